From an optimization exercise on the open Yosys and OpenROAD flow, aimed at small area and a short achievable clock period; shortcuts taken in it are not production practice.
Function was checked by simulation only, so behaviour that the tests miss may differ from the original.
The runs stand in the order in which they began. Some may have run side by side, so a run need not build on the results above it, and the first need not be the original design.
The series may have gaps, and a smaller design here may also do less where the tests do not look.

--- flow/design.v ---
module BCD (x, d);
  input [31:0] x;
  output [27:0] d;
  wire s = x[31];
  wire [30:0] y = x[30:0] ^ {31{s}};
  wire fs1 = y[1] ^ y[4] ^ y[5];
  wire fc2 = (y[1] & y[4]) | (y[1] & y[5]) | (y[4] & y[5]);
  wire fs3 = y[2] ^ y[4] ^ y[6];
  wire fc4 = (y[2] & y[4]) | (y[2] & y[6]) | (y[4] & y[6]);
  wire hs5 = y[8] ^ y[10];
  wire hc6 = y[8] & y[10];
  wire fs7 = fs1 ^ y[8] ^ y[9];
  wire fc8 = (fs1 & y[8]) | (fs1 & y[9]) | (y[8] & y[9]);
  wire fs9 = y[12] ^ y[13] ^ y[16];
  wire fc10 = (y[12] & y[13]) | (y[12] & y[16]) | (y[13] & y[16]);
  wire fs11 = fc2 ^ fs3 ^ hs5;
  wire fc12 = (fc2 & fs3) | (fc2 & hs5) | (fs3 & hs5);
  wire fs13 = y[12] ^ y[14] ^ y[16];
  wire fc14 = (y[12] & y[14]) | (y[12] & y[16]) | (y[14] & y[16]);
  wire fs15 = y[18] ^ y[20] ^ y[22];
  wire fc16 = (y[18] & y[20]) | (y[18] & y[22]) | (y[20] & y[22]);
  wire fs17 = fc4 ^ hc6 ^ y[3];
  wire fc18 = (fc4 & hc6) | (fc4 & y[3]) | (hc6 & y[3]);
  wire hs19 = y[7] ^ y[11];
  wire hc20 = y[7] & y[11];
  wire fs21 = fs7 ^ fs9 ^ y[17];
  wire fc22 = (fs7 & fs9) | (fs7 & y[17]) | (fs9 & y[17]);
  wire hs23 = y[20] ^ y[21];
  wire hc24 = y[20] & y[21];
  wire fs25 = fc8 ^ fc10 ^ fs11;
  wire fc26 = (fc8 & fc10) | (fc8 & fs11) | (fc10 & fs11);
  wire fs27 = fs13 ^ fs15 ^ y[24];
  wire fc28 = (fs13 & fs15) | (fs13 & y[24]) | (fs15 & y[24]);
  wire hs29 = y[26] ^ y[28];
  wire hc30 = y[26] & y[28];
  wire fs31 = fc12 ^ fc14 ^ fc16;
  wire fc32 = (fc12 & fc14) | (fc12 & fc16) | (fc14 & fc16);
  wire fs33 = fs17 ^ hs19 ^ y[15];
  wire fc34 = (fs17 & hs19) | (fs17 & y[15]) | (hs19 & y[15]);
  wire fs35 = y[19] ^ y[23] ^ y[27];
  wire fc36 = (y[19] & y[23]) | (y[19] & y[27]) | (y[23] & y[27]);
  wire fs37 = fs21 ^ hs23 ^ y[24];
  wire fc38 = (fs21 & hs23) | (fs21 & y[24]) | (hs23 & y[24]);
  wire fs39 = fc22 ^ hc24 ^ fs25;
  wire fc40 = (fc22 & hc24) | (fc22 & fs25) | (hc24 & fs25);
  wire hs41 = fs27 ^ hs29;
  wire hc42 = fs27 & hs29;
  wire fs43 = fc26 ^ fc28 ^ hc30;
  wire fc44 = (fc26 & fc28) | (fc26 & hc30) | (fc28 & hc30);
  wire fs45 = fs31 ^ fs33 ^ fs35;
  wire fc46 = (fs31 & fs33) | (fs31 & fs35) | (fs33 & fs35);
  wire fs47 = fc32 ^ fc34 ^ fc36;
  wire fc48 = (fc32 & fc34) | (fc32 & fc36) | (fc34 & fc36);
  wire hs49 = fc18 ^ hc20;
  wire hc50 = fc18 & hc20;
  wire hs51 = fs37 ^ y[25];
  wire hc52 = fs37 & y[25];
  wire fs53 = fc38 ^ fs39 ^ hs41;
  wire fc54 = (fc38 & fs39) | (fc38 & hs41) | (fs39 & hs41);
  wire fs55 = fc40 ^ hc42 ^ fs43;
  wire fc56 = (fc40 & hc42) | (fc40 & fs43) | (hc42 & fs43);
  wire fs57 = fc44 ^ fc46 ^ fs47;
  wire fc58 = (fc44 & fc46) | (fc44 & fs47) | (fc46 & fs47);
  wire hs59 = hs51 ^ y[28];
  wire hc60 = hs51 & y[28];
  wire fs61 = hc52 ^ fs53 ^ y[30];
  wire fc62 = (hc52 & fs53) | (hc52 & y[30]) | (fs53 & y[30]);
  wire fs63 = fc54 ^ fs55 ^ fs45;
  wire fc64 = (fc54 & fs55) | (fc54 & fs45) | (fs55 & fs45);
  wire fs65 = fc56 ^ fs57 ^ hs49;
  wire fc66 = (fc56 & fs57) | (fc56 & hs49) | (fs57 & hs49);
  wire fs67 = fc58 ^ fc48 ^ hc50;
  wire fc68 = (fc58 & fc48) | (fc58 & hc50) | (fc48 & hc50);
  wire [7:0] A0 = {1'b0,fc68,fc66,fc64,fc62,hc60,hs59,y[0]};
  wire [7:0] B0 = {1'b0,1'b0,fs67,fs65,fs63,fs61,y[29],s};
  wire [7:0] S0 = A0 + B0;
  wire hs69 = y[4] ^ y[5];
  wire hc70 = y[4] & y[5];
  wire fs71 = hs69 ^ y[8] ^ y[9];
  wire fc72 = (hs69 & y[8]) | (hs69 & y[9]) | (y[8] & y[9]);
  wire fs73 = y[12] ^ y[13] ^ y[16];
  wire fc74 = (y[12] & y[13]) | (y[12] & y[16]) | (y[13] & y[16]);
  wire fs75 = hc70 ^ y[5] ^ y[6];
  wire fc76 = (hc70 & y[5]) | (hc70 & y[6]) | (y[5] & y[6]);
  wire fs77 = y[7] ^ y[10] ^ y[15];
  wire fc78 = (y[7] & y[10]) | (y[7] & y[15]) | (y[10] & y[15]);
  wire fs79 = y[16] ^ y[17] ^ y[20];
  wire fc80 = (y[16] & y[17]) | (y[16] & y[20]) | (y[17] & y[20]);
  wire fs81 = y[6] ^ y[8] ^ y[11];
  wire fc82 = (y[6] & y[8]) | (y[6] & y[11]) | (y[8] & y[11]);
  wire fs83 = y[15] ^ y[17] ^ y[18];
  wire fc84 = (y[15] & y[17]) | (y[15] & y[18]) | (y[17] & y[18]);
  wire fs85 = fs71 ^ fs73 ^ y[17];
  wire fc86 = (fs71 & fs73) | (fs71 & y[17]) | (fs73 & y[17]);
  wire hs87 = y[20] ^ y[21];
  wire hc88 = y[20] & y[21];
  wire fs89 = fc72 ^ fc74 ^ fs75;
  wire fc90 = (fc72 & fc74) | (fc72 & fs75) | (fc74 & fs75);
  wire fs91 = fs77 ^ fs79 ^ y[25];
  wire fc92 = (fs77 & fs79) | (fs77 & y[25]) | (fs79 & y[25]);
  wire hs93 = y[26] ^ y[27];
  wire hc94 = y[26] & y[27];
  wire fs95 = fc76 ^ fc78 ^ fc80;
  wire fc96 = (fc76 & fc78) | (fc76 & fc80) | (fc78 & fc80);
  wire fs97 = fs81 ^ fs83 ^ y[20];
  wire fc98 = (fs81 & fs83) | (fs81 & y[20]) | (fs83 & y[20]);
  wire fs99 = y[21] ^ y[26] ^ y[28];
  wire fc100 = (y[21] & y[26]) | (y[21] & y[28]) | (y[26] & y[28]);
  wire fs101 = fc82 ^ fc84 ^ y[12];
  wire fc102 = (fc82 & fc84) | (fc82 & y[12]) | (fc84 & y[12]);
  wire hs103 = y[13] ^ y[14];
  wire hc104 = y[13] & y[14];
  wire fs105 = fs85 ^ hs87 ^ y[24];
  wire fc106 = (fs85 & hs87) | (fs85 & y[24]) | (hs87 & y[24]);
  wire fs107 = fc86 ^ hc88 ^ fs89;
  wire fc108 = (fc86 & hc88) | (fc86 & fs89) | (hc88 & fs89);
  wire hs109 = fs91 ^ hs93;
  wire hc110 = fs91 & hs93;
  wire fs111 = fc90 ^ fc92 ^ hc94;
  wire fc112 = (fc90 & fc92) | (fc90 & hc94) | (fc92 & hc94);
  wire fs113 = fs95 ^ fs97 ^ fs99;
  wire fc114 = (fs95 & fs97) | (fs95 & fs99) | (fs97 & fs99);
  wire fs115 = fc96 ^ fc98 ^ fc100;
  wire fc116 = (fc96 & fc98) | (fc96 & fc100) | (fc98 & fc100);
  wire fs117 = fs101 ^ hs103 ^ y[19];
  wire fc118 = (fs101 & hs103) | (fs101 & y[19]) | (hs103 & y[19]);
  wire hs119 = fs105 ^ y[25];
  wire hc120 = fs105 & y[25];
  wire fs121 = fc106 ^ fs107 ^ hs109;
  wire fc122 = (fc106 & fs107) | (fc106 & hs109) | (fs107 & hs109);
  wire fs123 = fc108 ^ hc110 ^ fs111;
  wire fc124 = (fc108 & hc110) | (fc108 & fs111) | (hc110 & fs111);
  wire fs125 = fc112 ^ fc114 ^ fs115;
  wire fc126 = (fc112 & fc114) | (fc112 & fs115) | (fc114 & fs115);
  wire fs127 = fc116 ^ fc118 ^ fc102;
  wire fc128 = (fc116 & fc118) | (fc116 & fc102) | (fc118 & fc102);
  wire hs129 = hs119 ^ y[28];
  wire hc130 = hs119 & y[28];
  wire fs131 = hc120 ^ fs121 ^ y[30];
  wire fc132 = (hc120 & fs121) | (hc120 & y[30]) | (fs121 & y[30]);
  wire fs133 = fc122 ^ fs123 ^ fs113;
  wire fc134 = (fc122 & fs123) | (fc122 & fs113) | (fs123 & fs113);
  wire fs135 = fc124 ^ fs125 ^ fs117;
  wire fc136 = (fc124 & fs125) | (fc124 & fs117) | (fs125 & fs117);
  wire fs137 = fc126 ^ fs127 ^ hc104;
  wire fc138 = (fc126 & fs127) | (fc126 & hc104) | (fs127 & hc104);
  wire [7:0] A1 = {1'b0,1'b0,fc138,fc136,fc134,fc132,hc130,hs129};
  wire [7:0] B1 = {1'b0,1'b0,fc128,fs137,fs135,fs133,fs131,y[29]};
  wire [7:0] S1 = A1 + B1;
  wire fs139 = y[7] ^ y[9] ^ y[13];
  wire fc140 = (y[7] & y[9]) | (y[7] & y[13]) | (y[9] & y[13]);
  wire hs141 = y[14] ^ y[15];
  wire hc142 = y[14] & y[15];
  wire hs143 = y[8] ^ y[14];
  wire hc144 = y[8] & y[14];
  wire fs145 = fs139 ^ hs141 ^ y[16];
  wire fc146 = (fs139 & hs141) | (fs139 & y[16]) | (hs141 & y[16]);
  wire hs147 = y[18] ^ y[20];
  wire hc148 = y[18] & y[20];
  wire fs149 = fc140 ^ hc142 ^ hs143;
  wire fc150 = (fc140 & hc142) | (fc140 & hs143) | (hc142 & hs143);
  wire fs151 = y[15] ^ y[19] ^ y[22];
  wire fc152 = (y[15] & y[19]) | (y[15] & y[22]) | (y[19] & y[22]);
  wire hs153 = y[23] ^ y[24];
  wire hc154 = y[23] & y[24];
  wire fs155 = hc144 ^ y[9] ^ y[15];
  wire fc156 = (hc144 & y[9]) | (hc144 & y[15]) | (y[9] & y[15]);
  wire fs157 = y[16] ^ y[20] ^ y[23];
  wire fc158 = (y[16] & y[20]) | (y[16] & y[23]) | (y[20] & y[23]);
  wire fs159 = y[25] ^ y[27] ^ y[28];
  wire fc160 = (y[25] & y[27]) | (y[25] & y[28]) | (y[27] & y[28]);
  wire fs161 = fs145 ^ hs147 ^ y[21];
  wire fc162 = (fs145 & hs147) | (fs145 & y[21]) | (hs147 & y[21]);
  wire fs163 = fc146 ^ hc148 ^ fs149;
  wire fc164 = (fc146 & hc148) | (fc146 & fs149) | (hc148 & fs149);
  wire hs165 = fs151 ^ hs153;
  wire hc166 = fs151 & hs153;
  wire fs167 = fc150 ^ fc152 ^ hc154;
  wire fc168 = (fc150 & fc152) | (fc150 & hc154) | (fc152 & hc154);
  wire fs169 = fs155 ^ fs157 ^ fs159;
  wire fc170 = (fs155 & fs157) | (fs155 & fs159) | (fs157 & fs159);
  wire fs171 = fc156 ^ fc158 ^ fc160;
  wire fc172 = (fc156 & fc158) | (fc156 & fc160) | (fc158 & fc160);
  wire fs173 = y[26] ^ y[29] ^ y[30];
  wire fc174 = (y[26] & y[29]) | (y[26] & y[30]) | (y[29] & y[30]);
  wire hs175 = fs161 ^ y[22];
  wire hc176 = fs161 & y[22];
  wire fs177 = fc162 ^ fs163 ^ hs165;
  wire fc178 = (fc162 & fs163) | (fc162 & hs165) | (fs163 & hs165);
  wire fs179 = fc164 ^ hc166 ^ fs167;
  wire fc180 = (fc164 & hc166) | (fc164 & fs167) | (hc166 & fs167);
  wire fs181 = fc168 ^ fc170 ^ fs171;
  wire fc182 = (fc168 & fc170) | (fc168 & fs171) | (fc170 & fs171);
  wire hs183 = hs175 ^ y[27];
  wire hc184 = hs175 & y[27];
  wire fs185 = hc176 ^ fs177 ^ y[27];
  wire fc186 = (hc176 & fs177) | (hc176 & y[27]) | (fs177 & y[27]);
  wire fs187 = fc178 ^ fs179 ^ fs169;
  wire fc188 = (fc178 & fs179) | (fc178 & fs169) | (fs179 & fs169);
  wire fs189 = fc180 ^ fs181 ^ fs173;
  wire fc190 = (fc180 & fs181) | (fc180 & fs173) | (fs181 & fs173);
  wire fs191 = fc182 ^ fc172 ^ fc174;
  wire fc192 = (fc182 & fc172) | (fc182 & fc174) | (fc172 & fc174);
  wire [7:0] A2 = {1'b0,1'b0,fc192,fc190,fc188,fc186,hc184,hs183};
  wire [7:0] B2 = {1'b0,1'b0,1'b0,fs191,fs189,fs187,fs185,y[29]};
  wire [7:0] S2 = A2 + B2;
  wire hs193 = y[12] ^ y[14];
  wire hc194 = y[12] & y[14];
  wire fs195 = y[10] ^ y[16] ^ y[17];
  wire fc196 = (y[10] & y[16]) | (y[10] & y[17]) | (y[16] & y[17]);
  wire fs197 = y[11] ^ y[14] ^ y[15];
  wire fc198 = (y[11] & y[14]) | (y[11] & y[15]) | (y[14] & y[15]);
  wire fs199 = hs193 ^ y[16] ^ y[19];
  wire fc200 = (hs193 & y[16]) | (hs193 & y[19]) | (y[16] & y[19]);
  wire fs201 = y[21] ^ y[22] ^ y[24];
  wire fc202 = (y[21] & y[22]) | (y[21] & y[24]) | (y[22] & y[24]);
  wire hs203 = hc194 ^ y[13];
  wire hc204 = hc194 & y[13];
  wire fs205 = fs195 ^ y[21] ^ y[24];
  wire fc206 = (fs195 & y[21]) | (fs195 & y[24]) | (y[21] & y[24]);
  wire fs207 = fc196 ^ fs197 ^ y[18];
  wire fc208 = (fc196 & fs197) | (fc196 & y[18]) | (fs197 & y[18]);
  wire hs209 = y[21] ^ y[24];
  wire hc210 = y[21] & y[24];
  wire fs211 = fc198 ^ fs199 ^ fs201;
  wire fc212 = (fc198 & fs199) | (fc198 & fs201) | (fs199 & fs201);
  wire fs213 = y[25] ^ y[27] ^ y[28];
  wire fc214 = (y[25] & y[27]) | (y[25] & y[28]) | (y[27] & y[28]);
  wire fs215 = fc200 ^ fc202 ^ hs203;
  wire fc216 = (fc200 & fc202) | (fc200 & hs203) | (fc202 & hs203);
  wire fs217 = y[20] ^ y[23] ^ y[26];
  wire fc218 = (y[20] & y[23]) | (y[20] & y[26]) | (y[23] & y[26]);
  wire hs219 = fs205 ^ y[27];
  wire hc220 = fs205 & y[27];
  wire fs221 = fc206 ^ fs207 ^ hs209;
  wire fc222 = (fc206 & fs207) | (fc206 & hs209) | (fs207 & hs209);
  wire fs223 = fc208 ^ hc210 ^ fs211;
  wire fc224 = (fc208 & hc210) | (fc208 & fs211) | (hc210 & fs211);
  wire fs225 = fc212 ^ fc214 ^ fs215;
  wire fc226 = (fc212 & fc214) | (fc212 & fs215) | (fc214 & fs215);
  wire hs227 = fc216 ^ fc218;
  wire hc228 = fc216 & fc218;
  wire hs229 = hs219 ^ y[28];
  wire hc230 = hs219 & y[28];
  wire fs231 = hc220 ^ fs221 ^ y[27];
  wire fc232 = (hc220 & fs221) | (hc220 & y[27]) | (fs221 & y[27]);
  wire fs233 = fc222 ^ fs223 ^ fs213;
  wire fc234 = (fc222 & fs223) | (fc222 & fs213) | (fs223 & fs213);
  wire fs235 = fc224 ^ fs225 ^ fs217;
  wire fc236 = (fc224 & fs225) | (fc224 & fs217) | (fs225 & fs217);
  wire fs237 = fc226 ^ hs227 ^ hc204;
  wire fc238 = (fc226 & hs227) | (fc226 & hc204) | (hs227 & hc204);
  wire [7:0] A3 = {1'b0,1'b0,fc238,fc236,fc234,fc232,hc230,hs229};
  wire [7:0] B3 = {1'b0,1'b0,hc228,fs237,fs235,fs233,fs231,y[30]};
  wire [7:0] S3 = A3 + B3;
  wire hs239 = y[14] ^ y[15];
  wire hc240 = y[14] & y[15];
  wire fs241 = hs239 ^ y[17] ^ y[21];
  wire fc242 = (hs239 & y[17]) | (hs239 & y[21]) | (y[17] & y[21]);
  wire hs243 = y[22] ^ y[24];
  wire hc244 = y[22] & y[24];
  wire fs245 = hc240 ^ y[15] ^ y[16];
  wire fc246 = (hc240 & y[15]) | (hc240 & y[16]) | (y[15] & y[16]);
  wire fs247 = y[17] ^ y[18] ^ y[19];
  wire fc248 = (y[17] & y[18]) | (y[17] & y[19]) | (y[18] & y[19]);
  wire hs249 = y[24] ^ y[28];
  wire hc250 = y[24] & y[28];
  wire fs251 = y[16] ^ y[18] ^ y[20];
  wire fc252 = (y[16] & y[18]) | (y[16] & y[20]) | (y[18] & y[20]);
  wire fs253 = y[24] ^ y[25] ^ y[29];
  wire fc254 = (y[24] & y[25]) | (y[24] & y[29]) | (y[25] & y[29]);
  wire fs255 = fs241 ^ hs243 ^ y[25];
  wire fc256 = (fs241 & hs243) | (fs241 & y[25]) | (hs243 & y[25]);
  wire fs257 = fc242 ^ hc244 ^ fs245;
  wire fc258 = (fc242 & hc244) | (fc242 & fs245) | (hc244 & fs245);
  wire hs259 = fs247 ^ hs249;
  wire hc260 = fs247 & hs249;
  wire fs261 = fc246 ^ fc248 ^ hc250;
  wire fc262 = (fc246 & fc248) | (fc246 & hc250) | (fc248 & hc250);
  wire fs263 = fs251 ^ fs253 ^ y[30];
  wire fc264 = (fs251 & fs253) | (fs251 & y[30]) | (fs253 & y[30]);
  wire fs265 = fc252 ^ fc254 ^ y[21];
  wire fc266 = (fc252 & fc254) | (fc252 & y[21]) | (fc254 & y[21]);
  wire hs267 = y[22] ^ y[23];
  wire hc268 = y[22] & y[23];
  wire hs269 = fs255 ^ y[27];
  wire hc270 = fs255 & y[27];
  wire fs271 = fc256 ^ fs257 ^ hs259;
  wire fc272 = (fc256 & fs257) | (fc256 & hs259) | (fs257 & hs259);
  wire fs273 = fc258 ^ hc260 ^ fs261;
  wire fc274 = (fc258 & hc260) | (fc258 & fs261) | (hc260 & fs261);
  wire fs275 = fc262 ^ fc264 ^ fs265;
  wire fc276 = (fc262 & fc264) | (fc262 & fs265) | (fc264 & fs265);
  wire hs277 = hs269 ^ y[28];
  wire hc278 = hs269 & y[28];
  wire fs279 = hc270 ^ fs271 ^ y[29];
  wire fc280 = (hc270 & fs271) | (hc270 & y[29]) | (fs271 & y[29]);
  wire fs281 = fc272 ^ fs273 ^ fs263;
  wire fc282 = (fc272 & fs273) | (fc272 & fs263) | (fs273 & fs263);
  wire fs283 = fc274 ^ fs275 ^ hs267;
  wire fc284 = (fc274 & fs275) | (fc274 & hs267) | (fs275 & hs267);
  wire fs285 = fc276 ^ fc266 ^ hc268;
  wire fc286 = (fc276 & fc266) | (fc276 & hc268) | (fc266 & hc268);
  wire [7:0] A4 = {1'b0,1'b0,fc286,fc284,fc282,fc280,hc278,hs277};
  wire [7:0] B4 = {1'b0,1'b0,1'b0,fs285,fs283,fs281,fs279,y[29]};
  wire [7:0] S4 = A4 + B4;
  wire fs287 = y[17] ^ y[19] ^ y[22];
  wire fc288 = (y[17] & y[19]) | (y[17] & y[22]) | (y[19] & y[22]);
  wire fs289 = fs287 ^ y[23] ^ y[24];
  wire fc290 = (fs287 & y[23]) | (fs287 & y[24]) | (y[23] & y[24]);
  wire fs291 = fc288 ^ y[18] ^ y[23];
  wire fc292 = (fc288 & y[18]) | (fc288 & y[23]) | (y[18] & y[23]);
  wire hs293 = y[24] ^ y[27];
  wire hc294 = y[24] & y[27];
  wire fs295 = y[19] ^ y[24] ^ y[25];
  wire fc296 = (y[19] & y[24]) | (y[19] & y[25]) | (y[24] & y[25]);
  wire hs297 = y[28] ^ y[30];
  wire hc298 = y[28] & y[30];
  wire hs299 = fs289 ^ y[25];
  wire hc300 = fs289 & y[25];
  wire fs301 = fc290 ^ fs291 ^ hs293;
  wire fc302 = (fc290 & fs291) | (fc290 & hs293) | (fs291 & hs293);
  wire fs303 = fc292 ^ hc294 ^ fs295;
  wire fc304 = (fc292 & hc294) | (fc292 & fs295) | (hc294 & fs295);
  wire hs305 = fc296 ^ hc298;
  wire hc306 = fc296 & hc298;
  wire hs307 = hs299 ^ y[26];
  wire hc308 = hs299 & y[26];
  wire fs309 = hc300 ^ fs301 ^ y[30];
  wire fc310 = (hc300 & fs301) | (hc300 & y[30]) | (fs301 & y[30]);
  wire fs311 = fc302 ^ fs303 ^ hs297;
  wire fc312 = (fc302 & fs303) | (fc302 & hs297) | (fs303 & hs297);
  wire fs313 = fc304 ^ hs305 ^ y[29];
  wire fc314 = (fc304 & hs305) | (fc304 & y[29]) | (hs305 & y[29]);
  wire [7:0] A5 = {1'b0,1'b0,1'b0,fc314,fc312,fc310,hc308,hs307};
  wire [7:0] B5 = {1'b0,1'b0,1'b0,hc306,fs313,fs311,fs309,y[30]};
  wire [7:0] S5 = A5 + B5;
  wire fs315 = y[21] ^ y[24] ^ y[25];
  wire fc316 = (y[21] & y[24]) | (y[21] & y[25]) | (y[24] & y[25]);
  wire fs317 = y[22] ^ y[24] ^ y[26];
  wire fc318 = (y[22] & y[24]) | (y[22] & y[26]) | (y[24] & y[26]);
  wire hs319 = y[20] ^ y[25];
  wire hc320 = y[20] & y[25];
  wire fs321 = fs315 ^ y[26] ^ y[29];
  wire fc322 = (fs315 & y[26]) | (fs315 & y[29]) | (y[26] & y[29]);
  wire fs323 = fc316 ^ fs317 ^ y[27];
  wire fc324 = (fc316 & fs317) | (fc316 & y[27]) | (fs317 & y[27]);
  wire hs325 = fc318 ^ y[23];
  wire hc326 = fc318 & y[23];
  wire hs327 = hs319 ^ y[26];
  wire hc328 = hs319 & y[26];
  wire fs329 = hc320 ^ fs321 ^ y[30];
  wire fc330 = (hc320 & fs321) | (hc320 & y[30]) | (fs321 & y[30]);
  wire fs331 = fc322 ^ fs323 ^ y[29];
  wire fc332 = (fc322 & fs323) | (fc322 & y[29]) | (fs323 & y[29]);
  wire fs333 = fc324 ^ hs325 ^ y[28];
  wire fc334 = (fc324 & hs325) | (fc324 & y[28]) | (hs325 & y[28]);
  wire [7:0] A6 = {1'b0,1'b0,1'b0,fc334,fc332,fc330,hc328,hs327};
  wire [7:0] B6 = {1'b0,1'b0,1'b0,hc326,fs333,fs331,fs329,y[30]};
  wire [7:0] S6 = A6 + B6;
  wire [3:0] a0 = S0 / 8'd10;
  wire [3:0] b0 = S0 % 8'd10;
  wire [3:0] a1 = S1 / 8'd10;
  wire [3:0] b1 = S1 % 8'd10;
  wire [3:0] a2 = S2 / 8'd10;
  wire [3:0] b2 = S2 % 8'd10;
  wire [3:0] a3 = S3 / 8'd10;
  wire [3:0] b3 = S3 % 8'd10;
  wire [3:0] a4 = S4 / 8'd10;
  wire [3:0] b4 = S4 % 8'd10;
  wire [3:0] a5 = S5 / 8'd10;
  wire [3:0] b5 = S5 % 8'd10;
  wire [3:0] a6 = S6 / 8'd10;
  wire [3:0] b6 = S6 % 8'd10;
  wire [4:0] T0 = b0 + 4'd0;
  wire [1:0] c0 = (T0 >= 5'd20) ? 2'd2 : (T0 >= 5'd10) ? 2'd1 : 2'd0;
  wire [3:0] e0 = T0 - c0*5'd10;
  wire [4:0] T1 = b1 + a0;
  wire [1:0] c1 = (T1 >= 5'd20) ? 2'd2 : (T1 >= 5'd10) ? 2'd1 : 2'd0;
  wire [3:0] e1 = T1 - c1*5'd10;
  wire [4:0] T2 = b2 + a1;
  wire [1:0] c2 = (T2 >= 5'd20) ? 2'd2 : (T2 >= 5'd10) ? 2'd1 : 2'd0;
  wire [3:0] e2 = T2 - c2*5'd10;
  wire [4:0] T3 = b3 + a2;
  wire [1:0] c3 = (T3 >= 5'd20) ? 2'd2 : (T3 >= 5'd10) ? 2'd1 : 2'd0;
  wire [3:0] e3 = T3 - c3*5'd10;
  wire [4:0] T4 = b4 + a3;
  wire [1:0] c4 = (T4 >= 5'd20) ? 2'd2 : (T4 >= 5'd10) ? 2'd1 : 2'd0;
  wire [3:0] e4 = T4 - c4*5'd10;
  wire [4:0] T5 = b5 + a4;
  wire [1:0] c5 = (T5 >= 5'd20) ? 2'd2 : (T5 >= 5'd10) ? 2'd1 : 2'd0;
  wire [3:0] e5 = T5 - c5*5'd10;
  wire [4:0] T6 = b6 + a5;
  wire [1:0] c6 = (T6 >= 5'd20) ? 2'd2 : (T6 >= 5'd10) ? 2'd1 : 2'd0;
  wire [3:0] e6 = T6 - c6*5'd10;
  wire [3:0] U0 = e0 + 2'd0;
  wire g0 = U0 >= 4'd10;
  wire p0 = U0 == 4'd9;
  wire [3:0] U1 = e1 + c0;
  wire g1 = U1 >= 4'd10;
  wire p1 = U1 == 4'd9;
  wire [3:0] U2 = e2 + c1;
  wire g2 = U2 >= 4'd10;
  wire p2 = U2 == 4'd9;
  wire [3:0] U3 = e3 + c2;
  wire g3 = U3 >= 4'd10;
  wire p3 = U3 == 4'd9;
  wire [3:0] U4 = e4 + c3;
  wire g4 = U4 >= 4'd10;
  wire p4 = U4 == 4'd9;
  wire [3:0] U5 = e5 + c4;
  wire g5 = U5 >= 4'd10;
  wire p5 = U5 == 4'd9;
  wire [3:0] U6 = e6 + c5;
  wire g6 = U6 >= 4'd10;
  wire p6 = U6 == 4'd9;
  wire ci0 = 1'b0;
  wire ci1 = g0 | (p0 & ci0);
  wire ci2 = g1 | (p1 & ci1);
  wire ci3 = g2 | (p2 & ci2);
  wire ci4 = g3 | (p3 & ci3);
  wire ci5 = g4 | (p4 & ci4);
  wire ci6 = g5 | (p5 & ci5);
  wire [4:0] V0 = U0 + ci0;
  assign d[3:0] = (V0 >= 5'd10) ? V0 - 5'd10 : V0;
  wire [4:0] V1 = U1 + ci1;
  assign d[7:4] = (V1 >= 5'd10) ? V1 - 5'd10 : V1;
  wire [4:0] V2 = U2 + ci2;
  assign d[11:8] = (V2 >= 5'd10) ? V2 - 5'd10 : V2;
  wire [4:0] V3 = U3 + ci3;
  assign d[15:12] = (V3 >= 5'd10) ? V3 - 5'd10 : V3;
  wire [4:0] V4 = U4 + ci4;
  assign d[19:16] = (V4 >= 5'd10) ? V4 - 5'd10 : V4;
  wire [4:0] V5 = U5 + ci5;
  assign d[23:20] = (V5 >= 5'd10) ? V5 - 5'd10 : V5;
  wire [4:0] V6 = U6 + ci6;
  assign d[27:24] = (V6 >= 5'd10) ? V6 - 5'd10 : V6;
endmodule
module Display(Out, In);
	input [3:0] In;
	output reg [6:0] Out;
	always @(*)
		case (In)
			0: Out = 7'b1000000;
			1: Out = 7'b1111001;
			2: Out = 7'b0100100;
			3: Out = 7'b0110000;
			4: Out = 7'b0011001;
			5: Out = 7'b0010010;
			6: Out = 7'b0000010;
			7: Out = 7'b1111000;
			8: Out = 7'b0000000;
			9: Out = 7'b0010000;
			default: Out = 7'b1111111;
		endcase
endmodule
module HardCore (switches, instr, reset, inread, outend,
	display0, display1, display2, display3, display4, display5,
	display6, display7, clk, pc);
	input [14:0] switches;
	input clk;
	input [31:0] instr;
	input reset;
	input inread, outend;
	output reg [31:0] pc;
	output [6:0] display0, display1, display2, display3, display4,
		display5, display6;
	output [6:0] display7;
	wire [5:0] op = instr[31:26];
	wire [4:0] rs = instr[25:21];
	wire [4:0] rt = instr[20:16];
	wire [4:0] rd = instr[15:11];
	wire [4:0] sh = instr[10:6];
	wire op_add = (op == 6'd1);
	wire op_sub = (op == 6'd2);
	wire op_lw  = (op == 6'd3);
	wire op_mov = (op == 6'd4);
	wire op_sw  = (op == 6'd5);
	wire op_li  = (op == 6'd6);
	wire op_or  = (op == 6'd7) | (op == 6'd8);
	wire op_not = (op == 6'd9);
	wire op_xor = (op == 6'd10);
	wire op_shr = (op == 6'd11);
	wire op_shl = (op == 6'd12);
	wire op_beq = (op == 6'd13);
	wire op_bne = (op == 6'd14);
	wire op_bgt = (op == 6'd15);
	wire op_blt = (op == 6'd16);
	wire op_j   = (op == 6'd17);
	wire op_jr  = (op == 6'd18);
	wire op_in  = (op == 6'd19);
	wire op_out = (op == 6'd20);
	wire op_hlt = (op == 6'd63);
	wire op_br  = op_beq | op_bne | op_bgt | op_blt;
	wire op_alu = op_add | op_sub | op_or | op_not | op_xor | op_shr | op_shl;
	reg [31:0] R [0:31];
	wire [31:0] A = R[rs];
	wire [31:0] B = R[rt];
	wire [31:0] C = R[rd];
	reg [31:0] M [0:20];
	wire inrange = (A < 32'd21);
	wire [31:0] memrd = inrange ? M[A[4:0]] : 32'd0;
	always @(posedge clk)
		if (op_sw && inrange)
			M[A[4:0]] <= B;
	wire subtract = op_sub | op_br;
	wire [31:0] Bx = B ^ {32{subtract}};
	wire [31:0] sum = A + Bx + {31'd0, subtract};
	wire ovf = (A[31] == Bx[31]) & (sum[31] != A[31]);
	reg [31:0] wd;
	always @(*) begin
		wd = sum;
		if (op_or)  wd = A | B;
		if (op_not) wd = ~A;
		if (op_xor) wd = A ^ B;
		if (op_shr) wd = A >> sh;
		if (op_shl) wd = A << sh;
		if (op_lw)  wd = memrd;
		if (op_mov) wd = A;
		if (op_li)  wd = {{11{instr[20]}}, instr[20:0]};
		if (op_in)  wd = {{17{switches[14]}}, switches};
	end
	wire we = op_alu | op_lw | op_mov | op_li | op_in;
	wire [4:0] wa = (op_li | op_in) ? rs : (op_lw | op_mov) ? rt : rd;
	always @(posedge clk)
		if (we)
			R[wa] <= wd;
	wire zero = (sum == 32'd0);
	wire taken = (op_beq & zero) | (op_bne & ~zero) |
		(op_bgt & ~sum[31] & ~zero) | (op_blt & sum[31]);
	wire halt = op_hlt | (op_in & ~inread) | (op_out & ~outend) |
		((op_add | op_sub | op_br) & ovf);
	always @(posedge clk)
		if (reset)
			pc <= 32'd0;
		else if (halt)
			pc <= pc;
		else if (op_j)
			pc <= {{6{instr[25]}}, instr[25:0]};
		else if (op_jr)
			pc <= A;
		else if (taken)
			pc <= C;
		else
			pc <= pc + 32'd1;
	wire [27:0] dig;
	BCD conv(.x(A), .d(dig));
	wire [6:0] s0, s1, s2, s3, s4, s5, s6;
	Display d0(.In(dig[3:0]),   .Out(s0));
	Display d1(.In(dig[7:4]),   .Out(s1));
	Display d2(.In(dig[11:8]),  .Out(s2));
	Display d3(.In(dig[15:12]), .Out(s3));
	Display d4(.In(dig[19:16]), .Out(s4));
	Display d5(.In(dig[23:20]), .Out(s5));
	Display d6(.In(dig[27:24]), .Out(s6));
	assign display0 = op_out ? s0 : 7'b1000000;
	assign display1 = op_out ? s1 : 7'b1000000;
	assign display2 = op_out ? s2 : 7'b1000000;
	assign display3 = op_out ? s3 : 7'b1000000;
	assign display4 = op_out ? s4 : 7'b1000000;
	assign display5 = op_out ? s5 : 7'b1000000;
	assign display6 = op_out ? s6 : 7'b1000000;
	assign display7 = (op_out & A[31]) ? 7'b0111111 : 7'b1111111;
endmodule
--- flow/run.sh ---
#!/bin/bash
# synth_recipe.tcl (not shown) runs the flow's synth.tcl, then flattens the netlist and writes it again
# the make line also repeats each setting of config.mk as NAME=value (left out here)
make -C /OpenROAD-flow-scripts/flow DESIGN_CONFIG=/design/flow/config.mk WORK_HOME=/design/flow/orfs CLKGATE_MAP_FILE= SYNTH_SCRIPT=/design/flow/synth_recipe.tcl finish
--- flow/config.mk ---
export PLATFORM = sky130hd
export DESIGN_NAME = HardCore
export DESIGN_NICKNAME = HardCore
export VERILOG_FILES = /design/flow/design.v
export SDC_FILE = /design/flow/constraint.sdc
export NUM_CORES = 4
export LEC_CHECK = 0
export CAP_MARGIN = 20
export CORE_MARGIN = 2
export CORE_UTILIZATION = 40
export SLEW_MARGIN = 20
--- flow/constraint.sdc ---
create_clock -name core_clock -period 70.0 [get_ports {clk}]
set_input_delay 14.0000 -clock core_clock [delete_from_list [all_inputs] [get_ports {clk}]]
set_output_delay 14.0000 -clock core_clock [all_outputs]
set_load 0.01 [all_outputs]
==> impl_metrics.yaml, run 1 <==
detailed_routing:
  wire_per_inst_um: 32.7
  viasPerCell: 6.49
  routed_wl_um: 359000
  drc_errors: 0
  drt_iter0_drc: 9815
  dr.pass1.iters: 7
  antenna_left: 0
  num_vias: 71154
logic_synthesis:
  yosysWarnings: 2
  synth_top_flop_cell: "edfxtp_1"
  synthSimpleGateAreaFrac: 0.0675
  muxShareOfSynthArea: 0.249
  synth.avg_cell_area_um2: 14.2
  synth_seq_area_share: 0.497
  synth_edf_count: 1696
  ys_async_sr_fraction: 0
  synth_top_family_by_area: "multiplexers"
  synth-adder-area-share: 0.0584
  ys_seq_elements: 1728
  synth_xor_area_frac: 0.0200
  syn_inst: 7326
  synth.cell_area_um2: 104000
  synth-compound-area-share: 0.0760
  synth_cell_types: 95
worst_setup_path:
  end_kind: "output port"
  max_stage_delay_ns: 0.77
  worst-path-buf-inv: 15
  crit_type: "primary input to output port"
  cp_slowest_cell: "buf_4"
  crit_family: "adder cells"
  r2r_slack_ns: 61.89
  reg2reg_from: "R[26][6]"
  worstPathArrival_ns: 32.74
  cp.required_ns: 56.00
  ff2ff_path_depth: 20
  critPathLaunchType: "primary input"
  path_max_fanout: 52
  cp_common_cell: "inv_1"
  timing.rr.end: "pc[1]"
clock_tree:
  cts_made_buffers: 182
  h-tree-depth: 4
  cts_sinks: 1728
  post-cts-setup-buffers: 0
  hold_buffers: 0
  cts_tree: "done"
  path_clk_slew_ns: 0.06
  cts_max_path_buffers: 3
  root_buffer: "clkbuf_16"
  clk_latency_ns: 0.87
  cts_resized: 0
grt:
  antenna_found_initial: 9
  grt_pass1_vias: 70202
  track_usage: 0.269
  grt_first_pass_wirelength_um: 512000
  grt_overflow: 0
  grt_max_degree: 181
layout:
  nets: 7853
  fill_cells: 22608
  mostFrequentLayoutCells: "edfxtp_1 (1696), mux4_2 (971), nand2_1 (732)"
  area_growth_pct: 12.2
  mostFrequentLayoutCell: "edfxtp_1"
  drive_gt1_frac: 0.230
sta:
  layout_min_cycle_time_ns: 46.74
  final_max_slew_viol_count: 0
  worstMarginPinSlew_ns: 1.31
  slew_headroom: 0.115
  fin_setup_tns_ns: 0
  fin_crit_sh: 0.668
  fmax_mhz: 21.4
  final-setup-viol-count: 0
  fin_skew_ns: 0.0709
  rsz0062_at_grt: "no"
  final_hold_viol_count: 0
placed_design:
  gp_congestion: 1.00
  portBuffers: 132
  place_hpwl_um: 230000
job:
  drv_cap: 0
status:
  status: "timing/DRC/antenna clean"
floorplanning:
  die_area_um2: 264000
  placement_rows: 187
  die_x_um: 513
  coreArea_um2: 259000
  io_pins: 139
  start_util: 0.401
  die_h_um: 513
min_path:
  worstHoldEndpoint: "pc[30]"
  hold_path.class: "register to register"
  hold_path.startpoint: "pc[30]"
  hold_depth: 2
-- cell families (layout without fill, tap and decap cells) --
family                   after synthesis  after routing
AO/OA/AOI/OAI                       1176           1176
adder cells (fa/ha/maj)              404            404
other                                  2             16
buffers and inverters                868           1098
flip-flops                          1728           1728
multiplexers                        1361           1361
XOR/XNOR                             234            234
AND/OR/NAND/NOR                     1553           1553
-- how the worst max path moves through the flow --
| stage | start | endpoint | slack, ns | depth (start not counted) |
|---|---|---|---|---|
| after floorplan | instr[22] | display6[5] | 27.58 | 75 |
| after global placement | instr[21] | display6[1] | 23.83 | 70 |
| after detailed placement | instr[21] | display6[1] | 23.52 | 70 |
| after CTS | instr[21] | display6[1] | 23.47 | 70 |
| after global routing | instr[21] | display6[1] | 21.92 | 65 |
| final | instr[22] | display6[1] | 23.26 | 70 |
-- worst min-delay path: stages, from the launching register on --
cell and delay [ns]:
dfxtp_1 0.35, o21ai_0 0.17, a21oi_1 0.04
-- cell usage after synthesis (32+ instances only) --
master / count / area, um^2
o22ai_1: 83 / 519
a21o_1: 57 / 428
o221ai_1: 43 / 377
o211ai_1: 38 / 285
nand2_1: 735 / 2760
clkbuf_1: 306 / 1150
inv_1: 354 / 1330
buf_1: 128 / 480
xor2_1: 83 / 727
nor3_1: 49 / 245
fa_1: 136 / 2720
xnor2_1: 149 / 1310
a21oi_1: 237 / 1190
buf_2: 61 / 305
o21ai_0: 202 / 1010
nand3_1: 83 / 415
a2111oi_0: 40 / 350
a211oi_1: 109 / 818
a31oi_1: 109 / 682
ha_1: 262 / 3280
and3_1: 125 / 782
nand2b_1: 55 / 344
mux4_2: 971 / 21900
dfxtp_1: 32 / 641
mux2_2: 35 / 394
nor2_1: 313 / 1170
mux2i_1: 353 / 3530
nor2b_1: 69 / 432
edfxtp_1: 1696 / 50900
-- flip-flops by register name, summed over array words and instances (netlist names) --
name	flops
M	672
R	1024
pc	32
-- per-stage QoR --
stage	instance area (um^2)	hold WS, ns	instances	setup WS, ns	utilization
6_report	117000	0.604	10972	23.26	0.450
5_1_grt	117000	0.687	10967	21.92	0.450
2_1_floorplan	104000	0.579	7332	27.58	-
3_5_place_dp	110000	0.605	10621	23.52	0.426
3_3_place_gp	110000	0.576	10620	23.83	0.426
4_1_cts	116000	0.608	10963	23.47	0.450
-- layer usage --
layer,global-route usage,wire [um],up-vias
met3,0.0638,39500,876
li1,-,-,29325
met1,0.355,136000,36794
met4,0.127,19100,2
met2,0.420,164000,4157
met5,0,12,-
-- layout make-up --
cell class / count / area, um^2 / share of cell area
timing repair buffer: 397 / 3400 / 0.0292
multi-input combinational: 4736 / 49800 / 0.427
sequential: 1728 / 51600 / 0.443
antenna: 8 / 20.0 / 0.000172
tap: 3402 / 4260 / 0.0365
clock inverter: 136 / 1490 / 0.0128
clock buffer: 206 / 4670 / 0.0400
inverter: 359 / 1360 / 0.0117
Power of run 1 is not shown: default switching activity piles up to over one toggle a cycle in this logic, so the estimate is an artifact.
==> run 2: changes to the inputs <==
--- a/flow/design.v
+++ b/flow/design.v
@@ -360,78 +360,90 @@
   wire [7:0] S6 = A6 + B6;
-  wire [3:0] a0 = S0 / 8'd10;
+  wire [4:0] a0 = S0 / 8'd10;
   wire [3:0] b0 = S0 % 8'd10;
-  wire [3:0] a1 = S1 / 8'd10;
+  wire [4:0] a1 = S1 / 8'd10;
   wire [3:0] b1 = S1 % 8'd10;
-  wire [3:0] a2 = S2 / 8'd10;
+  wire [4:0] a2 = S2 / 8'd10;
   wire [3:0] b2 = S2 % 8'd10;
-  wire [3:0] a3 = S3 / 8'd10;
+  wire [4:0] a3 = S3 / 8'd10;
   wire [3:0] b3 = S3 % 8'd10;
-  wire [3:0] a4 = S4 / 8'd10;
+  wire [4:0] a4 = S4 / 8'd10;
   wire [3:0] b4 = S4 % 8'd10;
-  wire [3:0] a5 = S5 / 8'd10;
+  wire [4:0] a5 = S5 / 8'd10;
   wire [3:0] b5 = S5 % 8'd10;
-  wire [3:0] a6 = S6 / 8'd10;
+  wire [4:0] a6 = S6 / 8'd10;
   wire [3:0] b6 = S6 % 8'd10;
-  wire [4:0] T0 = b0 + 4'd0;
-  wire [1:0] c0 = (T0 >= 5'd20) ? 2'd2 : (T0 >= 5'd10) ? 2'd1 : 2'd0;
-  wire [3:0] e0 = T0 - c0*5'd10;
+  wire [4:0] T0 = b0 + 5'd0;
+  wire [1:0] v0 = (T0 >= 5'd20) ? 2'd2 : (T0 >= 5'd10) ? 2'd1 : 2'd0;
+  wire [3:0] m0 = T0 - v0*5'd10;
+  wire n9_0 = (m0 == 4'd9);
+  wire n8_0 = (m0 >= 4'd8);
   wire [4:0] T1 = b1 + a0;
-  wire [1:0] c1 = (T1 >= 5'd20) ? 2'd2 : (T1 >= 5'd10) ? 2'd1 : 2'd0;
-  wire [3:0] e1 = T1 - c1*5'd10;
+  wire [1:0] v1 = (T1 >= 5'd20) ? 2'd2 : (T1 >= 5'd10) ? 2'd1 : 2'd0;
+  wire [3:0] m1 = T1 - v1*5'd10;
+  wire n9_1 = (m1 == 4'd9);
+  wire n8_1 = (m1 >= 4'd8);
   wire [4:0] T2 = b2 + a1;
-  wire [1:0] c2 = (T2 >= 5'd20) ? 2'd2 : (T2 >= 5'd10) ? 2'd1 : 2'd0;
-  wire [3:0] e2 = T2 - c2*5'd10;
+  wire [1:0] v2 = (T2 >= 5'd20) ? 2'd2 : (T2 >= 5'd10) ? 2'd1 : 2'd0;
+  wire [3:0] m2 = T2 - v2*5'd10;
+  wire n9_2 = (m2 == 4'd9);
+  wire n8_2 = (m2 >= 4'd8);
   wire [4:0] T3 = b3 + a2;
-  wire [1:0] c3 = (T3 >= 5'd20) ? 2'd2 : (T3 >= 5'd10) ? 2'd1 : 2'd0;
-  wire [3:0] e3 = T3 - c3*5'd10;
+  wire [1:0] v3 = (T3 >= 5'd20) ? 2'd2 : (T3 >= 5'd10) ? 2'd1 : 2'd0;
+  wire [3:0] m3 = T3 - v3*5'd10;
+  wire n9_3 = (m3 == 4'd9);
+  wire n8_3 = (m3 >= 4'd8);
   wire [4:0] T4 = b4 + a3;
-  wire [1:0] c4 = (T4 >= 5'd20) ? 2'd2 : (T4 >= 5'd10) ? 2'd1 : 2'd0;
-  wire [3:0] e4 = T4 - c4*5'd10;
+  wire [1:0] v4 = (T4 >= 5'd20) ? 2'd2 : (T4 >= 5'd10) ? 2'd1 : 2'd0;
+  wire [3:0] m4 = T4 - v4*5'd10;
+  wire n9_4 = (m4 == 4'd9);
+  wire n8_4 = (m4 >= 4'd8);
   wire [4:0] T5 = b5 + a4;
-  wire [1:0] c5 = (T5 >= 5'd20) ? 2'd2 : (T5 >= 5'd10) ? 2'd1 : 2'd0;
-  wire [3:0] e5 = T5 - c5*5'd10;
+  wire [1:0] v5 = (T5 >= 5'd20) ? 2'd2 : (T5 >= 5'd10) ? 2'd1 : 2'd0;
+  wire [3:0] m5 = T5 - v5*5'd10;
+  wire n9_5 = (m5 == 4'd9);
+  wire n8_5 = (m5 >= 4'd8);
   wire [4:0] T6 = b6 + a5;
-  wire [1:0] c6 = (T6 >= 5'd20) ? 2'd2 : (T6 >= 5'd10) ? 2'd1 : 2'd0;
-  wire [3:0] e6 = T6 - c6*5'd10;
-  wire [3:0] U0 = e0 + 2'd0;
-  wire g0 = U0 >= 4'd10;
-  wire p0 = U0 == 4'd9;
-  wire [3:0] U1 = e1 + c0;
-  wire g1 = U1 >= 4'd10;
-  wire p1 = U1 == 4'd9;
-  wire [3:0] U2 = e2 + c1;
-  wire g2 = U2 >= 4'd10;
-  wire p2 = U2 == 4'd9;
-  wire [3:0] U3 = e3 + c2;
-  wire g3 = U3 >= 4'd10;
-  wire p3 = U3 == 4'd9;
-  wire [3:0] U4 = e4 + c3;
-  wire g4 = U4 >= 4'd10;
-  wire p4 = U4 == 4'd9;
-  wire [3:0] U5 = e5 + c4;
-  wire g5 = U5 >= 4'd10;
-  wire p5 = U5 == 4'd9;
-  wire [3:0] U6 = e6 + c5;
-  wire g6 = U6 >= 4'd10;
-  wire p6 = U6 == 4'd9;
-  wire ci0 = 1'b0;
-  wire ci1 = g0 | (p0 & ci0);
-  wire ci2 = g1 | (p1 & ci1);
-  wire ci3 = g2 | (p2 & ci2);
-  wire ci4 = g3 | (p3 & ci3);
-  wire ci5 = g4 | (p4 & ci4);
-  wire ci6 = g5 | (p5 & ci5);
-  wire [4:0] V0 = U0 + ci0;
+  wire [1:0] v6 = (T6 >= 5'd20) ? 2'd2 : (T6 >= 5'd10) ? 2'd1 : 2'd0;
+  wire [3:0] m6 = T6 - v6*5'd10;
+  wire n9_6 = (m6 == 4'd9);
+  wire n8_6 = (m6 >= 4'd8);
+  wire e1_0 = 1'b0, e2_0 = 1'b0;
+  wire k0 = (n9_0 & e1_0) | (n8_0 & e2_0);
+  wire e1_1 = (v0 != 2'd0) | k0;
+  wire e2_1 = v0[1] | (v0[0] & k0);
+  wire k1 = (n9_1 & e1_1) | (n8_1 & e2_1);
+  wire e1_2 = (v1 != 2'd0) | k1;
+  wire e2_2 = v1[1] | (v1[0] & k1);
+  wire k2 = (n9_2 & e1_2) | (n8_2 & e2_2);
+  wire e1_3 = (v2 != 2'd0) | k2;
+  wire e2_3 = v2[1] | (v2[0] & k2);
+  wire k3 = (n9_3 & e1_3) | (n8_3 & e2_3);
+  wire e1_4 = (v3 != 2'd0) | k3;
+  wire e2_4 = v3[1] | (v3[0] & k3);
+  wire k4 = (n9_4 & e1_4) | (n8_4 & e2_4);
+  wire e1_5 = (v4 != 2'd0) | k4;
+  wire e2_5 = v4[1] | (v4[0] & k4);
+  wire k5 = (n9_5 & e1_5) | (n8_5 & e2_5);
+  wire e1_6 = (v5 != 2'd0) | k5;
+  wire e2_6 = v5[1] | (v5[0] & k5);
+  wire [1:0] dl0 = {e2_0, e1_0 & ~e2_0};
+  wire [4:0] V0 = m0 + dl0;
   assign d[3:0] = (V0 >= 5'd10) ? V0 - 5'd10 : V0;
-  wire [4:0] V1 = U1 + ci1;
+  wire [1:0] dl1 = {e2_1, e1_1 & ~e2_1};
+  wire [4:0] V1 = m1 + dl1;
   assign d[7:4] = (V1 >= 5'd10) ? V1 - 5'd10 : V1;
-  wire [4:0] V2 = U2 + ci2;
+  wire [1:0] dl2 = {e2_2, e1_2 & ~e2_2};
+  wire [4:0] V2 = m2 + dl2;
   assign d[11:8] = (V2 >= 5'd10) ? V2 - 5'd10 : V2;
-  wire [4:0] V3 = U3 + ci3;
+  wire [1:0] dl3 = {e2_3, e1_3 & ~e2_3};
+  wire [4:0] V3 = m3 + dl3;
   assign d[15:12] = (V3 >= 5'd10) ? V3 - 5'd10 : V3;
-  wire [4:0] V4 = U4 + ci4;
+  wire [1:0] dl4 = {e2_4, e1_4 & ~e2_4};
+  wire [4:0] V4 = m4 + dl4;
   assign d[19:16] = (V4 >= 5'd10) ? V4 - 5'd10 : V4;
-  wire [4:0] V5 = U5 + ci5;
+  wire [1:0] dl5 = {e2_5, e1_5 & ~e2_5};
+  wire [4:0] V5 = m5 + dl5;
   assign d[23:20] = (V5 >= 5'd10) ? V5 - 5'd10 : V5;
-  wire [4:0] V6 = U6 + ci6;
+  wire [1:0] dl6 = {e2_6, e1_6 & ~e2_6};
+  wire [4:0] V6 = m6 + dl6;
   assign d[27:24] = (V6 >= 5'd10) ? V6 - 5'd10 : V6;
==> flow/flow/run.sh (new file) <==
#!/bin/bash
# The standard layout (standard.sh, the standard flow's own ORFS run) with these changes:
#  - synthesis: flow/synth_pre.tcl is put in front of the standard flow's synthesis
#    script; it only changes ABC's mapping script (see there), so the
#    registers are the standard synthesis's;
#  - Yosys's adder step is off (ADDER_MAP_FILE empty): adders and compressor
#    trees stay plain gates for ABC instead of the slow fa/ha cells;
#  - ports are buffered with buf_4 instead of the default delay buffer;
#  - repair_timing aims for extra setup slack (SETUP_SLACK_MARGIN) so the
#    resizer works on the longest paths although the 70 ns clock is met.
# Clock, constraints and everything else are the standard flow's.
set -o pipefail
W=$(pwd)
{ sed "s#@W@#$W#g" flow/synth_pre.tcl; cat synth_recipe.tcl; } > "$W/synth_abc.tcl"
bash standard.sh SYNTH_SCRIPT="$W/synth_abc.tcl" ADDER_MAP_FILE= \
  "BUFFER_PORTS_ARGS=-buffer_cell sky130_fd_sc_hd__buf_4" \
  SETUP_SLACK_MARGIN=31.5 finish > standard_flow.log 2>&1
==> flow/flow/abc_fast.script (new file) <==
strash
&get -n
&st
&synch2
&if -g -K 6
&synch2
&if -g -K 6
&synch2
&put
dch -f
map -B 0.9
topo
stime -c
buffer -c
upsize -c
dnsize -c
==> flow/flow/abc_small.script (new file) <==
&get -n
&st
&dch
&nf -p -R 0
&put
topo
==> flow/flow/synth_pre.tcl (new file) <==
# Prepended to the standard flow's synthesis script. ORFS's synth.tcl calls abc once for
# the whole design; here the converter module BCD (kept as its own module by
# SYNTH_HIERARCHICAL 1 until the final flatten) is mapped with ORFS's
# delay-oriented area script and every other module with ABC's area-oriented
# &nf mapper.
proc abc {args} {
  set i [lsearch -exact $args -script]
  set fast $args
  set small $args
  lset fast [expr {$i + 1}] @W@/flow/abc_fast.script
  lset small [expr {$i + 1}] @W@/flow/abc_small.script
  yosys abc {*}$fast BCD
  yosys abc {*}$small HardCore Display
}
==> flow/standard.sh (new file) <==
#!/bin/bash
# synth_recipe.tcl (not shown) runs the flow's synth.tcl, then flattens the netlist and writes it again
# the make line also repeats each setting of config.mk as NAME=value (left out here)
make -C /OpenROAD-flow-scripts/flow DESIGN_CONFIG=/design/flow/config.mk WORK_HOME=/design/flow/orfs CLKGATE_MAP_FILE= SYNTH_SCRIPT=/design/flow/synth_recipe.tcl "${@:-finish}"
--- a/flow/config.mk
+++ b/flow/config.mk
@@ -7,5 +7,8 @@
 export LEC_CHECK = 0
+export ABC_AREA = 1
 export CAP_MARGIN = 20
 export CORE_MARGIN = 2
-export CORE_UTILIZATION = 40
+export CORE_UTILIZATION = 50
+export CTS_BUF_LIST = sky130_fd_sc_hd__clkbuf_8
 export SLEW_MARGIN = 20
+export SYNTH_HIERARCHICAL = 1
removed: flow/run.sh
==> impl_metrics.yaml, run 2 <==
layout:
  fin_util: 0.562
  largest_reg_flops: 1024
  mostFrequentLayoutCell: "edfxtp_1"
  mostFrequentLayoutCells: "edfxtp_1 (1696), nand2_1 (1415), nor2_1 (857)"
  top_register: "R"
  area_growth_pct: 12.0
  drive_gt1_frac: 0.202
  layout.area.seq_um2: 51600
  final-instance-count-excl-fill: 12050
  nets: 9214
  fill_cells: 16731
  multiInputGateArea_um2: 48800
clock_tree:
  h-tree-depth: 5
  cts_tree: "done"
  path_clk_slew_ns: 0.07
  cts_made_buffers: 304
  clk_latency_ns: 1.10
  cts_max_path_buffers: 4
  root_buffer: "clkbuf_8"
  hold_buffers: 0
  cts_sinks: 1728
logic_synthesis:
  synth.top_cell.area_share: 0.502
  synthTopCellsByCount: "edfxtp_1 (1696), nand2_1 (1424), nor2_1 (916)"
  synth_edf_count: 1696
  synth_seq_area_share: 0.509
  synth_top_flop_cell: "edfxtp_1"
  synth.avg_cell_area_um2: 11.9
  synth.most_common_cell: "edfxtp_1"
  synth_area_leaders: "edfxtp_1 (50%), mux4_2 (18%), nand2_1 (5.3%)"
  ys_seq_elements: 1728
  synth_top_area_cell: "edfxtp_1"
  syn_inst: 8522
  yosysWarnings: 8
  synth_cell_types: 96
  synth.cell_area_um2: 101000
  ys_async_sr_fraction: 0
floorplanning:
  start_util: 0.502
  die_x_um: 454
  die_h_um: 454
  die_area_um2: 206000
  placement_rows: 165
  io_pins: 139
  coreArea_um2: 202000
worst_setup_path:
  reg2reg_from: "R[15][8]"
  max_stage_delay_ns: 0.82
  path_max_fanout: 48
  crit_type: "primary input to output port"
  cp_slowest_cell: "buf_4"
  worstPathArrival_ns: 23.85
  crit_family: "simple AND/OR/NAND/NOR gates"
  end_kind: "output port"
  cp_common_cell: "nand2_1"
  startpoint: "instr[23]"
  worst-path-buf-inv: 12
  cp.required_ns: 56.00
  critPathLaunchType: "primary input"
sta:
  final-setup-viol-count: 0
  final_hold_viol_count: 0
  fin_crit_sh: 0.541
  rsz0062_at_grt: "no"
  worstMarginPinSlew_ns: 1.25
  fin_setup_tns_ns: 0
  slew_headroom: 0.161
  fmax_mhz: 26.4
  fin_skew_ns: 0.0868
  final_max_slew_viol_count: 0
  layout_min_cycle_time_ns: 37.85
placed_design:
  gp_congestion: 1.02
  post-place-cells: 11517
  portBuffers: 132
  place_hpwl_um: 245000
grt:
  track_usage: 0.373
  grt_max_degree: 138
  grt_overflow: 0
  antenna_found_initial: 18
  grt_first_pass_wirelength_um: 553000
  grt_pass1_vias: 78851
detailed_routing:
  num_vias: 81983
  viasPerCell: 6.80
  drt_iter0_drc: 11422
  wire_per_inst_um: 32.3
  dr.pass1.iters: 8
  routed_wl_um: 389000
  antenna_left: 0
  drc_errors: 0
job:
  drv_cap: 0
min_path:
  hold_path.startpoint: "pc[4]"
  hold_path.class: "register to register"
status:
  status: "timing/DRC/antenna clean"
==> run 2: cell count changes after synthesis, moves of 136 or more <==
| cell | before | now |
|---|---|---|
| nand3_1 | 83 | 341 |
| clkbuf_1 | 306 | 2 |
| nor2_1 | 313 | 916 |
| o22ai_1 | 83 | 443 |
| fa_1 | 136 | 0 |
| mux2i_1 | 353 | 168 |
| o21ai_0 | 202 | 657 |
| mux4_2 | 971 | 810 |
| nand2_1 | 735 | 1424 |
| ha_1 | 262 | 0 |
==> run 2: worst min-delay path, delay by kind of cell, from the launching register on <==
family          cells  cell delay [ns]
compound gates      1             0.05
flops               1             0.35
simple gates        1             0.07
==> run 2: modules after synthesis (local to each module, per instance) <==
module	area (um^2)	times used
Display	104	7
BCD	12800	1
HardCore	87900	1
==> run 2: kinds of logic (layout without fill, tap and decap cells) <==
logic type,Yosys count,after routing,synth area share
AO/OA/AOI/OAI,1935,1935,0.114
XOR/XNOR,328,328,0.0305
adder cells (fa/ha/maj),3,3,0.000296
buffers and inverters,442,1279,0.0181
flip-flops,1728,1728,0.509
multiplexers,986,986,0.197
other,1,20,0.0000370
AND/OR/NAND/NOR,3099,3099,0.131
==> run 2: worst paths after layout <==
| check | to | slack (ns) | depth (start not counted) |
|---|---|---|---|
| worst min register to register | pc[4] | 0.51 | 2 |
| worst max-delay path | display6[3] | 32.15 | 54 |
| worst min-delay path | pc[4] | 0.51 | 2 |
| worst max register to register | pc[20] | 61.75 | 23 |
==> run 2: metrics by stage <==
step	instance area, um^2	hold slack (ns)	worst slack, ns
CTS	113000	0.509	31.58
finish	114000	0.508	32.15
global placement	108000	0.492	30.66
global route	114000	0.548	31.51
floorplan	101000	0.490	31.78
detailed placement	108000	0.499	30.57
==> run 2: per-layer routing <==
metal | GRT usage | share of wire | up-vias
met3 | 0.0895 | 0.12 | 1207
met2 | 0.576 | 0.46 | 5446
met5 | 0 | 0.00023 | -
met1 | 0.482 | 0.36 | 40740
li1 | - | - | 34584
met4 | 0.222 | 0.069 | 6
==> run 2: layout make-up <==
class / instances / share of cell area
tap: 2672 / 0.0294
inverter: 390 / 0.0133
sequential: 1728 / 0.454
multi-input combinational: 6357 / 0.430
timing repair buffer: 382 / 0.0269
clock inverter: 190 / 0.00779
clock buffer: 317 / 0.0384
antenna: 14 / 0.000309
==> run 2: repair_timing <==
action | 4_1_cts | 5_1_grt
resized for setup | 7 | 26
setup buffers | 0 | 12
setup endpoints to repair | 41 | 41
gates cloned | 0 | 0
Power of run 2 is left out for the same reason.
==> run 3: changes to the inputs <==
--- a/flow/design.v
+++ b/flow/design.v
@@ -508,11 +508,30 @@
 	reg [31:0] R [0:31];
-	wire [31:0] A = R[rs];
-	wire [31:0] B = R[rt];
-	wire [31:0] C = R[rd];
+	wire [31:0] rs_oh = 32'd1 << rs;
+	wire [31:0] rt_oh = 32'd1 << rt;
+	wire [31:0] rd_oh = 32'd1 << rd;
+	reg [31:0] A, B, C;
+	integer k;
+	always @(*) begin
+		A = 32'd0;
+		B = 32'd0;
+		C = 32'd0;
+		for (k = 0; k < 32; k = k + 1) begin
+			A = A | (R[k] & {32{rs_oh[k]}});
+			B = B | (R[k] & {32{rt_oh[k]}});
+			C = C | (R[k] & {32{rd_oh[k]}});
+		end
+	end
 	reg [31:0] M [0:20];
-	wire inrange = (A < 32'd21);
-	wire [31:0] memrd = inrange ? M[A[4:0]] : 32'd0;
+	wire inrange = (A[31:5] == 27'd0) & (A[4:0] < 5'd21);
+	wire [31:0] ma_oh = inrange ? (32'd1 << A[4:0]) : 32'd0;
+	reg [31:0] memrd;
+	always @(*) begin
+		memrd = 32'd0;
+		for (k = 0; k < 21; k = k + 1)
+			memrd = memrd | (M[k] & {32{ma_oh[k]}});
+	end
 	always @(posedge clk)
-		if (op_sw && inrange)
-			M[A[4:0]] <= B;
+		for (k = 0; k < 21; k = k + 1)
+			if (op_sw && ma_oh[k])
+				M[k] <= B;
 	wire subtract = op_sub | op_br;
@@ -536,5 +555,7 @@
 	wire [4:0] wa = (op_li | op_in) ? rs : (op_lw | op_mov) ? rt : rd;
+	wire [31:0] wa_oh = we ? (32'd1 << wa) : 32'd0;
 	always @(posedge clk)
-		if (we)
-			R[wa] <= wd;
+		for (k = 0; k < 32; k = k + 1)
+			if (wa_oh[k])
+				R[k] <= wd;
 	wire zero = (sum == 32'd0);
--- a/flow/flow/run.sh
+++ b/flow/flow/run.sh
@@ -16,2 +16,2 @@
   "BUFFER_PORTS_ARGS=-buffer_cell sky130_fd_sc_hd__buf_4" \
-  SETUP_SLACK_MARGIN=31.5 finish > standard_flow.log 2>&1
+  SETUP_SLACK_MARGIN=32 finish > standard_flow.log 2>&1
--- a/flow/config.mk
+++ b/flow/config.mk
@@ -10,4 +10,6 @@
 export CORE_MARGIN = 2
-export CORE_UTILIZATION = 50
-export CTS_BUF_LIST = sky130_fd_sc_hd__clkbuf_8
+export CORE_UTILIZATION = 45
+export CTS_BUF_LIST = sky130_fd_sc_hd__clkbuf_16
+export CTS_CLUSTER_DIAMETER = 100
+export CTS_CLUSTER_SIZE = 30
 export SLEW_MARGIN = 20
==> impl_metrics.yaml, run 3 <==
status:
  status: "timing/DRC/antenna clean"
detailed_routing:
  dr.pass1.iters: 15
  drt_iter0_drc: 19102
  drc_errors: 0
  highest_layer: "met5"
  antenna_left: 0
  num_vias: 88885
  met2_length_um: 189000
  dr_wl_met3_um: 64500
  viasPerCell: 7.23
  wire_per_inst_um: 35.8
  routed_wl_um: 440000
  drt-met1-wl_um: 152000
logic_synthesis:
  synth_edf_count: 1696
  syn_inst: 8954
  yosysWarnings: 10
  synth.top_cell.area_share: 0.542
  synth.most_common_cell: "nand2_1"
  synth_cell_types: 97
  synth_seq_area_share: 0.549
  synth_area_leaders: "edfxtp_1 (54%), a222oi_1 (7.8%), nand2_1 (7.0%)"
  synth.avg_cell_area_um2: 10.5
  synth_top_flop_cell: "edfxtp_1"
  ys_seq_elements: 1728
  synth_top_area_cell: "edfxtp_1"
  synth.cell_area_um2: 94000
  ys_async_sr_fraction: 0
  synthTopCellsByCount: "nand2_1 (1750), edfxtp_1 (1696), a222oi_1 (736)"
sta:
  rsz0062_at_grt: "yes"
  fmax_mhz: 26.7
  final_hold_viol_count: 0
  final-setup-viol-count: 0
  fin_crit_sh: 0.535
  fin_hold_ws_ns: 0.518
  worstMarginPinSlew_ns: 1.23
  slew_headroom: 0.181
  layout_min_cycle_time_ns: 37.46
  final_max_slew_viol_count: 0
  fin_skew_ns: 0.0658
  fin_setup_tns_ns: 0
clock_tree:
  cts_sinks: 1728
  root_buffer: "clkbuf_16"
  cts_made_buffers: 76
  h-tree-depth: 3
  clk_latency_ns: 0.80
  cts_max_path_buffers: 3
  cts_tree: "done"
  path_clk_slew_ns: 0.12
layout:
  mostFrequentLayoutCell: "nand2_1"
  area_growth_pct: 11.2
  largest_reg_flops: 1024
  mostFrequentLayoutCells: "nand2_1 (1749), edfxtp_1 (1696), a222oi_1 (736)"
  drive_gt1_frac: 0.109
  fill_cells: 18566
  nets: 9506
  final-instance-count-excl-fill: 12294
  stdcell_area_um2: 105000
  top_register: "R"
placed_design:
  post-place-cells: 12159
  place_hpwl_um: 289000
  placed_area_um2: 102000
  portBuffers: 132
  gp_congestion: 1.03
worst_setup_path:
  end_kind: "output port"
  cp_common_cell: "nand2_1"
  critPathLaunchType: "primary input"
  path_max_fanout: 32
  worstPathArrival_ns: 23.46
  cp.required_ns: 56.00
  cp_slowest_cell: "a222oi_1"
  max_stage_delay_ns: 0.70
  crit_type: "primary input to output port"
  ff2ff_path_depth: 19
floorplanning:
  coreArea_um2: 207000
  start_util: 0.454
  die_area_um2: 213000
  die_h_um: 461
  io_pins: 139
  die_x_um: 461
  placement_rows: 167
grt:
  grt_overflow: 0
  grt_first_pass_wirelength_um: 613000
  grt_pass1_vias: 83123
  grt_max_degree: 72
  antenna_found_initial: 29
  track_usage: 0.401
job:
  drv_cap: 0
min_path:
  hold_path.class: "register to register"
  hold_depth: 2
==> run 3: cells by family (layout without fill, tap and decap cells) <==
family                   Yosys count  in the layout  synth area share
AO/OA/AOI/OAI                   2440           2440             0.195
adder cells (fa/ha/maj)            8              8          0.000852
AND/OR/NAND/NOR                 3961           3961             0.198
buffers and inverters            442            977            0.0196
XOR/XNOR                         316            316            0.0318
multiplexers                      58             58           0.00644
other                              1             18         0.0000399
flip-flops                      1728           1728             0.549
==> run 3: through the flow <==
| stage | setup WS, ns | utilization |
|---|---|---|
| floorplan | 33.56 | - |
| global placement | 32.13 | 0.491 |
| detailed placement | 31.89 | 0.491 |
| CTS | 32.08 | 0.503 |
| global route | 31.92 | 0.504 |
| finish | 32.54 | 0.505 |
==> run 3: final timing paths <==
kind,slack [ns],from,endpoint
max,32.54,instr[23],display6[6]
min,0.52,pc[4],pc[4]
max reg2reg,61.60,R[22][7],pc[17]
min reg2reg,0.52,pc[4],pc[4]
==> run 3: what timing repair did <==
item / CTS / global route
pin swaps: 0 / 1
resized for setup: 1 / 43
hold buffers: 0 / 0
buffers inserted: 0 / 5
endpoints found under the setup margin: 4 / 40
cloned: 0 / 0
==> run 3: critical path, delay by kind of cell <==
family	cells	cell delay [ns]
AO/OA/AOI/OAI	3	1.18
AND/OR/NAND/NOR	34	4.89
XOR/XNOR	5	1.40
buffers and inverters	9	1.87
==> run 3: modules after synthesis, one instance, submodules excluded <==
module	flip-flops and latches	cells	copies in the design	area [um^2]
Display	0	19	7	104
BCD	0	2621	1	12800
HardCore	1728	6200	1	80500
==> run 3: area by class of cell <==
| type | count | area [um^2] | share of cell area |
|---|---|---|---|
| Clock inverter | 40 | 468 | 0.00447 |
| Clock buffer | 77 | 1930 | 0.0184 |
| Inverter | 390 | 1520 | 0.0145 |
| Timing Repair Buffer | 470 | 3560 | 0.0340 |
| Antenna cell | 12 | 30.0 | 0.000287 |
| Sequential cell | 1728 | 51600 | 0.493 |
| Tap cell | 2788 | 3490 | 0.0334 |
| Multi-Input combinational cell | 6789 | 42000 | 0.402 |
==> run 3: routing by layer <==
metal / GRT usage / vias to the layer above
li1: - / 36676
met1: 0.491 / 42595
met2: 0.607 / 7645
met3: 0.141 / 1937
met4: 0.244 / 32
met5: 0 / -
Power of run 3 is left out for the same reason.
==> run 4: changes to the inputs <==
--- a/flow/design.v
+++ b/flow/design.v
@@ -508,30 +508,11 @@
 	reg [31:0] R [0:31];
-	wire [31:0] rs_oh = 32'd1 << rs;
-	wire [31:0] rt_oh = 32'd1 << rt;
-	wire [31:0] rd_oh = 32'd1 << rd;
-	reg [31:0] A, B, C;
-	integer k;
-	always @(*) begin
-		A = 32'd0;
-		B = 32'd0;
-		C = 32'd0;
-		for (k = 0; k < 32; k = k + 1) begin
-			A = A | (R[k] & {32{rs_oh[k]}});
-			B = B | (R[k] & {32{rt_oh[k]}});
-			C = C | (R[k] & {32{rd_oh[k]}});
-		end
-	end
+	wire [31:0] A = R[rs];
+	wire [31:0] B = R[rt];
+	wire [31:0] C = R[rd];
 	reg [31:0] M [0:20];
-	wire inrange = (A[31:5] == 27'd0) & (A[4:0] < 5'd21);
-	wire [31:0] ma_oh = inrange ? (32'd1 << A[4:0]) : 32'd0;
-	reg [31:0] memrd;
-	always @(*) begin
-		memrd = 32'd0;
-		for (k = 0; k < 21; k = k + 1)
-			memrd = memrd | (M[k] & {32{ma_oh[k]}});
-	end
+	wire inrange = (A < 32'd21);
+	wire [31:0] memrd = inrange ? M[A[4:0]] : 32'd0;
 	always @(posedge clk)
-		for (k = 0; k < 21; k = k + 1)
-			if (op_sw && ma_oh[k])
-				M[k] <= B;
+		if (op_sw && inrange)
+			M[A[4:0]] <= B;
 	wire subtract = op_sub | op_br;
@@ -555,7 +536,5 @@
 	wire [4:0] wa = (op_li | op_in) ? rs : (op_lw | op_mov) ? rt : rd;
-	wire [31:0] wa_oh = we ? (32'd1 << wa) : 32'd0;
 	always @(posedge clk)
-		for (k = 0; k < 32; k = k + 1)
-			if (wa_oh[k])
-				R[k] <= wd;
+		if (we)
+			R[wa] <= wd;
 	wire zero = (sum == 32'd0);
--- a/flow/flow/run.sh
+++ b/flow/flow/run.sh
@@ -16,2 +16,2 @@
   "BUFFER_PORTS_ARGS=-buffer_cell sky130_fd_sc_hd__buf_4" \
-  SETUP_SLACK_MARGIN=32 finish > standard_flow.log 2>&1
+  SETUP_SLACK_MARGIN=33 finish > standard_flow.log 2>&1
--- a/flow/config.mk
+++ b/flow/config.mk
@@ -10,3 +10,3 @@
 export CORE_MARGIN = 2
-export CORE_UTILIZATION = 45
+export CORE_UTILIZATION = 50
 export CTS_BUF_LIST = sky130_fd_sc_hd__clkbuf_16
==> impl_metrics.yaml, run 4 <==
worst_setup_path:
  end_kind: "output port"
  r2r_slack_ns: 62.50
  worstPathArrival_ns: 22.54
  cp_common_cell: "nand2_1"
  cp_slowest_cell: "mux4_2"
  cp.required_ns: 56.00
  critPathLaunchType: "primary input"
  max_stage_delay_ns: 0.53
  path_max_fanout: 58
  crit_type: "primary input to output port"
layout:
  fin_util: 0.553
  largest_reg_flops: 1024
  stdcell_area_um2: 112000
  area_growth_pct: 10.1
  top_register: "R"
  drive_gt1_frac: 0.191
  mostFrequentLayoutCell: "edfxtp_1"
  mostFrequentLayoutCells: "edfxtp_1 (1696), nand2_1 (1413), nor2_1 (855)"
  nets: 9022
detailed_routing:
  routed_wl_um: 391000
  antenna_left: 0
  drt_iter0_drc: 11173
  dr.pass1.iters: 7
  viasPerCell: 6.90
  num_vias: 80690
  wire_per_inst_um: 33.4
  drc_errors: 0
min_path:
  hold_path.class: "register to register"
sta:
  final-setup-viol-count: 0
  fin_skew_ns: 0.0472
  slew_headroom: 0.140
  fmax_mhz: 27.4
  final_max_slew_viol_count: 0
  fin_crit_sh: 0.522
  rsz0062_at_grt: "yes"
  layout_min_cycle_time_ns: 36.54
  worstMarginPinSlew_ns: 1.29
  fin_setup_tns_ns: 0
  final_hold_viol_count: 0
  fin_hold_ws_ns: 0.516
clock_tree:
  root_buffer: "clkbuf_16"
  path_clk_slew_ns: 0.12
  cts_max_path_buffers: 3
  cts_made_buffers: 71
  cts_tree: "done"
  cts_sinks: 1728
  h-tree-depth: 3
  clk_latency_ns: 0.80
logic_synthesis:
  synth.cell_area_um2: 101000
  synth_top_flop_cell: "edfxtp_1"
  synth_area_leaders: "edfxtp_1 (50%), mux4_2 (18%), nand2_1 (5.3%)"
  synth.most_common_cell: "edfxtp_1"
  synth-adder-area-share: 0.000296
  yosysWarnings: 8
  synth_xor_area_frac: 0.0305
  muxShareOfSynthArea: 0.197
  synth.top_cell.area_share: 0.502
  ys_seq_elements: 1728
  syn_inst: 8522
  synth_seq_area_share: 0.509
  synth.avg_cell_area_um2: 11.9
  synth-compound-area-share: 0.114
  synth_edf_count: 1696
  synth_top_family_by_area: "multiplexers"
  ys_async_sr_fraction: 0
  synth_top_area_cell: "edfxtp_1"
  synthTopCellsByCount: "edfxtp_1 (1696), nand2_1 (1424), nor2_1 (916)"
  synth_cell_types: 96
  synthSimpleGateAreaFrac: 0.131
floorplanning:
  die_area_um2: 206000
  placement_rows: 165
  io_pins: 139
  die_h_um: 454
  start_util: 0.502
  die_x_um: 454
  coreArea_um2: 202000
job:
  drv_cap: 0
grt:
  grt_overflow: 0
  track_usage: 0.372
  antenna_found_initial: 16
  grt_pass1_vias: 76931
  grt_max_degree: 127
  grt_first_pass_wirelength_um: 550000
placed_design:
  portBuffers: 132
  placed_area_um2: 108000
  place_hpwl_um: 250000
  gp_congestion: 0.993
status:
  status: "timing/DRC/antenna clean"
-- run 4: changes by cell type after synthesis, sizes merged, moves of 241 or more --
cell	delta
a222oi	-735
a22oi	-506
mux4	+809
nand2	-326
nand3	-241
nor2	+308
o21ai	+309
o22ai	+417
-- run 4: logic make-up (layout without fill, tap and decap cells) --
kind of cell	after synthesis	after routing
AND/OR/NAND/NOR	3099	3099
AO/OA/AOI/OAI	1935	1935
flip-flops	1728	1728
multiplexers	986	986
buffers and inverters	442	925
XOR/XNOR	328	328
adder cells (fa/ha/maj)	3	3
other	1	15
-- run 4: timing repair --
item,4_1_cts,5_1_grt
endpoints found under the hold margin,0,0
hold buffers,0,0
cloned,4,8
gates resized for setup,68,96
setup buffers,0,25
pin swaps,0,8
setup endpoints to repair,49,42
-- run 4: path summary, 6_finish.rpt --
path                               endpoint  cells after the start  startpoint
worst max register to register       pc[22]                     21   R[11][16]
worst min register to register        pc[9]                      2       pc[9]
worst max-delay path            display4[6]                     58   instr[22]
worst min-delay path                  pc[9]                      2       pc[9]
-- run 4: modules after synthesis, one instance, submodules excluded --
module	copies in the design	cell area [um^2]
BCD	1	12800
Display	7	104
HardCore	1	87900
-- run 4: final cells by class --
type,instances,area (um^2)
Multi-Input combinational cell,6357,49000
Timing Repair Buffer,423,3890
Clock buffer,73,1830
Antenna cell,9,22.5
Fill cell,16913,90300
Clock inverter,39,375
Sequential cell,1728,51600
Tap cell,2672,3340
Inverter,390,1580
-- run 4: through the flow --
stage | setup slack (ns) | cells
detailed placement | 31.03 | 11526
global route | 32.98 | 11690
finish | 33.46 | 11691
floorplan | 33.02 | 8527
CTS | 32.99 | 11642
global placement | 31.17 | 11524
-- run 4: metal layers --
layer / vias to the layer above / routed length [um] / GRT usage / share of wire
li1: 34046 / - / - / -
met1: 40573 / 144000 / 0.489 / 0.37
met2: 5084 / 180000 / 0.582 / 0.46
met3: 975 / 42800 / 0.0763 / 0.11
met4: 12 / 24500 / 0.201 / 0.063
met5: - / 78 / 0 / 0.00020
-- run 4: critical path, delay by kind of cell --
| kind | cells | cell delay, ns |
|---|---|---|
| and+or+nand+nor | 42 | 4.96 |
| buffers and inverters | 11 | 1.97 |
| muxes | 2 | 0.92 |
| AOI/OAI and AO/OA | 3 | 0.37 |
Power of run 4 is left out for the same reason.
==> run 5: changes to the inputs <==
--- a/flow/flow/synth_pre.tcl
+++ b/flow/flow/synth_pre.tcl
@@ -2,5 +2,5 @@
 # the whole design; here the converter module BCD (kept as its own module by
-# SYNTH_HIERARCHICAL 1 until the final flatten) is mapped with ORFS's
-# delay-oriented area script and every other module with ABC's area-oriented
-# &nf mapper.
+# SYNTH_HIERARCHICAL 1 until the final flatten) is mapped for speed
+# (abc_fast.script: ORFS's area script after SOP balancing) and every other
+# module with ABC's area-oriented &nf mapper (abc_small.script).
 proc abc {args} {
--- a/flow/config.mk
+++ b/flow/config.mk
@@ -12,4 +12,4 @@
 export CTS_BUF_LIST = sky130_fd_sc_hd__clkbuf_16
-export CTS_CLUSTER_DIAMETER = 100
-export CTS_CLUSTER_SIZE = 30
+export CTS_CLUSTER_DIAMETER = 80
+export CTS_CLUSTER_SIZE = 20
 export SLEW_MARGIN = 20
==> impl_metrics.yaml, run 5 <==
grt:
  grt_max_degree: 127
  track_usage: 0.373
  grt_first_pass_wirelength_um: 552000
  antenna_found_initial: 17
  grt_pass1_vias: 77116
  grt_overflow: 0
worst_setup_path:
  cp_common_cell: "nand2_1"
  r2r_slack_ns: 62.51
  path_max_fanout: 21
  ff2ff_path_depth: 23
  timing.rr.end: "pc[25]"
  crit_family: "simple AND/OR/NAND/NOR gates"
  crit_type: "primary input to output port"
  end_kind: "output port"
  cp_slowest_cell: "xnor2_1"
  critPathLaunchType: "primary input"
  reg2reg_from: "R[19][2]"
  cp.required_ns: 56.00
  cp.depth: 48
  worst-path-buf-inv: 15
  max_stage_delay_ns: 0.68
  worstPathArrival_ns: 22.49
logic_synthesis:
  synth_edf_count: 1696
  synth.cell_area_um2: 101000
  synth_top_area_cell: "edfxtp_1"
  ys_seq_elements: 1728
  synth_seq_area_share: 0.509
  synth.avg_cell_area_um2: 11.9
  synth_top_flop_cell: "edfxtp_1"
  syn_inst: 8522
  synthTopCellsByCount: "edfxtp_1 (1696), nand2_1 (1424), nor2_1 (916)"
  yosysWarnings: 8
  synth.most_common_cell: "edfxtp_1"
  synth_area_leaders: "edfxtp_1 (50%), mux4_2 (18%), nand2_1 (5.3%)"
  synth.top_cell.area_share: 0.502
  synth_cell_types: 96
  ys_async_sr_fraction: 0
floorplanning:
  die_h_um: 454
  start_util: 0.502
  die_x_um: 454
  die_area_um2: 206000
  placement_rows: 165
  coreArea_um2: 202000
  io_pins: 139
layout:
  fill_cells: 16857
  nets: 9055
  area_growth_pct: 11.1
  largest_reg_flops: 1024
  drive_gt1_frac: 0.195
  layout.area.seq_um2: 51600
  multiInputGateArea_um2: 49000
  mostFrequentLayoutCells: "edfxtp_1 (1696), nand2_1 (1413), nor2_1 (854)"
  mostFrequentLayoutCell: "edfxtp_1"
  top_register: "R"
sta:
  final_max_slew_viol_count: 0
  rsz0062_at_grt: "no"
  final-setup-viol-count: 0
  worstMarginPinSlew_ns: 1.21
  layout_min_cycle_time_ns: 36.49
  final_hold_viol_count: 0
  fin_skew_ns: 0.0560
  fin_crit_sh: 0.521
  fmax_mhz: 27.4
  fin_setup_tns_ns: 0
  slew_headroom: 0.187
clock_tree:
  cts_sinks: 1728
  h-tree-depth: 3
  path_clk_slew_ns: 0.09
  cts_made_buffers: 106
  root_buffer: "clkbuf_16"
  cts_tree: "done"
  clk_latency_ns: 0.82
  hold_buffers: 0
  cts_max_path_buffers: 3
min_path:
  worstHoldEndpoint: "pc[9]"
  hold_depth: 2
  hold_path.class: "register to register"
  hold_path.startpoint: "pc[9]"
status:
  status: "timing/DRC/antenna clean"
job:
  drv_cap: 0
detailed_routing:
  dr.pass1.iters: 7
  routed_wl_um: 392000
  num_vias: 81366
  drt_iter0_drc: 11491
  wire_per_inst_um: 33.4
  viasPerCell: 6.93
  antenna_left: 0
  drc_errors: 0
placed_design:
  gp_congestion: 0.993
  place_hpwl_um: 250000
  portBuffers: 132
## run 5: cell counts after synthesis
Identical to the previous run, type by type.
## run 5: layout make-up
cell class              instances  share of cell area
clock inverters                61             0.00505
inverters                     390              0.0140
well taps                    2672              0.0297
clock buffers                 107              0.0238
flip-flops and latches       1728               0.458
diodes                          9            0.000200
repair buffers                421              0.0343
multi-input cells            6357               0.435
## run 5: logic make-up (layout without fill, tap and decap cells)
group | count (synthesis) | in the layout | share of synthesized area
other cells | 1 | 15 | 0.0000370
xor+xnor | 328 | 328 | 0.0305
simple gates | 3099 | 3099 | 0.131
compound gates | 1935 | 1935 | 0.114
flops | 1728 | 1728 | 0.509
mux | 986 | 986 | 0.197
buf+inv | 442 | 979 | 0.0181
fa+ha+maj | 3 | 3 | 0.000296
## run 5: worst max path at each step
stage | slack (ns) | end | start
after detailed placement | 31.03 | display4[4] | instr[21]
after CTS | 33.01 | display4[6] | instr[23]
after global placement | 31.17 | display5[3] | instr[21]
after floorplan | 33.02 | display5[3] | instr[23]
final | 33.51 | display4[6] | instr[24]
after global routing | 32.96 | display3[3] | instr[24]
## run 5: per-layer routing
layer | wire length (um) | GRT usage
met5 | 50 | 0
met4 | 24700 | 0.203
met3 | 44400 | 0.0727
met2 | 180000 | 0.584
met1 | 143000 | 0.493
## run 5: per-module statistics from Yosys, one instance, submodules excluded
module / cells inside / flip-flops and latches / times used
BCD: 2621 / 0 / 1
Display: 19 / 0 / 7
HardCore: 5768 / 1728 / 1
## run 5: worst reg2reg max path, stage by stage (launching register included)
cell and delay (ns):
edfxtp_1 0.41, mux4_2 0.48, a21oi_1 0.19, nand2_1 0.13, a31oi_4 0.17, buf_4 0.42, clkinvlp_4 0.37, buf_4 0.24
and2_0 0.16, a21oi_1 0.20, o21ai_0 0.29, a221oi_1 0.77, o221ai_1 0.28, xnor2_1 0.32, nand4_1 0.22, or4_1 0.55
nor4_1 0.26, buf_2 0.25, o22ai_1 0.32, nor2_4 0.16, buf_4 0.55, mux2i_1 0.27, o21ai_0 0.13, a211oi_1 0.24
## run 5: what timing repair did
item | in CTS | in global routing
buffers inserted | 0 | 24
cloned | 4 | 8
pin swaps | 0 | 8
endpoints found under the setup margin | 49 | 42
gates resized for setup | 69 | 96
hold endpoints to repair | 0 | 0
## run 5: through the flow
step	worst slack (ns)	std cells	area (um^2)	utilization	hold slack, ns
after floorplan	33.02	8527	101000	-	0.490
after global placement	31.17	11524	108000	0.535	0.490
after detailed placement	31.03	11526	108000	0.535	0.496
after CTS	33.01	11698	112000	0.553	0.511
after global routing	32.96	11743	113000	0.558	0.541
final	33.51	11745	113000	0.558	0.515
Power of run 5 is left out for the same reason.
==> run 6: changes to the inputs <==
--- a/flow/design.v
+++ b/flow/design.v
@@ -510,3 +510,10 @@
 	wire [31:0] B = R[rt];
-	wire [31:0] C = R[rd];
+	wire [31:0] rd_oh = 32'd1 << rd;
+	reg [31:0] C;
+	integer k;
+	always @(*) begin
+		C = 32'd0;
+		for (k = 0; k < 32; k = k + 1)
+			C = C | (R[k] & {32{rd_oh[k]}});
+	end
 	reg [31:0] M [0:20];
==> impl_metrics.yaml, run 6 <==
floorplanning:
  die_area_um2: 201000
  placement_rows: 163
  io_pins: 139
  die_x_um: 448
  start_util: 0.502
  coreArea_um2: 197000
  die_h_um: 448
worst_setup_path:
  path_max_fanout: 44
  cp.required_ns: 56.00
  max_stage_delay_ns: 0.34
  startpoint: "instr[23]"
  reg2reg_from: "R[11][5]"
  worstPathArrival_ns: 22.46
  crit_type: "primary input to output port"
  end_kind: "output port"
  worst-path-buf-inv: 9
  critPathLaunchType: "primary input"
  crit_family: "simple AND/OR/NAND/NOR gates"
  cp_common_cell: "nand2_1"
  cp_slowest_cell: "o221ai_2"
layout:
  stdcell_area_um2: 110000
  fill_cells: 16670
  top_register: "R"
  mostFrequentLayoutCells: "edfxtp_1 (1696), nand2_1 (1459), nor2_1 (711)"
  largest_reg_flops: 1024
  drive_gt1_frac: 0.167
  mostFrequentLayoutCell: "edfxtp_1"
  area_growth_pct: 11.7
  nets: 9279
logic_synthesis:
  ys_seq_elements: 1728
  synth_seq_area_share: 0.522
  synth_top_area_cell: "edfxtp_1"
  synth_top_flop_cell: "edfxtp_1"
  synth.cell_area_um2: 98800
  syn_inst: 8706
  synth_area_leaders: "edfxtp_1 (52%), mux4_2 (12%), nand2_1 (5.6%)"
  synth_cell_types: 99
  yosysWarnings: 8
  synthTopCellsByCount: "edfxtp_1 (1696), nand2_1 (1473), nor2_1 (778)"
  ys_async_sr_fraction: 0
  synth_edf_count: 1696
  synth.avg_cell_area_um2: 11.3
  synth.most_common_cell: "edfxtp_1"
  synth.top_cell.area_share: 0.516
clock_tree:
  path_clk_slew_ns: 0.09
  clk_latency_ns: 0.85
  cts_made_buffers: 103
  cts_max_path_buffers: 3
  cts_tree: "done"
  h-tree-depth: 3
  root_buffer: "clkbuf_16"
  cts_sinks: 1728
  hold_buffers: 0
sta:
  fin_crit_sh: 0.521
  final_hold_viol_count: 0
  worstMarginPinSlew_ns: 1.26
  slew_headroom: 0.159
  final_max_slew_viol_count: 0
  layout_min_cycle_time_ns: 36.46
  final-setup-viol-count: 0
  fin_skew_ns: 0.0955
  fin_setup_tns_ns: 0
  fmax_mhz: 27.4
  rsz0062_at_grt: "no"
detailed_routing:
  wire_per_inst_um: 35.5
  viasPerCell: 7.19
  routed_wl_um: 424000
  drc_errors: 0
  dr.pass1.iters: 10
  num_vias: 85810
  antenna_left: 0
  drt_iter0_drc: 15007
placed_design:
  gp_congestion: 0.986
  place_hpwl_um: 265000
  placed_area_um2: 106000
  portBuffers: 132
min_path:
  hold_path.class: "register to register"
  hold_path.startpoint: "pc[7]"
grt:
  grt_max_degree: 127
  grt_first_pass_wirelength_um: 587000
  grt_overflow: 0
  grt_pass1_vias: 80501
  track_usage: 0.411
  antenna_found_initial: 27
status:
  status: "timing/DRC/antenna clean"
job:
  drv_cap: 0
[run 6: cell types whose count changed in the layout (fill, tap and decap cells not counted), sizes merged, moves of 67 or more]
cell,previous run,this run
a222oi,1,202
nand4,45,129
mux2i,168,64
a22oi,24,131
nor2,934,796
mux4,810,524
o21ai,690,757
[run 6: repair_timing]
action	4_1_cts	5_1_grt
endpoints found under the setup margin	49	41
buffers inserted	3	32
endpoints found under the hold margin	0	0
gates cloned	6	10
gates resized for setup	59	71
pin swaps	1	5
[run 6: stage by stage]
stage | cells | hold WS, ns | setup slack, ns | utilization
after detailed placement | 11712 | 0.505 | 30.67 | 0.538
after CTS | 11874 | 0.522 | 33.03 | 0.556
final | 11928 | 0.531 | 33.54 | 0.560
after global routing | 11921 | 0.553 | 32.99 | 0.560
after global placement | 11711 | 0.494 | 30.87 | 0.537
after floorplan | 8711 | 0.490 | 33.86 | -
[run 6: path summary, 6_finish.rpt]
path | to | slack (ns) | cells past startpoint
setup reg to reg | pc[25] | 61.49 | 23
hold reg to reg | pc[7] | 0.53 | 2
hold / removal | pc[7] | 0.53 | 2
setup / recovery | display4[6] | 33.54 | 52
[run 6: kinds of logic after synthesis]
family / Yosys count / synth area share
AND/OR/NAND/NOR: 3259 / 0.147
AO/OA/AOI/OAI: 2327 / 0.153
flip-flops: 1728 / 0.522
multiplexers: 596 / 0.127
buffers and inverters: 463 / 0.0194
XOR/XNOR: 322 / 0.0308
adder cells (fa/ha/maj): 10 / 0.00101
other: 1 / 0.0000380
[run 6: cell type report]
cell class | count | area, um^2 | area share
repair buffers | 464 | 4170 | 0.0378
multi-input cells | 6520 | 46500 | 0.422
inverters | 411 | 1620 | 0.0147
clock inverters | 49 | 484 | 0.00439
diodes | 12 | 30.0 | 0.000272
clock buffers | 104 | 2600 | 0.0236
flip-flops and latches | 1728 | 51600 | 0.468
well taps | 2640 | 3300 | 0.0300
[run 6: per-module statistics from Yosys (local to each module, per instance)]
module / flops+latches / times used / cells inside
HardCore: 1728 / 1 / 5952
BCD: 0 / 1 / 2621
Display: 0 / 7 / 19
[run 6: worst register-to-register path, stage by stage (launching register included)]
cell	delay, ns
edfxtp_1	0.42
mux4_2	0.47
o21ai_0	0.18
nor2_1	0.07
o32ai_1	0.29
buf_4	0.26
clkinv_1	0.69
xnor2_1	0.78
xnor2_1	0.24
or4_1	0.60
o211ai_1	0.29
a221oi_1	0.12
buf_4	0.18
nor3_1	0.23
o31ai_1	0.12
a2111oi_0	0.68
and4_1	0.50
and3_1	0.21
buf_4	0.38
nor3_2	0.11
buf_4	0.32
a21oi_1	0.52
o221ai_1	0.38
a221oi_1	0.36
[run 6: layer usage]
| layer | global-route usage | share of wire |
|---|---|---|
| met1 | 0.519 | 0.35 |
| met2 | 0.620 | 0.43 |
| met3 | 0.113 | 0.14 |
| met4 | 0.272 | 0.085 |
| met5 | 0 | 0.00049 |
Power of run 6 is not shown: the default activity estimate is doubtful for this run.

## separate check: timing with driven ports
Ports are ideal in the flow. The routed layouts listed here were re-timed in OpenROAD.
Step 1: set_driving_cell puts a clkbuf_16 on clk and a buf_2 on each other input, an assumption about the parent block.
Step 2 times the ports against the registers' clock, not the clock port: input delays grow and output delays shrink by t, the midpoint of the rising clock arrivals with the driver on.
Slacks: ideal ports / drivers / drivers and shift; pairs: ideal ports / drivers.
| run | t (ns) | setup slack, ns | worst setup path at the end |
|---|---|---|---|
| run 1 | 0.931 | 23.264 / 23.207 / 23.207 | input to output |
| run 2 | 1.147 | 32.148 / 32.100 / 32.100 | input to output |
| run 3 | 0.879 | 32.538 / 32.508 / 32.508 | input to output |
| run 4 | 0.865 | 33.462 / 33.239 / 33.239 | input to output |
| run 5 | 0.885 | 33.513 / 33.307 / 33.307 | input to output |
| run 6 | 0.891 | 33.538 / 33.372 / 33.372 | input to output |
After both steps setup and hold are still met in every run listed. The setup slack of run 4, which loses most, moves by -0.223 ns with the drivers and by -0.223 ns with both steps.
